What follows belongs to an exercise in optimizing a design on an open flow for small area; a production flow would make more cautious choices.
Function was checked by simulation only, so behaviour that the tests miss may differ from the original.
Order is by start time. A run may have started before the one above it ended, and the first run may already hold edits.
Not every run is shown, and edits may drop behaviour that the tests do not exercise.

### config.mk
export PLATFORM = sky130hd
export DESIGN_NAME = snake_vga
export DESIGN_NICKNAME = snake_vga
export VERILOG_FILES = /design/flow/design.v
export SDC_FILE = /design/flow/constraint.sdc
export NUM_CORES = 4
export LEC_CHECK = 0
export CAP_MARGIN = 20
export CORE_MARGIN = 2
export CORE_UTILIZATION = 40
export SLEW_MARGIN = 20
### constraint.sdc
create_clock -name core_clock -period 40.0 [get_ports {clk}]
set_input_delay 8.0000 -clock core_clock [delete_from_list [all_inputs] [get_ports {clk}]]
set_output_delay 8.0000 -clock core_clock [all_outputs]
set_load 0.01 [all_outputs]
### design.v
module vga_driver(
	input  clk25,
	input  rst_n,
	output [3:0] vga_red,
	output [3:0] vga_green,
	output [3:0] vga_blue,
	output reg vga_hsync,
	output reg vga_vsync,
	output [9:0] data_h,
	output [9:0] data_v,
	input [11:0] data
    );
parameter hRez   = 640;
parameter hStartSync   = 640+16;
parameter hEndSync     = 640+16+96;
parameter hMaxCount    = 640+16+96+48;
parameter vRez         = 480;
parameter vStartSync   = 480+10;
parameter vEndSync     = 480+10+2;
parameter vMaxCount    = 480+10+2+33;
parameter hsync_active  = 0;
parameter vsync_active  = 0;
reg [9:0] hCounter;
reg [9:0] vCounter;
reg blank;
wire [11:0] colour;
assign colour = (~blank) ? data : 12'd0;
assign vga_red = colour[11:8];
assign vga_green = colour[7:4];
assign vga_blue = colour[3:0];
assign data_h = (~blank) ? hCounter : 10'd0;
assign data_v = (~blank) ? vCounter : 10'd0;
always@(posedge clk25 or negedge rst_n)begin
    if (~rst_n) begin
        hCounter <= 10'b0;
        vCounter <= 10'b0;
        blank <= 1'b1;
    end
    else begin
        if( hCounter == hMaxCount-1 )begin
            hCounter <=  10'b0;
            if (vCounter == vMaxCount-1)
                vCounter <=  10'b0;
            else
                vCounter <= vCounter+1;
        end
        else
            hCounter <= hCounter+1;
        if(  vCounter  >= 480 ) begin
            blank <= 1;
        end
        else begin
            if ( hCounter  < 640 ) begin
                blank <= 0;
            end
            else
                blank <= 1;
        end
    end
end
always@(posedge clk25)begin
   	if( hCounter > hStartSync && hCounter <= hEndSync)
   		vga_hsync <= hsync_active;
   	else
   		vga_hsync <= ~ hsync_active;
   	if( vCounter >= vStartSync && vCounter < vEndSync )
   		vga_vsync <= vsync_active;
   	else
   		vga_vsync <= ~ vsync_active;
end
endmodule
module vga_display(
	input clk25,
	input rst_n,
	input [1:0] snake,
	input egg,
	input score_char,
	input [1:0] status,
	input [9:0] posx,
	input [9:0] posy,
	output reg [11:0] data
);
localparam RESTART = 2'b00;
localparam START = 2'b01;
localparam PLAY = 2'b10;
localparam DIE = 2'b11;
parameter C_BLACK    =   12'b000000000000;
parameter C_RED    =   12'b111100000000;
parameter C_GREEN    =   12'b000011110000;
parameter C_BLUE    =   12'b000000001111;
parameter C_YELLOW    =   12'b111111110000;
parameter C_WHITE    =   12'b111111111111;
parameter C_START    =   12'h349;
localparam N = 2'b00;
localparam H = 2'b01;
localparam B = 2'b10;
localparam W = 2'b11;
wire [11:0] st_display = C_START;
always @(*)begin
	if(status == RESTART || status == START)begin
	   data = st_display;
	end
	else begin
		if(egg || score_char)
			data = C_BLACK;
		else begin
			case(snake)
				N:data=C_WHITE;
				H:data=C_BLUE;
				B:data=C_GREEN;
				W:data=C_RED;
			endcase
		end
	end
end
endmodule
module key_filter #(
	parameter SCAN = 8           
)(
	input  clk,
	input  rst_n,
	input  [4:0] BOTTOM,
	output b_up,
	output b_down,
	output b_left,
	output b_right,
	output b_center
);
reg [4:0] bottom_scan;
reg [4:0] bottom_scan_d0;
reg [4:0] bottom;    
reg [24:0] b_cnt;
always @(posedge clk or negedge rst_n)begin
	if(~rst_n)begin
		b_cnt <= 25'd0;
		bottom_scan <= 5'b0;
	end
	else if(b_cnt == SCAN-1)begin
		b_cnt <= 25'd0;
		bottom_scan <= BOTTOM;
	end
	else
		b_cnt <= b_cnt + 25'd1;
end
always @(posedge clk or negedge rst_n)begin
	if(~rst_n)begin
		bottom_scan_d0 <= 5'b0;
		bottom <= 5'b0;
	end
	else begin
		bottom_scan_d0 <= bottom_scan;
		bottom <= (~bottom_scan_d0) & bottom_scan;   
	end
end
assign b_up = bottom[4];
assign b_down = bottom[3];
assign b_left = bottom[2];
assign b_right = bottom[1];
assign b_center = bottom[0];
endmodule
module game_control #(
	parameter [31:0] DIE_STEP = 32'd250    
)(
	input clk,
	input rst_n,
	input hitwall,
    input hitbody,
	input key,
	input [15:0] point,
	output reg die,
	output reg [1:0]status,
	output reg score_flag
);
	localparam RESTART = 2'b00;
	localparam START = 2'b01;
	localparam PLAY = 2'b10;
	localparam DIE = 2'b11;
	reg restart ;
	reg[31:0]cnt;
	always@(posedge clk or negedge rst_n)
	begin
		if(~rst_n) begin
			status <= RESTART;
			cnt <= 0;
			die <= 1;
			restart <= 0;
		end
		else begin
			case(status)
				RESTART:begin
					if(cnt <= 20) begin
						cnt <= cnt + 1;
						restart <= 1;
					end
					else begin
						status <= START;
						cnt <= 0;
						restart <= 0;
					end
				end
				START:begin
					if (key)
                        status <= PLAY;
					else
					    status <= START;
				end
				PLAY:begin
					if(hitwall | hitbody)
					   status <= DIE;
					else if(point[11:8]>=1'd1)
					   status <= DIE;
					else
					   status <= PLAY;
				end
				DIE:begin
					if(cnt <= 8*DIE_STEP) begin
						cnt <= cnt + 1'b1;
					   if(cnt == DIE_STEP)
					       die <= 0;
					   else if(cnt == 2*DIE_STEP)
					       die <= 1'b1;
					   else if(cnt == 3*DIE_STEP)
					       die <= 1'b0;
					   else if(cnt == 4*DIE_STEP)
					       die <= 1'b1;
					   else if(cnt == 5*DIE_STEP)
					       die <= 1'b0;
					   else if(cnt == 6*DIE_STEP)
					       die <= 1'b1;
				    end
					else if(key)
						begin
							die <= 1;
							cnt <= 0;
							status <= RESTART;
						end
					else
					      status <= DIE;
                    end
			endcase
		end
	end
    always@(posedge clk or negedge rst_n)
    begin
    	if(!rst_n) begin
			score_flag <= 1'd0;
    	end
		else if (status == DIE)
		    score_flag <= 1'd1;
	    else
		    score_flag <= 1'd0;
	end
endmodule
module snake_control #(
	parameter [31:0] CNT_MAX0 = 32'd140,
	parameter [31:0] CNT_MAX1 = 32'd100,
	parameter [31:0] CNT_MAX2 = 32'd60,
	parameter [31:0] CNT_MAX3 = 32'd20
)
(
    input clk,
    input rst_n,
    input b_left,
    input b_right,
    input b_up,
    input b_down,
	input b_center,
	input [1:0]SW,
    input [9:0]posx,
    input [9:0]posy,
    input add,
    input [1:0]status,
    input die,
    output reg [1:0]snake,
	output [6:0] score,
    output [5:0]headx,
    output [5:0]heady,
    output reg hitbody,
    output reg hitwall
);
	reg [31:0] CNT_MAX;
    localparam UP 	= 2'd0;
    localparam DOWN = 2'd1;
    localparam LEFT = 2'd2;
    localparam RIGHT= 2'd3;
    localparam N = 2'b00;    
    localparam H = 2'b01;    
    localparam B = 2'b10;    
    localparam W = 2'b11;    
    localparam RESTART = 2'b00;
    localparam PLAY = 2'b10;
	localparam SEGS = 100;
	reg [6:0]length;
    reg[31:0]cnt;
    reg[1:0]c_state_snake;
    reg[1:0]n_state_snake;
	reg	stop;
    reg [6*SEGS-1:0]cubex;
	reg [6*SEGS-1:0]cubey;
    reg [SEGS-1:0]exist;
    reg addstate;
    assign headx = cubex[5:0];
    assign heady = cubey[5:0];
	assign score = length-7'd3;
	always @(*)
		case(SW)
			2'b00:CNT_MAX=CNT_MAX0;
			2'b01:CNT_MAX=CNT_MAX1;
			2'b10:CNT_MAX=CNT_MAX2;
			2'b11:CNT_MAX=CNT_MAX3;
		endcase
	always @(posedge clk or negedge rst_n) begin
        if(~rst_n)
            stop <= 1'b0;
        else if(b_center)
            stop <= ~stop;
    end
    always @(posedge clk or negedge rst_n) begin
        if(~rst_n)
            c_state_snake <= RIGHT;
        else if(status == RESTART)
            c_state_snake <= RIGHT;
        else if(status == PLAY)
            c_state_snake <= n_state_snake;
    end
    always @(*) begin
		case ({b_up,b_down,b_left,b_right})
			4'b1000: n_state_snake = (c_state_snake != DOWN	)? UP    : c_state_snake;
			4'b0100: n_state_snake = (c_state_snake != UP	)? DOWN  : c_state_snake;
			4'b0010: n_state_snake = (c_state_snake != RIGHT)? LEFT  : c_state_snake;
			4'b0001: n_state_snake = (c_state_snake != LEFT	)? RIGHT : c_state_snake;
			default: n_state_snake = c_state_snake;
		endcase
    end
	wire wall_ahead = (c_state_snake == UP && heady == 1)|(c_state_snake == DOWN && heady == 28)|
	                  (c_state_snake == LEFT && headx == 1)|(c_state_snake == RIGHT && headx == 35);
	reg body_ahead;
	integer i;
	always @(*) begin
		body_ahead = 1'b0;
		for (i = 1; i < SEGS; i = i + 1)
			if (cubey[6*i +: 6] == heady && cubex[6*i +: 6] == headx && exist[i] == 1)
				body_ahead = 1'b1;
	end
	wire step = (status == PLAY) && (cnt > CNT_MAX) && ~stop;
    always @(posedge clk or negedge rst_n) begin
        if(~rst_n) begin
            cnt <= 0;
            hitwall <= 0;
            hitbody <= 0;
        end
        else if(status == RESTART) begin
            cnt <= 0;
			hitwall <= 0;
            hitbody <= 0;
        end
        else if(status == PLAY) begin
            cnt <= cnt + 1;
            if(cnt > CNT_MAX) begin
                cnt <= 0;
				if(~stop)begin
					if(wall_ahead)
						hitwall <= 1;
					else if(body_ahead)
						hitbody <= 1;
				end
            end
        end
    end
	reg [5:0] new_headx, new_heady;
	always @(*) begin
		new_headx = headx;
		new_heady = heady;
		case(c_state_snake)
			UP:    new_heady = heady - 1;
			DOWN:  new_heady = heady + 1;
			LEFT:  new_headx = headx - 1;
			RIGHT: new_headx = headx + 1;
		endcase
	end
	always @(posedge clk) begin
		if(status == RESTART) begin
			cubex <= {{(6*(SEGS-3)){1'b0}}, 6'd8, 6'd9, 6'd10};
			cubey <= {{(6*(SEGS-3)){1'b0}}, 6'd5, 6'd5, 6'd5};
		end
		else if(step && !wall_ahead && !body_ahead) begin
			cubex <= {cubex[6*(SEGS-1)-1:0], new_headx};
			cubey <= {cubey[6*(SEGS-1)-1:0], new_heady};
		end
	end
	always @(posedge clk or negedge rst_n) begin
        if(~rst_n) begin
            exist <= 100'd7;
            length <= 3;
            addstate <= 0;
        end
        else if (status == RESTART) begin
            exist <= 100'd7;
            length <= 3;
            addstate <= 0;
        end
        else begin
            case(addstate)
                0:begin
                    if(add) begin
                        length <= length + 1;
                        if (length < SEGS)
                            exist[length] <= 1;
                        addstate <= 1;
                    end
                end
                1:begin
                    if(~add)
                        addstate <= 0;
                end
            endcase
        end
    end
	reg body_here;
	integer j;
	always @(*) begin
		body_here = 1'b0;
		for (j = 1; j < SEGS; j = j + 1)
			if (posx[9:4] == cubex[6*j +: 6] && posy[9:4] == cubey[6*j +: 6] && exist[j] == 1)
				body_here = 1'b1;
	end
    always @(*) begin
		snake = N;
        if(posx < 640 && posy < 480) begin
            if(posx[9:4] == 0 | (posy[9:4] == 0&&posx[9:4] <= 36) | posx[9:4] == 36 | (posy[9:4] == 29&&posx[9:4] <= 36))
                snake = W;
            else if(posx[9:4] == headx && posy[9:4] == heady && exist[0] == 1)
                snake = (die == 1) ? H : N;
            else if(body_here)
                snake = (die == 1) ? B : N;
            else snake = N;
        end
    end
endmodule
module egg_fresh(
	input   clk,
	input	rst_n,
	input  [5:0] snake_x,
	input  [5:0] snake_y,
	input  [9:0] posx,
    input  [9:0] posy,
	output [5:0] egg_x,
	output [5:0] egg_y,
	output reg   egg,
	output reg 	 add
);
parameter HPOS = 10'd1;
parameter VPOS = 10'd1;
parameter WIDTH = 10'd34;
parameter HEIGHT = 10'd26;
reg [9:0] random_cnt;
reg [9:0] rand_h ;
reg [9:0] rand_v ;
always @(posedge clk or negedge rst_n)begin
	if(~rst_n)
		random_cnt <= 10'd0;
	else
		random_cnt <= random_cnt + 10'd1;
end
always @(posedge clk or negedge rst_n)begin
	if(~rst_n)
		add <= 1'b0;
	else if(snake_x==egg_x && snake_y==egg_y)
		add <= 1'b1;
	else
		add <= 1'b0;
end
always @(posedge clk)begin
	if(~rst_n)begin
		rand_h <= WIDTH / 2 + HPOS;
		rand_v <= HEIGHT / 2 + VPOS;
	end
	else if(add == 1'b1)begin
		rand_h <= random_cnt[9:1] % (WIDTH) + HPOS;
		rand_v <= random_cnt[9:1] % (HEIGHT) + VPOS;
	end
end
always @(*) begin
	egg = 1'b0;
    if(posx < 640 && posy < 480)
		if(posx[9:4] == egg_x && posy[9:4] == egg_y)
			egg = 1'b1;
end
assign egg_x = rand_h[5:0];
assign egg_y = rand_v[5:0];
endmodule
module score_display(
	input        clk,
	input        rst_n,
	input  [6:0] score,
	input  [9:0] posx,
    input  [9:0] posy,
	output reg   score_char
);
localparam FREM_X_START = 	10'd608  ;	 
localparam FREM_Y_START = 	10'd16 ;	 
localparam LENGTH		=	5'd2	;
localparam OSD_WIDTH   	=  	12'd8  ;	 
localparam OSD_HEGIHT  	=  	12'd16 ;	 
reg	 [6:0]  		score_cnt0 ;
reg	 [6:0]  		score_cnt1 ;
reg	 [5:0]  		addr ;
reg  [127:0]        char_data;
reg  [LENGTH-1:0]   score_region_active;
wire [5:0]          score_data0;
wire [5:0]          score_data1;
assign score_data0 = score/10%10;
assign score_data1 = score  %10;
always@(posedge clk)
begin
	if(posy >= FREM_Y_START && posy <= FREM_Y_START + OSD_HEGIHT - 10'd1
		&& posx >= FREM_X_START  && posx  <= FREM_X_START + OSD_WIDTH-10'd1)
        score_region_active[0] <= 1'b1;
	else
		score_region_active[0] <= 1'b0;
	if(posy >= FREM_Y_START && posy <= FREM_Y_START + OSD_HEGIHT - 10'd1
		&& posx >= FREM_X_START + OSD_WIDTH  && posx  <= FREM_X_START + OSD_WIDTH*2-10'd1)
        score_region_active[1] <= 1'b1;
	else
		score_region_active[1] <= 1'b0;
end
always@(posedge clk or negedge rst_n)
begin
    if(~rst_n) begin
        score_cnt0 <= 7'd0;
        score_cnt1 <= 7'd0;
    end
	else begin
		if(score_region_active[0] == 1'b1)
			score_cnt0 <= score_cnt0 + 7'd1;
		if(score_region_active[1] == 1'b1)
			score_cnt1 <= score_cnt1 + 7'd1;
	end
end
always@(posedge clk)
begin
	case(score_region_active)
		'b01: score_char <= (char_data[127-score_cnt0] == 1'b1)? 1'b1: 1'b0;
		'b10: score_char <= (char_data[127-score_cnt1] == 1'b1)? 1'b1: 1'b0;
		default	: score_char <= 1'b0;
	endcase
end
always@(*)
begin
	case(score_region_active)
		'b01: addr = score_data0;
		'b10: addr = score_data1;
		default	: addr = 6'd0;
	endcase
end
always@(*)
begin
	case(addr)
		6'd0: char_data = 128'h00000018244242424242424224180000;
		6'd1: char_data = 128'h000000083808080808080808083E0000;
		6'd2: char_data = 128'h0000003C4242420204081020427E0000;
		6'd3: char_data = 128'h0000003C4242020418040242423C0000;
		6'd4: char_data = 128'h000000040C0C142424447F04041F0000;
		6'd5: char_data = 128'h0000007E404040784402024244380000;
		6'd6: char_data = 128'h000000182440405C62424242221C0000;
		6'd7: char_data = 128'h0000007E420404080810101010100000;
		6'd8: char_data = 128'h0000003C4242422418244242423C0000;
		6'd9: char_data = 128'h0000003844424242463A020224180000;
		default: char_data = 128'd0;
	endcase
end
endmodule
module snake_vga(
	input clk,
	input rst_n,
	input [4:0] BOTTOM,
	input [1:0] SW,
	output [3:0] vga_red,
	output [3:0] vga_green,
	output [3:0] vga_blue,
	output vga_hsync,
	output vga_vsync,
	output [5:0] head_x,
	output [5:0] head_y,
	output [5:0] egg_x,
	output [5:0] egg_y,
	output [6:0] score,
	output [1:0] game_state
);
wire [9:0] data_h;
wire [9:0] data_v;
wire [11:0] data;
wire b_up,b_down,b_left,b_right,b_center;
wire [1:0]snake;
wire [5:0]headx;
wire [5:0]heady;
wire	hitbody;
wire	hitwall;
wire	die;
wire [1:0]status;
wire	score_flag;
wire [15:0] point = 16'd0;
wire		score_char;
wire	   egg;
wire	add;
assign head_x = headx;
assign head_y = heady;
assign game_state = status;
vga_driver u_vga_driver(
	.clk25		(clk),
	.rst_n		(rst_n),
	.vga_red	(vga_red),
	.vga_green	(vga_green),
	.vga_blue	(vga_blue),
	.vga_hsync	(vga_hsync),
	.vga_vsync	(vga_vsync),
	.data_h		(data_h),
	.data_v		(data_v),
	.data		(data)
);
vga_display u_vga_display(
	.clk25		(clk),
	.rst_n		(rst_n),
	.snake		(snake),
	.egg		(egg),
	.data   	(data),
	.status		(status),
	.posx       (data_h),
	.posy       (data_v),
	.score_char	(score_char)
);
key_filter u_key_filter(
	.clk		(clk),
	.rst_n		(rst_n),
	.BOTTOM		(BOTTOM),
	.b_up		(b_up),
	.b_down		(b_down),
	.b_left		(b_left),
	.b_right	(b_right),
	.b_center	(b_center)
);
game_control u_game_control(
    .clk		(clk),
	.rst_n		(rst_n),
	.hitwall	(hitwall),
    .hitbody	(hitbody),
	.key		(b_center),
	.die		(die),
    .status		(status),
	.score_flag	(score_flag),
	.point		(point)
);
snake_control u_snake_control (
    .clk		(clk),
    .rst_n		(rst_n),
    .b_left		(b_left),
    .b_right	(b_right),
    .b_up		(b_up),
    .b_down		(b_down),
	.b_center	(b_center),
	.SW			(SW),
    .posx		(data_h),
    .posy		(data_v),
    .add		(add),
    .status		(status),
    .die		(die),
    .snake		(snake),
	.score		(score),
    .headx		(headx),
    .heady		(heady),
    .hitbody	(hitbody),
    .hitwall    (hitwall)
);
egg_fresh u_egg_fresh(
	.clk		(clk),
	.rst_n		(rst_n),
	.snake_x	(headx),
	.snake_y	(heady),
	.posx		(data_h),
    .posy		(data_v),
	.egg_x		(egg_x),
	.egg_y		(egg_y),
	.egg		(egg),
	.add        (add)
);
score_display u_score_display(
	.clk		(clk),
	.rst_n		(rst_n),
	.score		(score),
	.posx		(data_h),
    .posy		(data_v),
	.score_char	(score_char)
);
endmodule
### run.sh
#!/bin/bash
# synth_recipe.tcl (not shown) runs the flow's synth.tcl, then flattens the netlist and writes it again
# the make line also repeats each setting of config.mk as NAME=value (left out here)
make -C /OpenROAD-flow-scripts/flow DESIGN_CONFIG=/design/flow/config.mk WORK_HOME=/design/flow/orfs CLKGATE_MAP_FILE= SYNTH_SCRIPT=/design/flow/synth_recipe.tcl finish
==> results of run 1 <==
## cell families (layout without fill, tap and decap cells)
| kind of cell | Yosys count | in the layout | synth area share, % |
|---|---|---|---|
| AO/OA/AOI/OAI | 490 | 490 | 3.74 |
| XOR/XNOR | 2535 | 2535 | 25.7 |
| adder cells (fa/ha/maj) | 60 | 60 | 0.867 |
| buffers and inverters | 739 | 565 | 3.39 |
| flip-flops | 1482 | 1482 | 35.9 |
| multiplexers | 1222 | 1222 | 14.2 |
| other | 0 | 8 | 0 |
| AND/OR/NAND/NOR | 2889 | 2889 | 16.1 |
## per-layer routing
metal	part of all wire (%)	track usage [%]
met5	0.027	0
met1	43	35.4
met3	7.7	5.15
met2	44	40.9
met4	4.9	12.6
## final timing paths
check,start,to
worst max-delay path,u_vga_driver.blank$_DFF_PN1_,vga_blue[3]
max in group asynchronous,rst_n,u_snake_control.exist[26]$_DFFE_PN0P_
worst min-delay path,u_key_filter.bottom_scan_d0[4]$_DFF_PN0_,u_key_filter.bottom[4]$_DFF_PN0_
worst max register to register,u_snake_control.cubey[2]$_SDFFE_PP1P_,u_snake_control.cubey[424]$_SDFFE_PP0P_
min in group asynchronous,rst_n,u_snake_control.cnt[6]$_DFFE_PN0N_
worst min register to register,u_key_filter.bottom_scan_d0[4]$_DFF_PN0_,u_key_filter.bottom[4]$_DFF_PN0_
## registers in the layout, indices dropped and copies added, names as in the netlist, 5 cells and up
register                     cells
u_key_filter.bottom              5
u_key_filter.bottom_scan         5
u_game_control.cnt              32
u_egg_fresh.rand_v               6
u_snake_control.cubey          600
u_vga_driver.hCounter           10
u_snake_control.exist          100
u_score_display.score_cnt0       7
u_snake_control.cnt             32
u_key_filter.b_cnt              25
u_key_filter.bottom_scan_d0      5
u_score_display.score_cnt1       7
u_snake_control.length           7
u_egg_fresh.rand_h               5
u_snake_control.cubex          600
u_vga_driver.vCounter           10
u_egg_fresh.random_cnt          10
## cells in the mapped netlist (6+ instances only)
cell type     n
a41oi_1       6
o21ai_0      66
a2111oi_0     6
nand3_1      71
nor2b_1      42
nor3b_1      15
mux2_2       16
and2_1       16
xnor2_1    1079
ha_1         59
xor2_1     1455
nor3_1       46
nor4_1      446
nand2b_1     25
o31ai_1       9
nand3b_1      7
o211ai_1     13
buf_1       229
a211oi_1     19
o21ai_1       8
nor2_1     1508
clkbuf_1    358
nand2_1     143
buf_4        19
dfstp_2       9
a21oi_1     186
a221oi_1     13
a31oi_1      30
nand4_1     484
a21o_1       15
mux2i_1    1204
o22ai_1      10
dfxtp_1    1216
dfrtp_1     257
inv_1        67
buf_2        61
or3_1        10
and3_1       39
a211o_1      15
## critical path: stages, from the launching register on
cell             delay [ps]
dfstp_2                 600
nor2b_4                 680
buf_4                   730
buf_4                   850
buf_4                   720
xor2_1                  190
nor4_1                   70
nand4_1                 180
nand4_1                 230
or4_1                   600
nor4_1                  570
nand4_1                 630
a31oi_1                 350
or2_2                   200
ha_1                    150
o21ai_0                 130
a21oi_1                 220
clkdlybuf4s50_1         580
## stage by stage
stage / hold WS (ps) / utilization [%] / worst slack [ps] / instance area (µm²)
final: 371 / 44.2 / 23410 / 94800
after global routing: 401 / 44.2 / 23390 / 94800
after global placement: 379 / 41.5 / 23880 / 89100
after CTS: 381 / 44.1 / 23500 / 94700
after detailed placement: 382 / 41.5 / 23840 / 89100
after floorplan: 363 / - / 27470 / 86300
## final cells by class
cell class,count,area (µm²)
Inverter,71,267
Clock buffer,256,5060
Tap cell,2838,3550
Sequential cell,1482,31100
Timing Repair Buffer,185,1730
Fill cell,20400,120000
Clock inverter,53,586
Antenna cell,8,20.0
Multi-Input combinational cell,7196,52500
==> run_results.csv, run 1 <==
group,metric,value,unit
global_routing,grt_max_degree,141,
detailed_routing,wl_per_cell,24.7,µm
worst_setup_path,r2r_cells,20,
die,design.core.area,215000,µm²
logic_synthesis,ys_warn_count,7,
outcome,status,"no timing/DRC/antenna violations",
worst_setup_path,cp.arrival,8590,ps
global_routing,gr-total-overflow,0,
final_layout,fin_cells,12100,
worst_hold_path,hold_path.class,"register to register",
detailed_routing,num_vias,69700,
worst_setup_path,r2r_slack,28330,ps
placed_design,io_buffers,55,
clock_tree,htreeDepth,4,
detailed_routing,routed_wl,299000,µm
die,initial_core_util,40.2,%
worst_setup_path,worst_setup_path_end_kind,"output pin",
clock_tree,cts.path.max_buffers,3,
logic_synthesis,netlist_instances,9417,
clock_tree,tritoncts,"yes",
global_routing,antenna_found_initial,10,
die,pin_count,56,
sta,final.period_utilization,41.5,%
final_layout,layout-drive-gt1-share,5.44,%
detailed_routing,detail-route-antenna-nets,0,
clock_tree,ctsHoldBuffers,0,
die,die_height,469,µm
global_routing,grt_pass1_wl,447000,µm
logic_synthesis,syn_area_per_cell,9.17,µm²
worst_setup_path,crit_fanout,32,
logic_synthesis,ys_types,107,
placed_design,dp_hpwl,193000,µm
clock_tree,cts-root-buf,"clkbuf_16",
run,drv_cap,0,
worst_setup_path,cp-start-kind,"register",
global_routing,grt_pass1_vias,67200,
final_layout,synthToLayoutAreaGrowth,9.82,%
sta,finalHoldViolations,0,
logic_synthesis,yosys.area.top_type,"dfxtp_1",
sta,maxSlewViolCount,0,
clock_tree,insertion_delay,840,ps
logic_synthesis,synthArstFlopShare,17.9,%
worst_setup_path,path_class,"register to output pin",
logic_synthesis,yosys-top-cells-area,"dfxtp_1 (28%), xor2_1 (15%), mux2i_1 (14%)",
final_layout,final_common_cell,"nor2_1",
worst_setup_path,cp.required,32000,ps
logic_synthesis,syn-cell-area,86300,µm²
placed_design,place.gp.congestion,0.940,
placed_design,dp.cells,11800,
clock_tree,clkTransAtPathRegs,60,ps
logic_synthesis,syn_nets,9485,
sta,worstMarginPinSlew,1180,ps
clock_tree,cts_buffers,166,
sta,tns,0,ps
detailed_routing,drc,0,
sta,fmax,0.0603,GHz
final_layout,most-common-layout-cells,"nor2_1 (1501), xor2_1 (1455), mux2i_1 (1204), dfxtp_1 (1204), xnor2_1 (1079)",
logic_synthesis,yosysSeqAreaShare,35.9,%
sta,fin_crit,16590,ps
logic_synthesis,synth_flop_cell,"dfxtp_1",
die,die_w,469,µm
global_routing,grt_usage,26.5,%
clock_tree,clock_sinks,1482,
clock_tree,cts_setup_buffers,0,
logic_synthesis,synth_edf_count,0,
detailed_routing,drt_iter0_markers,6845,
die,rows,170,
clock_tree,cts_resized,0,
die,dieArea,220000,µm²
sta,relSlewSlack,21.1,%
logic_synthesis,yosysTopAreaCellShare,28.2,%
sta,skew,35.2,ps
detailed_routing,dr.pass1.iters,5,
sta,rsz0062_at_grt,"no",
detailed_routing,vias_per_cell,5.77,
final_layout,fin_nets,9170,
sta,setup_viol,0,
logic_synthesis,ys_seq_elements,1482,
worst_hold_path,min_path_cells,1,
Power of run 1 is not shown: the default activity estimate is doubtful for this run.
==> inputs of run 2 (changes only) <==
==> design.v (replaced) <==
module vga_driver(
	input clk,
	input rst_n,
	output reg [9:0] hc,
	output reg [9:0] vc,
	output reg blank,
	output reg vga_hsync,
	output reg vga_vsync
);
always @(posedge clk or negedge rst_n) begin
	if (~rst_n) begin
		hc <= 10'd0;
		vc <= 10'd0;
		blank <= 1'b1;
	end
	else begin
		if (hc == 10'd799) begin
			hc <= 10'd0;
			vc <= (vc == 10'd524) ? 10'd0 : vc + 10'd1;
		end
		else
			hc <= hc + 10'd1;
		blank <= (vc >= 10'd480) | (hc >= 10'd640);
	end
end
always @(posedge clk) begin
	vga_hsync <= ~(hc > 10'd656 && hc <= 10'd752);
	vga_vsync <= ~(vc >= 10'd490 && vc < 10'd492);
end
endmodule
module vga_display(
	input        blank,
	input  [9:0] hc,
	input  [9:0] vc,
	input  [1:0] status,
	input        die,
	input  [5:0] headx,
	input  [5:0] heady,
	input  [5:0] egg_x,
	input  [5:0] egg_y,
	input        body_here,
	input        score_char,
	output [3:0] vga_red,
	output [3:0] vga_green,
	output [3:0] vga_blue
);
wire [5:0] cx = hc[9:4];
wire [5:0] cy = vc[9:4];
wire vis = (hc != 10'd640);
wire wall = (cx == 6'd0) | (cx == 6'd36) | ((cy == 6'd0 || cy == 6'd29) && cx <= 6'd36);
wire head = (cx == headx) && (cy == heady);
wire egg = vis && (cx == egg_x) && (cy == egg_y);
reg [11:0] data;
always @(*) begin
	if (~status[1])
		data = 12'h349;
	else if (egg || score_char)
		data = 12'h000;
	else if (!vis)
		data = 12'hfff;
	else if (wall)
		data = 12'hf00;
	else if (head)
		data = die ? 12'h00f : 12'hfff;
	else if (body_here)
		data = die ? 12'h0f0 : 12'hfff;
	else
		data = 12'hfff;
end
wire [11:0] colour = blank ? 12'd0 : data;
assign vga_red = colour[11:8];
assign vga_green = colour[7:4];
assign vga_blue = colour[3:0];
endmodule
module key_filter(
	input  clk,
	input  rst_n,
	input  [4:0] BOTTOM,
	output [4:0] keys
);
reg [2:0] b_cnt;
reg [4:0] bottom_scan;
reg [4:0] bottom_scan_d0;
reg [4:0] bottom;
always @(posedge clk or negedge rst_n) begin
	if (~rst_n) begin
		b_cnt <= 3'd0;
		bottom_scan <= 5'b0;
		bottom_scan_d0 <= 5'b0;
		bottom <= 5'b0;
	end
	else begin
		b_cnt <= b_cnt + 3'd1;
		if (b_cnt == 3'd7)
			bottom_scan <= BOTTOM;
		bottom_scan_d0 <= bottom_scan;
		bottom <= (~bottom_scan_d0) & bottom_scan;
	end
end
assign keys = bottom;
endmodule
module game_control(
	input clk,
	input rst_n,
	input hit,
	input key,
	output reg die,
	output reg [1:0] status
);
	localparam RESTART = 2'b00;
	localparam START = 2'b01;
	localparam PLAY = 2'b10;
	localparam DIE = 2'b11;
	reg [10:0] cnt;
	always @(posedge clk or negedge rst_n) begin
		if (~rst_n) begin
			status <= RESTART;
			cnt <= 11'd0;
			die <= 1'b1;
		end
		else begin
			case (status)
				RESTART: begin
					if (cnt <= 11'd20)
						cnt <= cnt + 11'd1;
					else begin
						status <= START;
						cnt <= 11'd0;
					end
				end
				START: begin
					if (key)
						status <= PLAY;
				end
				PLAY: begin
					if (hit)
						status <= DIE;
				end
				DIE: begin
					if (cnt <= 11'd2000) begin
						cnt <= cnt + 11'd1;
						if (cnt == 11'd250 || cnt == 11'd750 || cnt == 11'd1250)
							die <= 1'b0;
						else if (cnt == 11'd500 || cnt == 11'd1000 || cnt == 11'd1500)
							die <= 1'b1;
					end
					else if (key) begin
						die <= 1'b1;
						cnt <= 11'd0;
						status <= RESTART;
					end
				end
			endcase
		end
	end
endmodule
module snake_control #(
	parameter [7:0] CNT_MAX0 = 8'd140,
	parameter [7:0] CNT_MAX1 = 8'd100,
	parameter [7:0] CNT_MAX2 = 8'd60,
	parameter [7:0] CNT_MAX3 = 8'd20
)(
	input            clk,
	input            rst_n,
	input      [4:0] keys,       
	input      [1:0] SW,
	input            add,
	input      [1:0] status,
	input      [9:0] hc,
	input      [9:0] vc,
	output reg [5:0] headx,
	output reg [5:0] heady,
	output reg [6:0] score,
	output           body_here,
	output reg       hit
);
	localparam UP    = 2'd0;
	localparam DOWN  = 2'd1;
	localparam LEFT  = 2'd2;
	localparam RIGHT = 2'd3;
	localparam RESTART = 2'b00;
	localparam PLAY    = 2'b10;
	wire rs = (status == RESTART);
	wire play = (status == PLAY);
	function [11:0] fwd(input [11:0] p, input [1:0] d);
		case (d)
			UP:    fwd = {p[11:6], p[5:0] - 6'd1};
			DOWN:  fwd = {p[11:6], p[5:0] + 6'd1};
			LEFT:  fwd = {p[11:6] - 6'd1, p[5:0]};
			RIGHT: fwd = {p[11:6] + 6'd1, p[5:0]};
		endcase
	endfunction
	function [11:0] back(input [11:0] p, input [1:0] d);
		case (d)
			UP:    back = {p[11:6], p[5:0] + 6'd1};
			DOWN:  back = {p[11:6], p[5:0] - 6'd1};
			LEFT:  back = {p[11:6] + 6'd1, p[5:0]};
			RIGHT: back = {p[11:6] - 6'd1, p[5:0]};
		endcase
	endfunction
	reg stop;
	always @(posedge clk or negedge rst_n)
		if (~rst_n)
			stop <= 1'b0;
		else if (keys[0])
			stop <= ~stop;
	reg [1:0] dir;
	reg [1:0] ndir;
	always @(*) begin
		case (keys[4:1])
			4'b1000: ndir = (dir != DOWN)  ? UP    : dir;
			4'b0100: ndir = (dir != UP)    ? DOWN  : dir;
			4'b0010: ndir = (dir != RIGHT) ? LEFT  : dir;
			4'b0001: ndir = (dir != LEFT)  ? RIGHT : dir;
			default: ndir = dir;
		endcase
	end
	always @(posedge clk or negedge rst_n)
		if (~rst_n)
			dir <= RIGHT;
		else if (rs)
			dir <= RIGHT;
		else if (play)
			dir <= ndir;
	reg [7:0] cnt_max;
	always @(*)
		case (SW)
			2'b00: cnt_max = CNT_MAX0;
			2'b01: cnt_max = CNT_MAX1;
			2'b10: cnt_max = CNT_MAX2;
			2'b11: cnt_max = CNT_MAX3;
		endcase
	reg [7:0] cnt;
	wire due = (cnt > cnt_max);
	wire [11:0] H = {headx, heady};
	wire wall_ahead = (dir == UP && heady == 6'd1) | (dir == DOWN && heady == 6'd28) |
	                  (dir == LEFT && headx == 6'd1) | (dir == RIGHT && headx == 6'd35);
	reg found;           
	wire step = play & due & ~stop;
	wire mv = step & ~wall_ahead & ~found;
	always @(posedge clk or negedge rst_n) begin
		if (~rst_n) begin
			cnt <= 8'd0;
			hit <= 1'b0;
		end
		else if (rs) begin
			cnt <= 8'd0;
			hit <= 1'b0;
		end
		else if (play) begin
			cnt <= due ? 8'd0 : cnt + 8'd1;
			if (step & (wall_ahead | found))
				hit <= 1'b1;
		end
	end
	reg [6:0] N;         
	reg [6:0] hist;      
	reg addstate;
	wire add_rise = ~rs & ~addstate & add;
	wire gr = add_rise & (N != 7'd100);
	always @(posedge clk or negedge rst_n) begin
		if (~rst_n) begin
			score <= 7'd0;
			addstate <= 1'b0;
		end
		else if (rs) begin
			score <= 7'd0;
			addstate <= 1'b0;
		end
		else if (~addstate) begin
			if (add) begin
				score <= score + 7'd1;
				addstate <= 1'b1;
			end
		end
		else if (~add)
			addstate <= 1'b0;
	end
	always @(posedge clk) begin
		if (rs) begin
			N <= 7'd3;
			hist <= 7'd3;
		end
		else begin
			if (gr)
				N <= N + 7'd1;
			if (mv && hist != 7'd100)
				hist <= hist + 7'd1;
		end
	end
	reg [197:0] D;
	wire [199:0] Dp = {2'b00, D};
	always @(posedge clk) begin
		if (rs) begin
			D[3:0] <= {RIGHT, RIGHT};
		end
		else if (mv)
			D <= {D[195:0], dir};
	end
	wire [11:0] new_head = fwd(H, dir);
	always @(posedge clk) begin
		if (rs)
			{headx, heady} <= {6'd10, 6'd5};
		else if (mv)
			{headx, heady} <= new_head;
	end
	reg  [11:0] TP;
	wire le = (N <= hist);
	wire lt = (N < hist);
	wire [6:0] tidx = gr ? N - 7'd1 : N - 7'd2;
	wire [1:0] dt = Dp[{tidx, 1'b0} +: 2];
	wire [11:0] Tn = back(TP, dt);        
	always @(posedge clk) begin
		if (rs)
			TP <= {6'd8, 6'd5};
		else if (mv & ~gr)
			TP <= le ? fwd(TP, dt) : {6'd8, 6'd5};
		else if (gr & ~mv)
			TP <= Tn;
	end
	reg        busy, doM, hs;
	reg [4:0]  g;
	reg [11:0] P;
	reg [5:0]  r;
	reg [35:1] M, MN;
	wire [5:0] target = vc[9:4] + {5'd0, (vc[3:0] == 4'hf) && (hc >= 10'd640)};
	wire need_rb = (r != target);
	wire [6:0] B = {g, 2'b00} + {2'b00, g};
	wire [6:0] L1 = le ? N : hist;
	wire [7:0] diff = {1'b0, L1} - {1'b0, B};
	wire [7:0] diff2 = diff - {7'd0, le};
	wire done = diff[7] | (diff[6:0] <= 7'd5);
	wire [9:0] win = Dp[g * 10 +: 10];
	reg [11:0] Q [0:4];
	reg [4:0] en, en2, hm, rm;
	integer i, k;
	always @(*) begin
		Q[0] = P;
		for (i = 1; i < 5; i = i + 1)
			Q[i] = back(Q[i-1], win[2*(i-1) +: 2]);
		for (i = 0; i < 5; i = i + 1) begin
			en[i]  = !diff[7] && (diff[6:0] > i) && !(g == 5'd0 && i == 0);
			en2[i] = !diff2[7] && (diff2[6:0] > i);
			hm[i]  = (Q[i] == H);
			rm[i]  = (Q[i][5:0] == r);
		end
	end
	reg [35:1] wsetM, wsetN;
	reg wfound;
	always @(*) begin
		wsetM = 35'd0;
		wsetN = 35'd0;
		wfound = 1'b0;
		for (i = 0; i < 5; i = i + 1) begin
			for (k = 1; k <= 35; k = k + 1)
				if (Q[i][11:6] == k) begin
					if (en[i] & rm[i] & doM)
						wsetM[k] = 1'b1;
					if (en2[i] & rm[i])
						wsetN[k] = 1'b1;
				end
			if (en[i] & hm[i] & hs)
				wfound = 1'b1;
		end
	end
	reg [35:1] gsetM, gsetN;
	always @(*) begin
		gsetM = 35'd0;
		gsetN = 35'd0;
		for (k = 1; k <= 35; k = k + 1) begin
			if (gr && lt && Tn[5:0] == r && Tn[11:6] == k)
				gsetM[k] = 1'b1;
			if (gr && le && TP[5:0] == r && TP[11:6] == k)
				gsetN[k] = 1'b1;
		end
	end
	wire gfound = gr && lt && (Tn == H);
	always @(posedge clk) begin
		if (rs) begin
			busy <= 1'b0;
			doM <= 1'b0;
			hs <= 1'b0;
			found <= 1'b0;
			r <= target;
			M <= (target == 6'd5) ? (35'd1 << 8) | (35'd1 << 7) : 35'd0;
			MN <= (target == 6'd5) ? (35'd1 << 9) | (35'd1 << 8) : 35'd0;
		end
		else if (mv) begin
			busy <= 1'b1;
			hs <= 1'b1;
			g <= 5'd0;
			P <= new_head;
			found <= 1'b0;
			MN <= 35'd0;
			if (need_rb | (busy & doM)) begin
				doM <= 1'b1;
				r <= target;
				M <= 35'd0;
			end
			else begin
				doM <= 1'b0;
				M <= MN | gsetN;
			end
		end
		else if (need_rb & ~busy) begin
			busy <= 1'b1;
			hs <= 1'b0;
			doM <= 1'b1;
			g <= 5'd0;
			P <= H;
			r <= target;
			M <= 35'd0;
			MN <= 35'd0;
			found <= found | gfound;
		end
		else begin
			if (busy) begin
				g <= g + 5'd1;
				P <= back(Q[4], win[9:8]);
				if (done)
					busy <= 1'b0;
			end
			M <= M | gsetM | (busy ? wsetM : 35'd0);
			MN <= MN | gsetN | (busy ? wsetN : 35'd0);
			found <= found | gfound | (busy & wfound);
		end
	end
	assign body_here = (hc[9:4] >= 6'd1 && hc[9:4] <= 6'd35) ? M[hc[9:4]] : 1'b0;
endmodule
module egg_fresh(
	input        clk,
	input        rst_n,
	input  [5:0] snake_x,
	input  [5:0] snake_y,
	output [5:0] egg_x,
	output [5:0] egg_y,
	output reg   add
);
reg [9:0] random_cnt;
reg [5:0] rand_h;
reg [4:0] rand_v;
always @(posedge clk or negedge rst_n) begin
	if (~rst_n)
		random_cnt <= 10'd0;
	else
		random_cnt <= random_cnt + 10'd1;
end
always @(posedge clk or negedge rst_n) begin
	if (~rst_n)
		add <= 1'b0;
	else
		add <= (snake_x == egg_x) && (snake_y == egg_y);
end
always @(posedge clk) begin
	if (~rst_n) begin
		rand_h <= 6'd18;
		rand_v <= 5'd14;
	end
	else if (add) begin
		rand_h <= random_cnt[9:1] % 9'd34 + 9'd1;
		rand_v <= random_cnt[9:1] % 9'd26 + 9'd1;
	end
end
assign egg_x = rand_h;
assign egg_y = {1'b0, rand_v};
endmodule
module score_display(
	input        clk,
	input  [6:0] score,
	input  [9:0] hc,
	input  [9:0] vc,
	input        blank,
	output reg   score_char
);
reg  [1:0]   region;
always @(posedge clk) begin
	region[0] <= ~blank && vc[9:4] == 6'd1 && hc[9:3] == 7'd76;
	region[1] <= ~blank && vc[9:4] == 6'd1 && hc[9:3] == 7'd77;
end
wire [3:0] tens = score / 7'd10 % 7'd10;
wire [3:0] ones = score % 7'd10;
wire [3:0] digit = region[0] ? tens : ones;
wire [2:0] col = hc[2:0] - 3'd1;
wire [6:0] idx = {vc[3:0], col};
reg [127:0] char_data;
always @(*) begin
	case (digit)
		4'd0: char_data = 128'h00000018244242424242424224180000;
		4'd1: char_data = 128'h000000083808080808080808083E0000;
		4'd2: char_data = 128'h0000003C4242420204081020427E0000;
		4'd3: char_data = 128'h0000003C4242020418040242423C0000;
		4'd4: char_data = 128'h000000040C0C142424447F04041F0000;
		4'd5: char_data = 128'h0000007E404040784402024244380000;
		4'd6: char_data = 128'h000000182440405C62424242221C0000;
		4'd7: char_data = 128'h0000007E420404080810101010100000;
		4'd8: char_data = 128'h0000003C4242422418244242423C0000;
		4'd9: char_data = 128'h0000003844424242463A020224180000;
		default: char_data = 128'd0;
	endcase
end
always @(posedge clk)
	score_char <= (region[0] ^ region[1]) & char_data[~idx];
endmodule
module snake_vga(
	input clk,
	input rst_n,
	input [4:0] BOTTOM,
	input [1:0] SW,
	output [3:0] vga_red,
	output [3:0] vga_green,
	output [3:0] vga_blue,
	output vga_hsync,
	output vga_vsync,
	output [5:0] head_x,
	output [5:0] head_y,
	output [5:0] egg_x,
	output [5:0] egg_y,
	output [6:0] score,
	output [1:0] game_state
);
wire [9:0] hc, vc;
wire blank;
wire [4:0] keys;
wire die, hit, add, body_here, score_char;
vga_driver u_vga_driver(
	.clk		(clk),
	.rst_n		(rst_n),
	.hc			(hc),
	.vc			(vc),
	.blank		(blank),
	.vga_hsync	(vga_hsync),
	.vga_vsync	(vga_vsync)
);
key_filter u_key_filter(
	.clk		(clk),
	.rst_n		(rst_n),
	.BOTTOM		(BOTTOM),
	.keys		(keys)
);
game_control u_game_control(
	.clk		(clk),
	.rst_n		(rst_n),
	.hit		(hit),
	.key		(keys[0]),
	.die		(die),
	.status		(game_state)
);
snake_control u_snake_control(
	.clk		(clk),
	.rst_n		(rst_n),
	.keys		(keys),
	.SW			(SW),
	.add		(add),
	.status		(game_state),
	.hc			(hc),
	.vc			(vc),
	.headx		(head_x),
	.heady		(head_y),
	.score		(score),
	.body_here	(body_here),
	.hit		(hit)
);
egg_fresh u_egg_fresh(
	.clk		(clk),
	.rst_n		(rst_n),
	.snake_x	(head_x),
	.snake_y	(head_y),
	.egg_x		(egg_x),
	.egg_y		(egg_y),
	.add		(add)
);
score_display u_score_display(
	.clk		(clk),
	.score		(score),
	.hc			(hc),
	.vc			(vc),
	.blank		(blank),
	.score_char	(score_char)
);
vga_display u_vga_display(
	.blank		(blank),
	.hc			(hc),
	.vc			(vc),
	.status		(game_state),
	.die		(die),
	.headx		(head_x),
	.heady		(head_y),
	.egg_x		(egg_x),
	.egg_y		(egg_y),
	.body_here	(body_here),
	.score_char	(score_char),
	.vga_red	(vga_red),
	.vga_green	(vga_green),
	.vga_blue	(vga_blue)
);
endmodule
==> run 2 against run 1 <==
Against the previous run: design area decreased by 60%; hold slack improved by 24 ps; worst setup slack improved by 3700 ps; register-to-register slack improved by 900 ps; synthesized area decreased by 59%; clock skew increased by 7.0 ps; synthesized cell count decreased by 58%; utilization decreased by 0.21 points; critical path depth increased by 2.
==> run_results.csv, run 2 <==
group,metric,value,unit
outcome,status,"no timing/DRC/antenna violations",
worst_setup_path,cp.required,40500,ps
die,dieArea,90200,µm²
worst_setup_path,path_common_cell,"inv_1",
logic_synthesis,ys_types,123,
clock_tree,insertion_delay,640,ps
final_layout,fin_nets,4028,
worst_hold_path,hold_path.class,"register to register",
final_layout,top_register,"u_snake_control.D",
worst_setup_path,worst_setup_path_end_kind,"register",
sta,rsz0062_at_grt,"no",
run,drv_cap,0,
die,pin_count,56,
worst_setup_path,path_class,"input port to register",
clock_tree,tritoncts,"yes",
sta,relSlewSlack,16.7,%
die,die_height,300,µm
worst_setup_path,path_cells,"clkdlybuf4s50_1 > inv_1 > ha_1 > inv_1 > ha_1 > a21o_1 > a21oi_1 > nor2b_1 > o32ai_1 > inv_1 > nand2_1 > or3_1 > nor2_4 > buf_4 > nand2_1 > o21ai_0 > a211oi_1 > o21ai_0 > o22a_1",
detailed_routing,drc,0,
global_routing,grt_pass1_vias,29800,
logic_synthesis,ys_seq_elements,432,
sta,maxSlewViolCount,0,
logic_synthesis,synth.most_common_cell,"nand2_1",
detailed_routing,vias_per_cell,6.32,
detailed_routing,wl_per_cell,24.1,µm
detailed_routing,drt_iter0_markers,3657,
final_layout,synthToLayoutAreaGrowth,8.71,%
clock_tree,cts_resized,0,
clock_tree,clock_sinks,432,
logic_synthesis,yosysTopAreaCellShare,18.5,%
clock_tree,ctsHoldBuffers,0,
global_routing,grt_max_degree,85,
logic_synthesis,synth_commonest_cells,"nand2_1 (381), nor2_1 (283), edfxtp_1 (217)",
logic_synthesis,yosysSeqAreaShare,32.0,%
final_layout,antenna_cells,0,
die,design.core.area,86900,µm²
sta,tns,0,ps
worst_setup_path,rr_endpoint,"u_snake_control.MN[24]$_SDFF_PP0_",
clock_tree,cts_buffers,51,
placed_design,place.gp.congestion,1.01,
logic_synthesis,yosys.area.top_type,"edfxtp_1",
global_routing,grt_pass1_wl,186000,µm
worst_setup_path,cp-start-kind,"input port",
logic_synthesis,syn_nets,4154,
final_layout,largestRegisters,"u_snake_control.D x198, u_snake_control.MN x35, u_snake_control.M x35",
clock_tree,cts_setup_buffers,0,
sta,fmax,0.0777,GHz
worst_setup_path,cp_top_family,"simple AND/OR/NAND/NOR gates",
detailed_routing,num_vias,32000,
worst_setup_path,r2r_slack,29230,ps
logic_synthesis,ys_warn_count,8,
sta,finalHoldViolations,0,
sta,worstMarginPinSlew,1250,ps
clock_tree,clkTransAtPathRegs,60,ps
sta,final.period_utilization,32.2,%
sta,skew,42.2,ps
final_layout,most-common-layout-cells,"nand2_1 (381), nor2_1 (280), edfxtp_1 (217), nand3_1 (214), a21oi_1 (205)",
final_layout,fill_cells,8484,
final_layout,layout-drive-gt1-share,8.54,%
worst_hold_path,hold_path_end,"u_key_filter.bottom_scan_d0[3]$_DFF_PN0_",
logic_synthesis,synth_flop_cell,"edfxtp_1",
logic_synthesis,yosys-top-cells-area,"edfxtp_1 (19%), dfxtp_1 (7.5%), dfrtp_1 (5.7%)",
worst_setup_path,critPathSlowestCell,"nand2_1",
sta,setup_viol,0,
worst_setup_path,crit_fanout,57,
worst_hold_path,min_path_cells,0,
global_routing,antenna_found_initial,0,
die,initial_core_util,40.4,%
global_routing,grt_usage,26.2,%
clock_tree,htreeDepth,2,
logic_synthesis,synth_edf_count,217,
sta,fin_crit,12860,ps
detailed_routing,detail-route-antenna-nets,0,
worst_setup_path,cp.arrival,13360,ps
worst_setup_path,slowest_delay,910,ps
final_layout,final_common_cell,"nand2_1",
logic_synthesis,netlist_instances,3996,
final_layout,largest_register_ff_count,198,
global_routing,gr-total-overflow,0,
worst_setup_path,worstReg2RegStart,"u_snake_control.g[0]$_SDFFCE_PP0P_",
logic_synthesis,syn-cell-area,35100,µm²
clock_tree,cts-root-buf,"clkbuf_16",
die,rows,108,
logic_synthesis,syn_area_per_cell,8.79,µm²
placed_design,io_buffers,54,
placed_design,dp_hpwl,88700,µm
detailed_routing,dr.pass1.iters,8,
worst_setup_path,path_buf_inv,5,
worst_setup_path,r2r_cells,34,
detailed_routing,routed_wl,122000,µm
clock_tree,cts.path.max_buffers,3,
worst_hold_path,hold_path.startpoint,"u_key_filter.bottom_scan[3]$_DFFE_PN0N_",
logic_synthesis,synthArstFlopShare,19.4,%
die,die_w,300,µm
==> run 2: cell types whose count changed after synthesis, moves of 115 or more <==
cell      change
buf_1       -203
clkbuf_1    -148
dfrtp_1     -177
dfxtp_1    -1085
edfxtp_1    +217
mux2i_1    -1070
nand2_1     +238
nand3_1     +143
nand4_1     -420
nor2_1     -1225
nor4_1      -420
o21ai_0     +115
xnor2_1     -879
xor2_1     -1362
==> run 2: layout make-up <==
cell class                 instances  area [µm²]  area share [%]
clock buffer                      65        1420            3.72
inverter                         152         573            1.50
multi-input combinational       3112       22100            57.8
tap                             1155        1450            3.78
clock inverter                    30         395            1.04
timing repair buffer             121        1040            2.73
sequential                       432       11200            29.4
==> run 2: cells by family (layout without fill, tap and decap cells) <==
kind of cell / count (synthesis) / after routing / share of synthesized area (%)
AOI/OAI and AO/OA: 1049 / 1049 / 21.0
xor gates and xnor gates: 313 / 313 / 8.46
adders and majority gates: 150 / 150 / 5.48
buffers and inverters: 452 / 368 / 5.36
DFF: 432 / 432 / 32.0
muxes: 216 / 216 / 8.12
other: 1 / 1 / 0.0107
and+or+nand+nor: 1383 / 1383 / 19.6
==> run 2: metal layers <==
metal	part of all wire [%]	track usage (%)	up-vias
met5	0	0	-
li1	-	-	14600
met4	4.7	11.4	0
met1	43	35.9	15600
met3	7.6	4.13	320
met2	45	41.0	1455
==> run 2: how the worst max path moves through the flow <==
stage                                          to  slack (ps)   from  depth (start not counted)
2_1_floorplan        u_snake_control.M[9]$_DFF_P_       19880  SW[0]                         18
3_5_place_dp        u_snake_control.MN[9]$_DFF_P_       26550  SW[0]                         19
4_1_cts             u_snake_control.MN[9]$_DFF_P_       27180  SW[0]                         19
3_3_place_gp        u_snake_control.MN[9]$_DFF_P_       26700  SW[0]                         19
5_1_grt        u_snake_control.TP[8]$_SDFFE_PP0P_       26650  SW[0]                         21
6_report             u_snake_control.M[9]$_DFF_P_       27140  SW[0]                         19
==> run 2: through the flow <==
stage | hold slack (ps) | utilization [%] | area (µm²) | setup slack (ps) | cells
after floorplan | 363 | - | 35100 | 19880 | 3996
after global placement | 375 | 41.9 | 36400 | 26700 | 4972
after detailed placement | 385 | 41.9 | 36400 | 26550 | 4972
after CTS | 398 | 44.0 | 38200 | 27180 | 5067
after global routing | 414 | 44.0 | 38200 | 26650 | 5067
final | 395 | 44.0 | 38200 | 27140 | 5067
Power of run 2 is not shown: the default activity estimate is doubtful for this run.
==> inputs of run 3 (changes only) <==
--- a/design.v
+++ b/design.v
@@ -171,6 +171,8 @@
 	output reg [5:0] headx,
 	output reg [5:0] heady,
 	output reg [6:0] score,
+	output reg [3:0] tens,
+	output reg [3:0] ones,
 	output           body_here,
 	output reg       hit
 );
@@ -215,10 +217,8 @@
 			default: ndir = dir;
 		endcase
 	end
-	always @(posedge clk or negedge rst_n)
-		if (~rst_n)
-			dir <= RIGHT;
-		else if (rs)
+	always @(posedge clk)
+		if (rs)
 			dir <= RIGHT;
 		else if (play)
 			dir <= ndir;
@@ -238,12 +238,8 @@
 	reg found;           
 	wire step = play & due & ~stop;
 	wire mv = step & ~wall_ahead & ~found;
-	always @(posedge clk or negedge rst_n) begin
-		if (~rst_n) begin
-			cnt <= 8'd0;
-			hit <= 1'b0;
-		end
-		else if (rs) begin
+	always @(posedge clk) begin
+		if (rs) begin
 			cnt <= 8'd0;
 			hit <= 1'b0;
 		end
@@ -258,19 +254,27 @@
 	reg addstate;
 	wire add_rise = ~rs & ~addstate & add;
 	wire gr = add_rise & (N != 7'd100);
-	always @(posedge clk or negedge rst_n) begin
-		if (~rst_n) begin
-			score <= 7'd0;
-			addstate <= 1'b0;
-		end
-		else if (rs) begin
+	always @(posedge clk) begin
+		if (rs) begin
 			score <= 7'd0;
+			tens <= 4'd0;
+			ones <= 4'd0;
 			addstate <= 1'b0;
 		end
 		else if (~addstate) begin
 			if (add) begin
 				score <= score + 7'd1;
 				addstate <= 1'b1;
+				if (score == 7'd127) begin
+					tens <= 4'd0;
+					ones <= 4'd0;
+				end
+				else if (ones == 4'd9) begin
+					ones <= 4'd0;
+					tens <= (tens == 4'd9) ? 4'd0 : tens + 4'd1;
+				end
+				else
+					ones <= ones + 4'd1;
 			end
 		end
 		else if (~add)
@@ -291,9 +295,8 @@
 	reg [197:0] D;
 	wire [199:0] Dp = {2'b00, D};
 	always @(posedge clk) begin
-		if (rs) begin
+		if (rs)
 			D[3:0] <= {RIGHT, RIGHT};
-		end
 		else if (mv)
 			D <= {D[195:0], dir};
 	end
@@ -318,11 +321,11 @@
 		else if (gr & ~mv)
 			TP <= Tn;
 	end
-	reg        busy, doM, hs;
+	reg        busy, doM, hs, u;
 	reg [4:0]  g;
 	reg [11:0] P;
 	reg [5:0]  r;
-	reg [35:1] M, MN;
+	reg [35:1] M;
 	wire [5:0] target = vc[9:4] + {5'd0, (vc[3:0] == 4'hf) && (hc >= 10'd640)};
 	wire need_rb = (r != target);
 	wire [6:0] B = {g, 2'b00} + {2'b00, g};
@@ -332,48 +335,39 @@
 	wire done = diff[7] | (diff[6:0] <= 7'd5);
 	wire [9:0] win = Dp[g * 10 +: 10];
 	reg [11:0] Q [0:4];
-	reg [4:0] en, en2, hm, rm;
+	reg [4:0] en, en2;
+	reg [35:1] wsetM;
+	reg wfound, wtail;
 	integer i, k;
 	always @(*) begin
 		Q[0] = P;
 		for (i = 1; i < 5; i = i + 1)
 			Q[i] = back(Q[i-1], win[2*(i-1) +: 2]);
-		for (i = 0; i < 5; i = i + 1) begin
-			en[i]  = !diff[7] && (diff[6:0] > i) && !(g == 5'd0 && i == 0);
-			en2[i] = !diff2[7] && (diff2[6:0] > i);
-			hm[i]  = (Q[i] == H);
-			rm[i]  = (Q[i][5:0] == r);
-		end
-	end
-	reg [35:1] wsetM, wsetN;
-	reg wfound;
-	always @(*) begin
 		wsetM = 35'd0;
-		wsetN = 35'd0;
 		wfound = 1'b0;
+		wtail = 1'b0;
 		for (i = 0; i < 5; i = i + 1) begin
+			en[i]  = !diff[7] && (diff[6:0] > i) && !(g == 5'd0 && i == 0);
+			en2[i] = en[i] && !diff2[7] && (diff2[6:0] > i);
 			for (k = 1; k <= 35; k = k + 1)
-				if (Q[i][11:6] == k) begin
-					if (en[i] & rm[i] & doM)
-						wsetM[k] = 1'b1;
-					if (en2[i] & rm[i])
-						wsetN[k] = 1'b1;
-				end
-			if (en[i] & hm[i] & hs)
+				if (Q[i][11:6] == k && Q[i][5:0] == r && en[i])
+					wsetM[k] = 1'b1;
+			if (en[i] && Q[i] == H)
 				wfound = 1'b1;
+			if (en2[i] && Q[i] == TP)
+				wtail = 1'b1;
 		end
 	end
-	reg [35:1] gsetM, gsetN;
+	reg [35:1] hbit, tbit, nbit;
 	always @(*) begin
-		gsetM = 35'd0;
-		gsetN = 35'd0;
 		for (k = 1; k <= 35; k = k + 1) begin
-			if (gr && lt && Tn[5:0] == r && Tn[11:6] == k)
-				gsetM[k] = 1'b1;
-			if (gr && le && TP[5:0] == r && TP[11:6] == k)
-				gsetN[k] = 1'b1;
+			hbit[k] = (heady == r) && (headx == k);
+			tbit[k] = (TP[5:0] == r) && (TP[11:6] == k);
+			nbit[k] = lt && (Tn[5:0] == r) && (Tn[11:6] == k);
 		end
 	end
+	wire [35:1] Mw = M | (doM ? wsetM : 35'd0);
+	wire Tn_in_body = |(Mw & nbit);           
 	wire gfound = gr && lt && (Tn == H);
 	always @(posedge clk) begin
 		if (rs) begin
@@ -381,9 +375,9 @@
 			doM <= 1'b0;
 			hs <= 1'b0;
 			found <= 1'b0;
+			u <= 1'b1;
 			r <= target;
 			M <= (target == 6'd5) ? (35'd1 << 8) | (35'd1 << 7) : 35'd0;
-			MN <= (target == 6'd5) ? (35'd1 << 9) | (35'd1 << 8) : 35'd0;
 		end
 		else if (mv) begin
 			busy <= 1'b1;
@@ -391,7 +385,7 @@
 			g <= 5'd0;
 			P <= new_head;
 			found <= 1'b0;
-			MN <= 35'd0;
+			u <= 1'b1;
 			if (need_rb | (busy & doM)) begin
 				doM <= 1'b1;
 				r <= target;
@@ -399,7 +393,7 @@
 			end
 			else begin
 				doM <= 1'b0;
-				M <= MN | gsetN;
+				M <= (M | hbit) & ~((~gr & le & u) ? tbit : 35'd0);
 			end
 		end
 		else if (need_rb & ~busy) begin
@@ -410,7 +404,7 @@
 			P <= H;
 			r <= target;
 			M <= 35'd0;
-			MN <= 35'd0;
+			u <= 1'b1;
 			found <= found | gfound;
 		end
 		else begin
@@ -420,9 +414,12 @@
 				if (done)
 					busy <= 1'b0;
 			end
-			M <= M | gsetM | (busy ? wsetM : 35'd0);
-			MN <= MN | gsetN | (busy ? wsetN : 35'd0);
-			found <= found | gfound | (busy & wfound);
+			M <= Mw | (gr ? nbit : 35'd0);
+			found <= found | gfound | (busy & hs & wfound);
+			if (gr)
+				u <= ~Tn_in_body;
+			else if (busy & wtail)
+				u <= 1'b0;
 		end
 	end
 	assign body_here = (hc[9:4] >= 6'd1 && hc[9:4] <= 6'd35) ? M[hc[9:4]] : 1'b0;
@@ -437,13 +434,29 @@
 	output reg   add
 );
 reg [9:0] random_cnt;
+reg [5:0] mh;
+reg [4:0] mv;
 reg [5:0] rand_h;
 reg [4:0] rand_v;
 always @(posedge clk or negedge rst_n) begin
-	if (~rst_n)
+	if (~rst_n) begin
 		random_cnt <= 10'd0;
-	else
+		mh <= 6'd1;
+		mv <= 5'd1;
+	end
+	else begin
 		random_cnt <= random_cnt + 10'd1;
+		if (random_cnt[0]) begin
+			if (random_cnt[9:1] == 9'd511) begin
+				mh <= 6'd1;
+				mv <= 5'd1;
+			end
+			else begin
+				mh <= (mh == 6'd34) ? 6'd1 : mh + 6'd1;
+				mv <= (mv == 5'd26) ? 5'd1 : mv + 5'd1;
+			end
+		end
+	end
 end
 always @(posedge clk or negedge rst_n) begin
 	if (~rst_n)
@@ -457,8 +470,8 @@
 		rand_v <= 5'd14;
 	end
 	else if (add) begin
-		rand_h <= random_cnt[9:1] % 9'd34 + 9'd1;
-		rand_v <= random_cnt[9:1] % 9'd26 + 9'd1;
+		rand_h <= mh;
+		rand_v <= mv;
 	end
 end
 assign egg_x = rand_h;
@@ -466,7 +479,8 @@
 endmodule
 module score_display(
 	input        clk,
-	input  [6:0] score,
+	input  [3:0] tens,
+	input  [3:0] ones,
 	input  [9:0] hc,
 	input  [9:0] vc,
 	input        blank,
@@ -477,29 +491,126 @@
 	region[0] <= ~blank && vc[9:4] == 6'd1 && hc[9:3] == 7'd76;
 	region[1] <= ~blank && vc[9:4] == 6'd1 && hc[9:3] == 7'd77;
 end
-wire [3:0] tens = score / 7'd10 % 7'd10;
-wire [3:0] ones = score % 7'd10;
 wire [3:0] digit = region[0] ? tens : ones;
 wire [2:0] col = hc[2:0] - 3'd1;
-wire [6:0] idx = {vc[3:0], col};
-reg [127:0] char_data;
+reg [7:0] rowbits;
 always @(*) begin
-	case (digit)
-		4'd0: char_data = 128'h00000018244242424242424224180000;
-		4'd1: char_data = 128'h000000083808080808080808083E0000;
-		4'd2: char_data = 128'h0000003C4242420204081020427E0000;
-		4'd3: char_data = 128'h0000003C4242020418040242423C0000;
-		4'd4: char_data = 128'h000000040C0C142424447F04041F0000;
-		4'd5: char_data = 128'h0000007E404040784402024244380000;
-		4'd6: char_data = 128'h000000182440405C62424242221C0000;
-		4'd7: char_data = 128'h0000007E420404080810101010100000;
-		4'd8: char_data = 128'h0000003C4242422418244242423C0000;
-		4'd9: char_data = 128'h0000003844424242463A020224180000;
-		default: char_data = 128'd0;
+	case ({digit, vc[3:0]})
+		8'h03: rowbits = 8'h18;
+		8'h04: rowbits = 8'h24;
+		8'h05: rowbits = 8'h42;
+		8'h06: rowbits = 8'h42;
+		8'h07: rowbits = 8'h42;
+		8'h08: rowbits = 8'h42;
+		8'h09: rowbits = 8'h42;
+		8'h0a: rowbits = 8'h42;
+		8'h0b: rowbits = 8'h42;
+		8'h0c: rowbits = 8'h24;
+		8'h0d: rowbits = 8'h18;
+		8'h13: rowbits = 8'h08;
+		8'h14: rowbits = 8'h38;
+		8'h15: rowbits = 8'h08;
+		8'h16: rowbits = 8'h08;
+		8'h17: rowbits = 8'h08;
+		8'h18: rowbits = 8'h08;
+		8'h19: rowbits = 8'h08;
+		8'h1a: rowbits = 8'h08;
+		8'h1b: rowbits = 8'h08;
+		8'h1c: rowbits = 8'h08;
+		8'h1d: rowbits = 8'h3e;
+		8'h23: rowbits = 8'h3c;
+		8'h24: rowbits = 8'h42;
+		8'h25: rowbits = 8'h42;
+		8'h26: rowbits = 8'h42;
+		8'h27: rowbits = 8'h02;
+		8'h28: rowbits = 8'h04;
+		8'h29: rowbits = 8'h08;
+		8'h2a: rowbits = 8'h10;
+		8'h2b: rowbits = 8'h20;
+		8'h2c: rowbits = 8'h42;
+		8'h2d: rowbits = 8'h7e;
+		8'h33: rowbits = 8'h3c;
+		8'h34: rowbits = 8'h42;
+		8'h35: rowbits = 8'h42;
+		8'h36: rowbits = 8'h02;
+		8'h37: rowbits = 8'h04;
+		8'h38: rowbits = 8'h18;
+		8'h39: rowbits = 8'h04;
+		8'h3a: rowbits = 8'h02;
+		8'h3b: rowbits = 8'h42;
+		8'h3c: rowbits = 8'h42;
+		8'h3d: rowbits = 8'h3c;
+		8'h43: rowbits = 8'h04;
+		8'h44: rowbits = 8'h0c;
+		8'h45: rowbits = 8'h0c;
+		8'h46: rowbits = 8'h14;
+		8'h47: rowbits = 8'h24;
+		8'h48: rowbits = 8'h24;
+		8'h49: rowbits = 8'h44;
+		8'h4a: rowbits = 8'h7f;
+		8'h4b: rowbits = 8'h04;
+		8'h4c: rowbits = 8'h04;
+		8'h4d: rowbits = 8'h1f;
+		8'h53: rowbits = 8'h7e;
+		8'h54: rowbits = 8'h40;
+		8'h55: rowbits = 8'h40;
+		8'h56: rowbits = 8'h40;
+		8'h57: rowbits = 8'h78;
+		8'h58: rowbits = 8'h44;
+		8'h59: rowbits = 8'h02;
+		8'h5a: rowbits = 8'h02;
+		8'h5b: rowbits = 8'h42;
+		8'h5c: rowbits = 8'h44;
+		8'h5d: rowbits = 8'h38;
+		8'h63: rowbits = 8'h18;
+		8'h64: rowbits = 8'h24;
+		8'h65: rowbits = 8'h40;
+		8'h66: rowbits = 8'h40;
+		8'h67: rowbits = 8'h5c;
+		8'h68: rowbits = 8'h62;
+		8'h69: rowbits = 8'h42;
+		8'h6a: rowbits = 8'h42;
+		8'h6b: rowbits = 8'h42;
+		8'h6c: rowbits = 8'h22;
+		8'h6d: rowbits = 8'h1c;
+		8'h73: rowbits = 8'h7e;
+		8'h74: rowbits = 8'h42;
+		8'h75: rowbits = 8'h04;
+		8'h76: rowbits = 8'h04;
+		8'h77: rowbits = 8'h08;
+		8'h78: rowbits = 8'h08;
+		8'h79: rowbits = 8'h10;
+		8'h7a: rowbits = 8'h10;
+		8'h7b: rowbits = 8'h10;
+		8'h7c: rowbits = 8'h10;
+		8'h7d: rowbits = 8'h10;
+		8'h83: rowbits = 8'h3c;
+		8'h84: rowbits = 8'h42;
+		8'h85: rowbits = 8'h42;
+		8'h86: rowbits = 8'h42;
+		8'h87: rowbits = 8'h24;
+		8'h88: rowbits = 8'h18;
+		8'h89: rowbits = 8'h24;
+		8'h8a: rowbits = 8'h42;
+		8'h8b: rowbits = 8'h42;
+		8'h8c: rowbits = 8'h42;
+		8'h8d: rowbits = 8'h3c;
+		8'h93: rowbits = 8'h38;
+		8'h94: rowbits = 8'h44;
+		8'h95: rowbits = 8'h42;
+		8'h96: rowbits = 8'h42;
+		8'h97: rowbits = 8'h42;
+		8'h98: rowbits = 8'h46;
+		8'h99: rowbits = 8'h3a;
+		8'h9a: rowbits = 8'h02;
+		8'h9b: rowbits = 8'h02;
+		8'h9c: rowbits = 8'h24;
+		8'h9d: rowbits = 8'h18;
+		default: rowbits = 8'h00;
 	endcase
 end
 always @(posedge clk)
-	score_char <= (region[0] ^ region[1]) & char_data[~idx];
+	score_char <= (region[0] ^ region[1]) & rowbits[~col];
 endmodule
 module snake_vga(
 	input clk,
@@ -521,6 +632,7 @@
 wire [9:0] hc, vc;
 wire blank;
 wire [4:0] keys;
+wire [3:0] tens, ones;
 wire die, hit, add, body_here, score_char;
 vga_driver u_vga_driver(
 	.clk		(clk),
@@ -557,6 +669,8 @@
 	.headx		(head_x),
 	.heady		(head_y),
 	.score		(score),
+	.tens		(tens),
+	.ones		(ones),
 	.body_here	(body_here),
 	.hit		(hit)
 );
@@ -571,7 +685,8 @@
 );
 score_display u_score_display(
 	.clk		(clk),
-	.score		(score),
+	.tens		(tens),
+	.ones		(ones),
 	.hc			(hc),
 	.vc			(vc),
 	.blank		(blank),
==> config.mk (replaced) <==
export PLATFORM = sky130hd
export DESIGN_NAME = snake_vga
export DESIGN_NICKNAME = snake_vga
export VERILOG_FILES = /design/flow/design.v
export SDC_FILE = /design/flow/constraint.sdc
export NUM_CORES = 4
export LEC_CHECK = 0
export ABC_AREA = 1
export CAP_MARGIN = 0
export CORE_MARGIN = 2
export CORE_UTILIZATION = 55
export CTS_BUF_LIST = sky130_fd_sc_hd__clkbuf_4
export GPL_TIMING_DRIVEN = 0
export SLEW_MARGIN = 0
==> run 3 against run 2 <==
Against the previous run: sequential share of layout area increased by 1.0 points; largest cell class unchanged; die area shrank 32%; clock-buffer cell count up 101; critical path depth decreased by 1; global-route usage is 14 points higher; hold slack worse by 33 ps; clock skew increased by 43 ps; synthesized cell count up 17%; via count is 10% higher; critical path type is now register to output pin; synthesized area fell by 7.1%; still clean on timing, DRC and antenna.
==> run_results.csv, run 3 <==
group,metric,value,unit
worst_setup_path,cp.required,32000,ps
worst_setup_path,slowest_delay,520,ps
logic_synthesis,syn_area_per_cell,6.97,µm²
logic_synthesis,yosysTopAreaCellShare,20.0,%
logic_synthesis,synthAdderAreaFrac,5.53,%
logic_synthesis,yosysSeqAreaShare,33.5,%
worst_setup_path,worst_setup_path_end_kind,"output pin",
global_routing,grt_usage,40.7,%
logic_synthesis,synth_compound_area_share,16.3,%
final_layout,fin_nets,5005,
detailed_routing,detail-route-antenna-nets,0,
final_layout,synthToLayoutAreaGrowth,9.87,%
detailed_routing,dr.pass1.iters,11,
sta,maxSlewViolCount,0,
detailed_routing,vias_per_cell,6.16,
worst_setup_path,path_common_cell,"nand3_1",
run,drv_cap,0,
logic_synthesis,yosys-top-cells-area,"edfxtp_1 (20%), nand2_1 (13%), dfxtp_1 (7.7%)",
worst_setup_path,crit_fanout,10,
logic_synthesis,syn-cell-area,32600,µm²
worst_setup_path,path_buf_inv,6,
sta,finalHoldViolations,0,
die,rows,89,
detailed_routing,wl_per_cell,22.3,µm
sta,final.period_utilization,33.5,%
global_routing,grt_pass1_wl,189000,µm
final_layout,fill_cells,5763,
worst_setup_path,critPathSlowestCell,"clkdlybuf4s50_1",
worst_hold_path,hold_path.class,"register to register",
clock_tree,tritoncts,"yes",
logic_synthesis,yosys.area.top_type,"edfxtp_1",
logic_synthesis,synthSimpleGateAreaFrac,29.8,%
logic_synthesis,ys_types,78,
placed_design,io_buffers,54,
clock_tree,cts_resized,0,
logic_synthesis,syn_nets,4829,
sta,skew,84.9,ps
sta,tns,0,ps
final_layout,seqCellArea,10900,µm²
logic_synthesis,synthArstFlopShare,18.2,%
sta,relSlewSlack,18.2,%
logic_synthesis,synth_mux_area_share,0.0307,%
logic_synthesis,synth_commonest_cells,"nand2_1 (1098), inv_1 (549), nor2_1 (476)",
detailed_routing,drc,0,
global_routing,grt_pass1_vias,32100,
final_layout,largest_register_ff_count,198,
worst_setup_path,cp_top_family,"buffers and inverters",
outcome,status,"no timing/DRC/antenna violations",
logic_synthesis,ys_warn_count,8,
die,dieArea,61300,µm²
worst_hold_path,hold_path.startpoint,"u_key_filter.bottom_scan[3]$_DFFE_PN0N_",
clock_tree,cts.path.max_buffers,3,
logic_synthesis,synth_flop_cell,"edfxtp_1",
worst_setup_path,cp.arrival,5420,ps
worst_setup_path,cp-start-kind,"register",
logic_synthesis,synth_edf_count,217,
final_layout,final_common_cell,"nand2_1",
logic_synthesis,synth.most_common_cell,"nand2_1",
clock_tree,clkTransAtPathRegs,70,ps
clock_tree,htreeDepth,3,
logic_synthesis,synth_top_family_by_area,"simple AND/OR/NAND/NOR gates",
placed_design,place.gp.congestion,1.06,
sta,setup_viol,0,
global_routing,grt_max_degree,70,
detailed_routing,drt_iter0_markers,4971,
die,initial_core_util,55.5,%
global_routing,antenna_found_initial,3,
final_layout,top_register,"u_snake_control.D",
clock_tree,cts_setup_buffers,0,
logic_synthesis,ys_seq_elements,418,
worst_setup_path,path_class,"register to output pin",
die,design.core.area,58800,µm²
placed_design,dp_hpwl,96300,µm
sta,fin_crit,13420,ps
clock_tree,cts-root-buf,"clkbuf_4",
worst_setup_path,worstReg2RegStart,"u_snake_control.g[1]$_SDFFCE_PP0P_",
die,die_height,248,µm
die,pin_count,56,
final_layout,layout-drive-gt1-share,7.87,%
detailed_routing,num_vias,35400,
clock_tree,ctsHoldBuffers,0,
global_routing,gr-total-overflow,0,
worst_setup_path,r2r_slack,30470,ps
sta,fmax,0.0745,GHz
logic_synthesis,netlist_instances,4680,
detailed_routing,routed_wl,128000,µm
worst_setup_path,path_cells,"buf_1 > inv_1 > ha_1 > clkbuf_1 > clkinv_1 > a21oi_1 > o21ai_0 > nand3_1 > nand3_1 > o21ai_0 > nand2_1 > nand3_1 > o21ai_0 > nand3_1 > nand2_1 > a21oi_1 > buf_4 > clkdlybuf4s50_1",
clock_tree,insertion_delay,980,ps
clock_tree,clock_sinks,418,
sta,worstMarginPinSlew,1220,ps
placed_design,dp.cells,5514,
final_layout,fin_cells,5734,
final_layout,largestRegisters,"u_snake_control.D x198, u_snake_control.M x35",
final_layout,most-common-layout-cells,"nand2_1 (1098), inv_1 (549), nor2_1 (475), nand3_1 (362), o21ai_0 (324)",
sta,rsz0062_at_grt,"no",
logic_synthesis,synthXorXnorAreaFrac,4.96,%
worst_setup_path,startpoint,"u_vga_driver.hc[4]$_DFF_PN0_",
final_layout,multi_input_area,18500,µm²
clock_tree,cts_buffers,113,
die,die_w,248,µm
[run 3: cell count changes after synthesis, sizes merged, moves of 60 or more]
cell | before | now
mux2i | 138 | 1
nand2 | 381 | 1135
o21ai | 188 | 345
o211ai | 28 | 90
xnor2 | 208 | 43
inv | 143 | 579
nor2 | 286 | 495
nand3 | 225 | 370
and3 | 62 | 2
clkbuf | 210 | 104
[run 3: worst paths after layout]
kind / endpoint / cells after the start
min in group asynchronous: u_vga_driver.hc[0]$_DFF_PN0_ / 1
hold / removal: u_key_filter.bottom_scan_d0[3]$_DFF_PN0_ / 0
max in group asynchronous: u_game_control.die$_DFFE_PN1P_ / 2
hold reg to reg: u_key_filter.bottom_scan_d0[3]$_DFF_PN0_ / 0
setup / recovery: vga_red[1] / 18
setup reg to reg: u_snake_control.u$_SDFFE_PP1P_ / 55
[run 3: cell families after synthesis]
logic type / Yosys count
other: 1
adders and majority gates: 140
muxes: 1
DFF: 418
buffers and inverters: 795
xor gates and xnor gates: 183
and+or+nand+nor: 2249
AOI/OAI and AO/OA: 893
[run 3: metal layers]
layer / vias to the layer above / global-route usage, % / share of wire (%)
li1: 16200 / - / -
met1: 16200 / 55.7 / 40
met2: 2542 / 58.9 / 41
met3: 441 / 13.4 / 15
met4: 0 / 16.7 / 4.4
met5: - / 0 / 0
[run 3: layout make-up]
type | count | share of cell area (%)
repair buffers | 61 | 1.95
flip-flops and latches | 418 | 30.5
clock inverters | 47 | 0.785
multi-input cells | 3467 | 51.5
plain buffers | 197 | 2.77
inverters | 598 | 6.27
diodes | 7 | 0.0489
well taps | 773 | 2.70
clock buffers | 166 | 3.48
[run 3: stage by stage]
| step | setup slack (ps) | hold WS [ps] | util, % | area, µm² |
|---|---|---|---|---|
| 3_5_place_dp | 26210 | 359 | 58.3 | 34300 |
| 2_1_floorplan | 20310 | 354 | - | 32600 |
| 6_report | 26580 | 362 | 61.0 | 35900 |
| 3_3_place_gp | 13690 | 355 | 58.1 | 34100 |
| 4_1_cts | 26670 | 365 | 60.9 | 35800 |
| 5_1_grt | 26240 | 381 | 61.0 | 35800 |
Power of run 3 is not shown: the default activity estimate is doubtful for this run.
==> inputs of run 4 (changes only) <==
==> flow/run.sh (new file) <==
#!/bin/bash
# Layout flow: the standard layout (standard.sh), with the synthesis
# script swapped for flow/area_synth.tcl, which maps the logic with ABC's
# area-oriented script flow/area.abc. Everything else is standard.sh's.
set -euo pipefail
W=$(pwd)
export AREA_ABC_SCRIPT="$W/flow/area.abc"
grep -q "SYNTH_SCRIPT=" standard.sh
sed -E "s#SYNTH_SCRIPT=[^ ]+#SYNTH_SCRIPT=$W/flow/area_synth.tcl#" standard.sh > area_standard.sh
grep -q "SYNTH_SCRIPT=$W/flow/area_synth.tcl" area_standard.sh
bash area_standard.sh > area_standard.log 2>&1
test -s out/final.def
==> flow/area.abc (new file) <==
strash
balance -l
resub -K 6 -l
rewrite -l
resub -K 6 -N 2 -l
refactor -l
resub -K 8 -l
balance -l
resub -K 8 -N 2 -l
rewrite -l
resub -K 10 -l
rewrite -z -l
resub -K 10 -N 2 -l
balance -l
resub -K 12 -l
refactor -z -l
resub -K 12 -N 2 -l
rewrite -z -l
balance -l
dch
map -a
mfs2
strash
dch
map -a
mfs2
strash
dch
map -a
topo
dnsize -c
==> flow/area_synth.tcl (new file) <==
# The standard flow's synthesis script (synth_recipe.tcl), with ABC's technology mapping
# run with an area-oriented script (flow/area.abc) in place of ORFS's own.
# Only ABC's mapping of the logic between registers changes: the registers,
# their names and their cells are those of the standard synthesis.
proc synth {args} { yosys synth -nofsm -noshare {*}$args }
proc abc {args} {
  set i [lsearch -exact $args -script]
  if { $i >= 0 } { lset args [expr {$i + 1}] $::env(AREA_ABC_SCRIPT) }
  yosys abc {*}$args
}
source $::env(SCRIPTS_DIR)/synth.tcl
# left out here: clear keep_hierarchy, flatten, clean up, hide names made inside functions, write 1_2_yosys.v
==> standard.sh (new file) <==
#!/bin/bash
# synth_recipe.tcl (not shown) runs the flow's synth.tcl, then flattens the netlist and writes it again
# the make line also repeats each setting of config.mk as NAME=value (left out here)
make -C /OpenROAD-flow-scripts/flow DESIGN_CONFIG=/design/flow/config.mk WORK_HOME=/design/flow/orfs CLKGATE_MAP_FILE= SYNTH_SCRIPT=/design/flow/synth_recipe.tcl "${@:-finish}"
removed: run.sh
==> run 4 against run 3 <==
Against the previous run: critical path depth grew 27; worst setup slack worse by 2800 ps; clock skew is 24 ps lower; largest cell class unchanged; highest routed layer is now met5.
==> run_results.csv, run 4 <==
group,metric,value,unit
worst_setup_path,cp.required,40720,ps
logic_synthesis,syn_area_per_cell,7.68,µm²
logic_synthesis,yosys-top-cells-area,"edfxtp_1 (22%), dfxtp_1 (8.6%), clkinv_1 (6.8%)",
logic_synthesis,synth_commonest_cells,"clkinv_1 (529), nor2_1 (499), nand2_1 (465)",
detailed_routing,drc,0,
detailed_routing,drt_iter0_markers,5060,
clock_tree,cts.path.max_buffers,3,
sta,setup_viol,0,
detailed_routing,dr.pass1.iters,8,
final_layout,most-common-layout-cells,"clkinv_1 (553), nor2_1 (495), nand2_1 (465), o21ai_0 (365), a21oi_1 (335)",
final_layout,fill_cells,4727,
worst_setup_path,critPathSlowestCell,"clkinv_1",
clock_tree,insertion_delay,920,ps
die,pin_count,56,
logic_synthesis,ys_warn_count,8,
detailed_routing,routed_wl,111000,µm
logic_synthesis,ys_seq_elements,418,
worst_setup_path,cp-start-kind,"register",
worst_setup_path,slowest_delay,1510,ps
worst_setup_path,path_buf_inv,9,
sta,relSlewSlack,5.73,%
logic_synthesis,synth.most_common_cell,"clkinv_1",
final_layout,top_register,"u_snake_control.D",
global_routing,antenna_found_initial,2,
worst_setup_path,path_class,"register to register",
sta,maxSlewViolCount,0,
logic_synthesis,yosys.area.top_type,"edfxtp_1",
clock_tree,ctsHoldBuffers,0,
run,drv_cap,0,
sta,tns,0,ps
logic_synthesis,syn-cell-area,29200,µm²
clock_tree,clock_sinks,418,
final_layout,largest_register_ff_count,198,
final_layout,largestRegisters,"u_snake_control.D x198, u_snake_control.M x35",
final_layout,fin_nets,4143,
logic_synthesis,yosysSeqAreaShare,37.4,%
clock_tree,clkTransAtPathRegs,70,ps
final_layout,synthToLayoutAreaGrowth,11.6,%
logic_synthesis,ys_types,53,
die,die_w,235,µm
die,rows,84,
die,initial_core_util,55.6,%
clock_tree,cts-root-buf,"clkbuf_4",
global_routing,gr-total-overflow,0,
worst_setup_path,path_common_cell,"o21ai_0",
final_layout,design_area,32600,µm²
placed_design,dp_hpwl,81900,µm
placed_design,place.gp.congestion,1.03,
sta,skew,61.0,ps
placed_design,io_buffers,54,
logic_synthesis,synthArstFlopShare,18.2,%
sta,finalHoldViolations,0,
sta,fmax,0.0615,GHz
clock_tree,cts_resized,0,
logic_synthesis,netlist_instances,3804,
worst_hold_path,hold_path.class,"register to register",
worst_setup_path,cp_top_family,"compound AO/OA/AOI/OAI gates",
global_routing,grt_pass1_vias,29800,
global_routing,grt_usage,39.6,%
global_routing,grt_pass1_wl,169000,µm
detailed_routing,wl_per_cell,23.3,µm
global_routing,grt_max_degree,74,
final_layout,final_common_cell,"clkinv_1",
logic_synthesis,synth_flop_cell,"edfxtp_1",
detailed_routing,detail-route-antenna-nets,0,
placed_design,detailed_place.area,31100,µm²
sta,worstMarginPinSlew,1410,ps
worst_setup_path,crit_fanout,37,
clock_tree,tritoncts,"yes",
clock_tree,cts_setup_buffers,0,
sta,fin_crit,16260,ps
worst_setup_path,cp.arrival,16980,ps
sta,rsz0062_at_grt,"no",
sta,final.period_utilization,40.6,%
logic_synthesis,syn_nets,3953,
final_layout,layout-drive-gt1-share,6.09,%
die,die_height,235,µm
die,dieArea,55000,µm²
outcome,status,"no timing/DRC/antenna violations",
die,design.core.area,52600,µm²
detailed_routing,vias_per_cell,6.63,
detailed_routing,num_vias,31700,
logic_synthesis,synth_edf_count,217,
clock_tree,htreeDepth,3,
worst_setup_path,worst_setup_path_end_kind,"register",
clock_tree,cts_buffers,110,
logic_synthesis,yosysTopAreaCellShare,22.3,%
run 4: changes by cell type in the layout (fill, tap and decap cells not counted), moves of 40 or more:
cell      previous run  this run
nand4_1             79        27
a31oi_1             16        63
o21ai_0            324       365
buf_2               47         1
o211ai_1            89        49
nand3_1            362       179
clkbuf_1           104         0
clkinv_1            53       553
o221ai_1            12        75
inv_1              549         0
a21oi_1            230       335
nand2_1           1098       465
run 4: cells by family (layout without fill, tap and decap cells):
| kind of cell | Yosys count | count (layout) | synth area share, % |
|---|---|---|---|
| AOI/OAI and AO/OA | 1213 | 1213 | 25.4 |
| xor gates and xnor gates | 168 | 168 | 5.03 |
| adders and majority gates | 140 | 140 | 6.17 |
| buffers and inverters | 536 | 821 | 6.97 |
| DFF | 418 | 418 | 37.4 |
| other | 1 | 2 | 0.0128 |
| and+or+nand+nor | 1328 | 1328 | 19.0 |
run 4: path summary, 6_finish.rpt:
path | startpoint | endpoint | slack (ps) | cells after the start
worst max-delay path | u_snake_control.g[0]$_SDFFCE_PP0P_ | u_snake_control.u$_SDFFE_PP1P_ | 23740 | 45
worst min-delay path | u_key_filter.bottom_scan[2]$_DFFE_PN0N_ | u_key_filter.bottom_scan_d0[2]$_DFF_PN0_ | 390 | 0
max in group asynchronous | rst_n | u_egg_fresh.mh[0]$_DFFE_PN1P_ | 32390 | 2
worst max register to register | u_snake_control.g[0]$_SDFFCE_PP0P_ | u_snake_control.u$_SDFFE_PP1P_ | 23740 | 45
worst min register to register | u_key_filter.bottom_scan[2]$_DFFE_PN0N_ | u_key_filter.bottom_scan_d0[2]$_DFF_PN0_ | 390 | 0
min in group asynchronous | rst_n | u_game_control.cnt[9]$_DFFE_PN0P_ | 6930 | 1
run 4: area by class of cell:
| cell class | count | area, µm² | share of cell area (%) |
|---|---|---|---|
| clock inverter | 35 | 199 | 0.610 |
| sequential | 418 | 10900 | 33.5 |
| timing repair buffer | 78 | 981 | 3.01 |
| inverter | 529 | 1990 | 6.09 |
| buffer | 7 | 52.6 | 0.161 |
| multi-input combinational | 2850 | 16300 | 50.0 |
| tap | 688 | 861 | 2.64 |
| clock buffer | 172 | 1290 | 3.96 |
| antenna | 1 | 2.50 | 0.00767 |
run 4: routing by layer:
layer	vias up	wire length (µm)	track usage (%)
met3	356	14100	10.8
li1	14200	-	-
met1	14900	44500	53.7
met5	-	13	0
met2	2243	48000	59.9
met4	2	4560	16.1
run 4: per-stage QoR:
step	cells	setup WS [ps]	utilization [%]	hold slack [ps]
global route	4778	23100	62.1	389
CTS	4776	24600	62.1	385
finish	4778	23740	62.1	388
floorplan	3804	18120	-	361
global placement	4546	11290	58.3	362
detailed placement	4569	24760	59.2	370
Power of run 4 is not shown: the default activity estimate is doubtful for this run.
==> inputs of run 5 (changes only) <==
--- a/design.v
+++ b/design.v
@@ -86,17 +86,17 @@
 	if (~rst_n) begin
 		b_cnt <= 3'd0;
 		bottom_scan <= 5'b0;
-		bottom_scan_d0 <= 5'b0;
-		bottom <= 5'b0;
 	end
 	else begin
 		b_cnt <= b_cnt + 3'd1;
 		if (b_cnt == 3'd7)
 			bottom_scan <= BOTTOM;
-		bottom_scan_d0 <= bottom_scan;
-		bottom <= (~bottom_scan_d0) & bottom_scan;
 	end
 end
+always @(posedge clk) begin
+	bottom_scan_d0 <= bottom_scan;
+	bottom <= (~bottom_scan_d0) & bottom_scan;
+end
 assign keys = bottom;
 endmodule
 module game_control(
@@ -249,11 +249,12 @@
 				hit <= 1'b1;
 		end
 	end
-	reg [6:0] N;         
+	reg sat;             
+	wire [6:0] N = sat ? 7'd100 : score + 7'd3;    
 	reg [6:0] hist;      
 	reg addstate;
 	wire add_rise = ~rs & ~addstate & add;
-	wire gr = add_rise & (N != 7'd100);
+	wire gr = add_rise & ~sat;
 	always @(posedge clk) begin
 		if (rs) begin
 			score <= 7'd0;
@@ -282,12 +283,12 @@
 	end
 	always @(posedge clk) begin
 		if (rs) begin
-			N <= 7'd3;
+			sat <= 1'b0;
 			hist <= 7'd3;
 		end
 		else begin
-			if (gr)
-				N <= N + 7'd1;
+			if (gr && score == 7'd96)
+				sat <= 1'b1;
 			if (mv && hist != 7'd100)
 				hist <= hist + 7'd1;
 		end
@@ -321,7 +322,7 @@
 		else if (gr & ~mv)
 			TP <= Tn;
 	end
-	reg        busy, doM, hs, u;
+	reg        busy, doM, u;
 	reg [4:0]  g;
 	reg [11:0] P;
 	reg [5:0]  r;
@@ -373,7 +374,6 @@
 		if (rs) begin
 			busy <= 1'b0;
 			doM <= 1'b0;
-			hs <= 1'b0;
 			found <= 1'b0;
 			u <= 1'b1;
 			r <= target;
@@ -381,7 +381,6 @@
 		end
 		else if (mv) begin
 			busy <= 1'b1;
-			hs <= 1'b1;
 			g <= 5'd0;
 			P <= new_head;
 			found <= 1'b0;
@@ -398,7 +397,6 @@
 		end
 		else if (need_rb & ~busy) begin
 			busy <= 1'b1;
-			hs <= 1'b0;
 			doM <= 1'b1;
 			g <= 5'd0;
 			P <= H;
@@ -415,7 +413,7 @@
 					busy <= 1'b0;
 			end
 			M <= Mw | (gr ? nbit : 35'd0);
-			found <= found | gfound | (busy & hs & wfound);
+			found <= found | gfound | (busy & wfound);
 			if (gr)
 				u <= ~Tn_in_body;
 			else if (busy & wtail)
==> flow/run.sh (replaced) <==
#!/bin/bash
# Layout flow: the standard layout (standard.sh) with three changes.
#  - Synthesis runs flow/area_synth.tcl, the standard flow's synthesis script with ABC's
#    technology mapping done by the area-oriented script flow/area.abc.
#  - ADDER_MAP_FILE is empty, so adders are left to ABC as plain logic
#    rather than mapped to half/full-adder cells.
#  - Port buffers use the smallest buffer, sky130_fd_sc_hd__buf_1.
# The registers, their names and cells are those of the standard synthesis;
# floorplan, power grid, placement, clock tree and routing are standard.sh's.
# Each tool's log is under orfs/logs; make's own output is area_standard.log.
set -euo pipefail
W=$(pwd)
export AREA_ABC_SCRIPT="$W/flow/area.abc"
export ADDER_MAP_FILE=
export BUFFER_PORTS_ARGS="-buffer_cell sky130_fd_sc_hd__buf_1"
grep -q "SYNTH_SCRIPT=" standard.sh
sed -E "s#SYNTH_SCRIPT=[^ ]+#SYNTH_SCRIPT=$W/flow/area_synth.tcl#" standard.sh > area_standard.sh
grep -q "SYNTH_SCRIPT=$W/flow/area_synth.tcl" area_standard.sh
bash area_standard.sh > area_standard.log 2>&1
test -s out/final.def
--- a/flow/area.abc
+++ b/flow/area.abc
@@ -18,14 +18,14 @@
 rewrite -z -l
 balance -l
 dch
-map -a
+amap
 mfs2
 strash
 dch
-map -a
+amap
 mfs2
 strash
 dch
-map -a
+amap
 topo
 dnsize -c
==> run 5 against run 4 <==
Against the previous run: the layout now fails its checks (max-capacitance violations, max-slew violations); clock-buffer cell count fell by 12; worst setup slack improved by 1700 ps; global-route usage rose by 1.1 points; flip-flop and latch count fell by 7; clock skew rose by 40 ps; via count fell by 3.5%; utilization fell by 0.51 points; design area fell by 10%; hold slack got worse by 13 ps; first-iteration DRC count rose by 16%; critical path type unchanged.
==> run_results.csv, run 5 <==
group,metric,value,unit
placed_design,io_buffers,54,
sta,worstMarginPinSlew,1510,ps
sta,rsz0062_at_grt,"no",
worst_setup_path,slowest_delay,1200,ps
detailed_routing,routed_wl,105000,µm
sta,skew,101,ps
logic_synthesis,synth_edf_count,217,
clock_tree,tritoncts,"yes",
worst_hold_path,hold_path_end,"u_key_filter.bottom_scan_d0[3]$_DFF_P_",
sta,maxSlewViolCount,13,
detailed_routing,drc,0,
run,drv_cap,1,
logic_synthesis,yosys.area.top_type,"edfxtp_1",
detailed_routing,drt_iter0_markers,5845,
placed_design,detailed_place.area,27800,µm²
worst_setup_path,cp.arrival,15440,ps
final_layout,design_area,29300,µm²
die,die_w,223,µm
worst_hold_path,hold_path.class,"register to register",
sta,fmax,0.0686,GHz
worst_setup_path,rr_endpoint,"u_snake_control.u$_SDFFE_PP1P_",
worst_setup_path,cp-start-kind,"register",
sta,final.period_utilization,36.4,%
global_routing,grt_max_degree,107,
detailed_routing,vias_per_cell,7.23,
clock_tree,cts_resized,0,
global_routing,grt_pass1_vias,27800,
logic_synthesis,netlist_instances,3336,
logic_synthesis,yosys-top-cells-area,"edfxtp_1 (25%), nor2_1 (9.8%), dfxtp_1 (9.7%)",
worst_setup_path,path_class,"register to register",
detailed_routing,wl_per_cell,24.9,µm
placed_design,dp.cells,4021,
final_layout,fin_nets,3528,
clock_tree,cts.path.max_buffers,3,
logic_synthesis,synth.most_common_cell,"nor2_1",
final_layout,fin_cells,4232,
sta,tns,0,ps
logic_synthesis,syn-cell-area,26400,µm²
final_layout,largestRegisters,"u_snake_control.D x198, u_snake_control.M x35",
die,dieArea,49800,µm²
final_layout,layout-drive-gt1-share,6.23,%
worst_setup_path,worstReg2RegStart,"u_snake_control.g[0]$_SDFFCE_PP0P_",
final_layout,synthToLayoutAreaGrowth,10.8,%
logic_synthesis,syn_nets,3345,
worst_setup_path,crit_fanout,35,
detailed_routing,num_vias,30600,
clock_tree,clkTransAtPathRegs,70,ps
clock_tree,insertion_delay,960,ps
outcome,status,"failed layout checks",
sta,finalHoldViolations,0,
global_routing,grt_pass1_wl,159000,µm
die,pin_count,56,
logic_synthesis,ys_warn_count,8,
worst_setup_path,r2r_cells,42,
die,die_height,223,µm
worst_setup_path,cp.required,40870,ps
final_layout,fill_cells,4264,
final_layout,most-common-layout-cells,"nor2_1 (681), clkinv_1 (368), o22ai_1 (252), o21ai_0 (232), edfxtp_1 (217)",
detailed_routing,dr.pass1.iters,10,
die,rows,80,
clock_tree,clock_sinks,411,
worst_hold_path,hold_path.startpoint,"u_key_filter.bottom_scan[3]$_DFFE_PN0N_",
worst_setup_path,r2r_slack,25430,ps
clock_tree,cts_setup_buffers,0,
global_routing,gr-total-overflow,0,
detailed_routing,detail-route-antenna-nets,0,
logic_synthesis,ys_types,60,
sta,fin_crit,14570,ps
logic_synthesis,synth_flop_cell,"edfxtp_1",
worst_hold_path,min_path_cells,0,
logic_synthesis,syn_area_per_cell,7.92,µm²
logic_synthesis,yosysTopAreaCellShare,24.7,%
die,design.core.area,47500,µm²
clock_tree,cts_buffers,109,
global_routing,grt_usage,40.7,%
final_layout,final_common_cell,"nor2_1",
final_layout,top_register,"u_snake_control.D",
placed_design,place.gp.congestion,1.06,
clock_tree,ctsHoldBuffers,0,
clock_tree,cts-root-buf,"clkbuf_4",
sta,relSlewSlack,-0.739,%
global_routing,antenna_found_initial,2,
logic_synthesis,synth_commonest_cells,"nor2_1 (688), clkinv_1 (346), o22ai_1 (253)",
final_layout,largest_register_ff_count,198,
sta,setup_viol,0,
logic_synthesis,ys_seq_elements,411,
logic_synthesis,synthArstFlopShare,16.1,%
clock_tree,htreeDepth,3,
die,initial_core_util,55.6,%
worst_setup_path,worst_setup_path_end_kind,"register",
logic_synthesis,yosysSeqAreaShare,40.6,%
outcome,so_faults,"max-capacitance violations, max-slew violations",
placed_design,dp_hpwl,74000,µm
worst_setup_path,critPathSlowestCell,"a21oi_1",
[run 5: changes by cell type in the layout (fill, tap and decap cells not counted), sizes merged, moves of 112 or more]
cell,previous run,this run
a21oi,336,199
nand3,179,67
o21ai,368,237
clkinv,560,383
nor2,499,688
ha,133,0
o22ai,92,253
nand2,465,191
xor2,123,1
[run 5: critical path: cells and delay by family, from the launching register on]
family	cells	cell delay, ps
AO/OA/AOI/OAI	18	6540
AND/OR/NAND/NOR	15	3750
buffers and inverters	9	3490
flip-flops	1	620
[run 5: cell type report]
| type | count | area (µm²) | share of cell area [%] |
|---|---|---|---|
| Multi-Input combinational cell | 2572 | 14400 | 49.3 |
| Sequential cell | 411 | 10700 | 36.7 |
| Inverter | 346 | 1310 | 4.46 |
| Clock buffer | 160 | 1200 | 4.10 |
| Tap cell | 615 | 769 | 2.63 |
| Timing Repair Buffer | 72 | 549 | 1.88 |
| Clock inverter | 44 | 210 | 0.718 |
| Buffer | 7 | 52.6 | 0.180 |
| Antenna cell | 5 | 12.5 | 0.0427 |
[run 5: kinds of logic after synthesis]
kind of cell / share of synthesized area, %
simple gates: 22.7
compound gates: 31.5
xor+xnor: 0.0331
other cells: 0.0142
flops: 40.6
buf+inv: 5.11
[run 5: how the worst max path moves through the flow]
stage	start	end	slack (ps)	cells after the start
after floorplan	SW[1]	u_snake_control.u$_SDFFE_PP1P_	23360	14
after global placement	SW[1]	u_snake_control.M[4]$_SDFF_PP0_	19130	14
after detailed placement	u_snake_control.g[0]$_SDFFCE_PP0P_	u_snake_control.u$_SDFFE_PP1P_	26210	42
after CTS	u_snake_control.g[0]$_SDFFCE_PP0P_	u_snake_control.u$_SDFFE_PP1P_	26130	42
after global routing	u_snake_control.g[0]$_SDFFCE_PP0P_	u_snake_control.u$_SDFFE_PP1P_	24680	44
final	u_snake_control.g[0]$_SDFFCE_PP0P_	u_snake_control.u$_SDFFE_PP1P_	25430	42
[run 5: per-stage QoR]
| stage | hold slack (ps) | setup slack [ps] | util, % |
|---|---|---|---|
| after floorplan | 354 | 23360 | - |
| after global placement | 359 | 19130 | 57.6 |
| after detailed placement | 359 | 26210 | 58.5 |
| after CTS | 378 | 26130 | 61.5 |
| after global routing | 391 | 24680 | 61.6 |
| final | 375 | 25430 | 61.6 |
[run 5: layer usage]
| metal | vias to the layer above | part of all wire (%) | global-route usage (%) |
|---|---|---|---|
| met5 | - | 0 | 0 |
| met4 | 0 | 4.6 | 17.1 |
| met3 | 476 | 16 | 13.6 |
| met2 | 2618 | 41 | 58.4 |
| met1 | 14100 | 39 | 56.2 |
| li1 | 13400 | - | - |
Power of run 5 is not shown: the default activity estimate is doubtful for this run.
==> inputs of run 6 (changes only) <==
==> flow/run.sh (replaced) <==
#!/bin/bash
# Layout flow: the standard layout (standard.sh) with these changes.
#  - Synthesis runs flow/area_synth.tcl, the standard flow's synthesis script with ABC's
#    technology mapping done by the area-oriented script flow/area.abc.
#  - ADDER_MAP_FILE is empty, so adders are left to ABC as plain logic
#    rather than mapped to half/full-adder cells.
#  - Port buffers use the smallest buffer, sky130_fd_sc_hd__buf_1.
#  - Clock tree synthesis builds the tree from sky130_fd_sc_hd__clkbuf_4
#    and inserts no dummy loads.
# The registers, their names and cells are those of the standard synthesis;
# floorplan, power grid, placement, clock tree and routing are standard.sh's.
# Each tool's log is under orfs/logs; make's own output is area_standard.log.
set -euo pipefail
W=$(pwd)
export AREA_ABC_SCRIPT="$W/flow/area.abc"
export ADDER_MAP_FILE=
export BUFFER_PORTS_ARGS="-buffer_cell sky130_fd_sc_hd__buf_1"
export CTS_ARGS="-sink_clustering_enable -repair_clock_nets -dont_use_dummy_load -buf_list sky130_fd_sc_hd__clkbuf_4"
grep -q "SYNTH_SCRIPT=" standard.sh
sed -E "s#SYNTH_SCRIPT=[^ ]+#SYNTH_SCRIPT=$W/flow/area_synth.tcl#" standard.sh > area_standard.sh
grep -q "SYNTH_SCRIPT=$W/flow/area_synth.tcl" area_standard.sh
bash area_standard.sh > area_standard.log 2>&1
test -s out/final.def
--- a/config.mk
+++ b/config.mk
@@ -6,9 +6,9 @@
 export NUM_CORES = 4
 export LEC_CHECK = 0
 export ABC_AREA = 1
-export CAP_MARGIN = 0
+export CAP_MARGIN = 15
 export CORE_MARGIN = 2
-export CORE_UTILIZATION = 55
+export CORE_UTILIZATION = 65
 export CTS_BUF_LIST = sky130_fd_sc_hd__clkbuf_4
 export GPL_TIMING_DRIVEN = 0
-export SLEW_MARGIN = 0
+export SLEW_MARGIN = 15
==> run 6 against run 5 <==
Against the previous run: the run now finishes clean; non-clock buffer count is 3 higher; design area is 2.4% lower; clock skew is 46 ps higher; die area is 15% lower; hold slack worse by 100 ps.
==> run_results.csv, run 6 <==
group,metric,value,unit
outcome,status,"no timing/DRC/antenna violations",
detailed_routing,routed_wl,108000,µm
final_layout,fin_nets,3528,
worst_hold_path,hold_path.class,"register to register",
clock_tree,cts.path.max_buffers,3,
clock_tree,ctsHoldBuffers,0,
worst_setup_path,slowest_delay,950,ps
final_layout,most-common-layout-cells,"nor2_1 (680), clkinv_1 (341), o22ai_1 (251), o21ai_0 (227), edfxtp_1 (217)",
sta,skew,147,ps
worst_setup_path,path_class,"register to register",
global_routing,gr-total-overflow,0,
worst_setup_path,cp.required,40800,ps
final_layout,post-route-util,71.6,%
clock_tree,htreeDepth,3,
logic_synthesis,syn_area_per_cell,7.92,µm²
die,pin_count,56,
final_layout,largest_register_ff_count,198,
detailed_routing,detail-route-antenna-nets,0,
run,drv_cap,0,
logic_synthesis,synth_edf_count,217,
clock_tree,cts-root-buf,"clkbuf_4",
die,design.core.area,39900,µm²
logic_synthesis,yosys-top-cells-area,"edfxtp_1 (25%), nor2_1 (9.8%), dfxtp_1 (9.7%)",
detailed_routing,drc,0,
global_routing,grt_pass1_vias,29700,
final_layout,synthToLayoutAreaGrowth,8.15,%
worst_setup_path,worst_setup_path_end_kind,"register",
die,initial_core_util,66.2,%
global_routing,grt_max_degree,87,
logic_synthesis,yosysTopAreaCellShare,24.7,%
global_routing,grt_pass1_wl,165000,µm
clock_tree,tritoncts,"yes",
detailed_routing,wl_per_cell,26.8,µm
final_layout,final_common_cell,"nor2_1",
worst_setup_path,crit_fanout,18,
global_routing,grt_usage,50.4,%
sta,fmax,0.0690,GHz
die,dieArea,42300,µm²
sta,worstMarginPinSlew,1360,ps
logic_synthesis,synth_commonest_cells,"nor2_1 (688), clkinv_1 (346), o22ai_1 (253)",
die,rows,73,
logic_synthesis,yosysSeqAreaShare,40.6,%
sta,setup_viol,0,
clock_tree,cts_buffers,106,
detailed_routing,vias_per_cell,7.89,
logic_synthesis,ys_types,60,
sta,relSlewSlack,9.07,%
clock_tree,clkTransAtPathRegs,70,ps
sta,maxSlewViolCount,0,
die,die_w,206,µm
logic_synthesis,ys_seq_elements,411,
global_routing,antenna_found_initial,3,
logic_synthesis,synth.most_common_cell,"nor2_1",
detailed_routing,drt_iter0_markers,7256,
final_layout,largestRegisters,"u_snake_control.D x198, u_snake_control.M x35",
worst_setup_path,cp.arrival,15290,ps
sta,fin_crit,14490,ps
worst_setup_path,cp-start-kind,"register",
clock_tree,cts_setup_buffers,0,
logic_synthesis,ys_warn_count,8,
clock_tree,insertion_delay,900,ps
sta,tns,0,ps
worst_setup_path,critPathSlowestCell,"edfxtp_1",
logic_synthesis,yosys.area.top_type,"edfxtp_1",
placed_design,place.gp.congestion,1.07,
logic_synthesis,netlist_instances,3336,
sta,rsz0062_at_grt,"no",
logic_synthesis,syn_nets,3345,
final_layout,top_register,"u_snake_control.D",
placed_design,io_buffers,54,
final_layout,layout-drive-gt1-share,4.66,%
sta,finalHoldViolations,0,
logic_synthesis,syn-cell-area,26400,µm²
logic_synthesis,synth_flop_cell,"edfxtp_1",
detailed_routing,num_vias,31900,
logic_synthesis,synthArstFlopShare,16.1,%
clock_tree,cts_resized,0,
clock_tree,clock_sinks,411,
detailed_routing,dr.pass1.iters,20,
die,die_height,206,µm
placed_design,dp_hpwl,74900,µm
sta,final.period_utilization,36.2,%
run 6: changes by cell type in the layout (fill, tap and decap cells not counted), sizes merged:
cell      before  now
clkinv       383  346
clkinvlp       1    0
diode          5    2
clkbuf       160  106
buf           79   82
inv            6    0
run 6: layout make-up:
cell class                      instances  area (µm²)
Antenna cell                            2        5.00
Fill cell                            2996       11300
Inverter                              346        1310
Timing Repair Buffer                   75         563
Buffer                                  7        52.6
Sequential cell                       411       10700
Clock buffer                          106         796
Multi-Input combinational cell       2572       14500
Tap cell                              525         657
run 6: worst paths after layout:
path	startpoint	to	slack [ps]	cells past startpoint
min	u_key_filter.bottom_scan[4]$_DFFE_PN0N_	u_key_filter.bottom_scan_d0[4]$_DFF_P_	280	0
min in group asynchronous	rst_n	u_vga_driver.hc[7]$_DFF_PN0_	7090	1
min reg2reg	u_key_filter.bottom_scan[4]$_DFFE_PN0N_	u_key_filter.bottom_scan_d0[4]$_DFF_P_	280	0
max in group asynchronous	rst_n	u_egg_fresh.mv[0]$_DFFE_PN1P_	32000	3
max reg2reg	u_snake_control.g[2]$_SDFFCE_PP0P_	u_snake_control.u$_SDFFE_PP1P_	25510	39
max	u_snake_control.g[2]$_SDFFCE_PP0P_	u_snake_control.u$_SDFFE_PP1P_	25510	39
run 6: critical path, delay by kind of cell (launching register included):
family	cells	cell delay, ps
flip-flops	1	950
buffers and inverters	8	3570
AO/OA/AOI/OAI	17	6040
AND/OR/NAND/NOR	14	3810
run 6: cell families (layout without fill, tap and decap cells):
group	count (synthesis)	in the layout	synth area share, %
and+or+nand+nor	1337	1337	22.7
buffers and inverters	353	534	5.11
AOI/OAI and AO/OA	1233	1233	31.5
DFF	411	411	40.6
xor gates and xnor gates	1	1	0.0331
other	1	3	0.0142
run 6: metrics by stage:
step | worst slack, ps | instance area (µm²) | hold WS (ps) | std cells
finish | 25510 | 28600 | 276 | 4044
global placement | 19650 | 27300 | 357 | 3915
floorplan | 23360 | 26400 | 354 | 3336
global route | 25040 | 28600 | 286 | 4044
CTS | 26700 | 28500 | 282 | 4040
detailed placement | 25950 | 27700 | 368 | 3934
run 6: layer usage:
layer	global-route usage (%)	wire, µm	vias up
met3	18.6	19800	852
met4	27.0	7530	2
met5	0	13	-
met1	65.0	36400	14300
li1	-	-	13300
met2	73.5	44800	3410
Power of run 6 is not shown: the default activity estimate is doubtful for this run.
==> inputs of run 7 (changes only) <==
--- a/design.v
+++ b/design.v
@@ -75,23 +75,18 @@
 module key_filter(
 	input  clk,
 	input  rst_n,
+	input  [2:0] phase,      
 	input  [4:0] BOTTOM,
 	output [4:0] keys
 );
-reg [2:0] b_cnt;
 reg [4:0] bottom_scan;
 reg [4:0] bottom_scan_d0;
 reg [4:0] bottom;
 always @(posedge clk or negedge rst_n) begin
-	if (~rst_n) begin
-		b_cnt <= 3'd0;
+	if (~rst_n)
 		bottom_scan <= 5'b0;
-	end
-	else begin
-		b_cnt <= b_cnt + 3'd1;
-		if (b_cnt == 3'd7)
-			bottom_scan <= BOTTOM;
-	end
+	else if (phase == 3'd7)
+		bottom_scan <= BOTTOM;
 end
 always @(posedge clk) begin
 	bottom_scan_d0 <= bottom_scan;
@@ -644,6 +639,7 @@
 key_filter u_key_filter(
 	.clk		(clk),
 	.rst_n		(rst_n),
+	.phase		(hc[2:0]),
 	.BOTTOM		(BOTTOM),
 	.keys		(keys)
 );
--- a/flow/run.sh
+++ b/flow/run.sh
@@ -1,7 +1,8 @@
 #!/bin/bash
 # Layout flow: the standard layout (standard.sh) with these changes.
 #  - Synthesis runs flow/area_synth.tcl, the standard flow's synthesis script with ABC's
-#    technology mapping done by the area-oriented script flow/area.abc.
+#    technology mapping done by the area-oriented script flow/area.abc
+#    (logic restructuring, a 90-second &deepsyn search, then area mapping).
 #  - ADDER_MAP_FILE is empty, so adders are left to ABC as plain logic
 #    rather than mapped to half/full-adder cells.
 #  - Port buffers use the smallest buffer, sky130_fd_sc_hd__buf_1.
--- a/flow/area.abc
+++ b/flow/area.abc
@@ -17,6 +17,9 @@
 resub -K 12 -N 2 -l
 rewrite -z -l
 balance -l
+&get -n
+&deepsyn -T 90
+&put
 dch
 amap
 mfs2
==> run 7 against run 6 <==
Against the previous run: synthesized area shrank 4.0%; clock-buffer cell count decreased by 2; global-route usage increased by 0.98 points; die area decreased by 3.9%; clock skew up 16 ps; largest cell class unchanged; final cell count decreased by 2.3%; design area fell by 4.2%; via count down 4.2%; still clean on timing, DRC and antenna; critical path depth down 2; utilization is 0.60 points lower; wire length fell by 0.64%; worst setup slack worse by 740 ps.
==> run_results.csv, run 7 <==
group,metric,value,unit
final_layout,fill_cells,3046,
logic_synthesis,synth_top_family_by_area,"compound AO/OA/AOI/OAI gates",
worst_hold_path,hold_path.class,"register to register",
logic_synthesis,synthSimpleGateAreaFrac,25.0,%
logic_synthesis,syn-cell-area,25400,µm²
logic_synthesis,synth_edf_count,217,
final_layout,layout-drive-gt1-share,4.75,%
global_routing,grt_pass1_vias,28000,
worst_setup_path,cp_top_family,"compound AO/OA/AOI/OAI gates",
worst_setup_path,critPathSlowestCell,"clkinv_1",
die,pin_count,56,
placed_design,place.gp.congestion,1.15,
worst_hold_path,min_path_cells,0,
logic_synthesis,yosysSeqAreaShare,42.0,%
clock_tree,cts.path.max_buffers,3,
sta,skew,163,ps
detailed_routing,num_vias,30600,
worst_hold_path,hold_path_end,"u_key_filter.bottom_scan_d0[2]$_DFF_P_",
worst_hold_path,hold_path.startpoint,"u_key_filter.bottom_scan[2]$_DFFE_PN0N_",
worst_setup_path,cp.required,40690,ps
detailed_routing,detail-route-antenna-nets,0,
die,die_w,202,µm
detailed_routing,vias_per_cell,7.73,
logic_synthesis,synth_mux_area_share,0,%
sta,worstMarginPinSlew,1430,ps
worst_setup_path,r2r_slack,24770,ps
die,die_height,202,µm
logic_synthesis,ys_warn_count,8,
die,rows,72,
logic_synthesis,synth_flop_cell,"edfxtp_1",
clock_tree,clkTransAtPathRegs,70,ps
worst_setup_path,crit_fanout,28,
sta,finalHoldViolations,0,
clock_tree,insertion_delay,890,ps
logic_synthesis,netlist_instances,3234,
sta,final.period_utilization,38.1,%
final_layout,fin_nets,3439,
clock_tree,cts-root-buf,"clkbuf_4",
global_routing,grt_max_degree,37,
worst_setup_path,rr_endpoint,"u_snake_control.u$_SDFFE_PP1P_",
final_layout,final_common_cell,"nor2_1",
global_routing,gr-total-overflow,0,
logic_synthesis,yosys-top-cells-area,"edfxtp_1 (26%), nor2_1 (11%), dfxtp_1 (10%)",
detailed_routing,wl_per_cell,27.3,µm
worst_setup_path,r2r_cells,37,
clock_tree,cts_resized,0,
final_layout,design_area,27400,µm²
final_layout,largest_register_ff_count,198,
logic_synthesis,synth_compound_area_share,27.3,%
die,initial_core_util,65.8,%
detailed_routing,drt_iter0_markers,6706,
sta,relSlewSlack,4.57,%
sta,tns,0,ps
global_routing,grt_pass1_wl,162000,µm
logic_synthesis,synthXorXnorAreaFrac,0,%
clock_tree,htreeDepth,3,
clock_tree,clock_sinks,408,
sta,rsz0062_at_grt,"no",
worst_setup_path,path_common_cell,"nor2_1",
final_layout,post-route-util,71.0,%
global_routing,antenna_found_initial,6,
placed_design,dp_hpwl,77300,µm
logic_synthesis,syn_nets,3243,
final_layout,synthToLayoutAreaGrowth,7.93,%
sta,fmax,0.0657,GHz
clock_tree,tritoncts,"yes",
detailed_routing,dr.pass1.iters,22,
placed_design,detailed_place.area,26600,µm²
worst_setup_path,worstReg2RegStart,"u_snake_control.g[0]$_SDFFCE_PP0P_",
logic_synthesis,synthAdderAreaFrac,0,%
logic_synthesis,synthArstFlopShare,15.4,%
final_layout,seqCellArea,10700,µm²
clock_tree,cts_buffers,104,
final_layout,most-common-layout-cells,"nor2_1 (728), clkinv_1 (368), o22ai_1 (266), edfxtp_1 (217), nand2_1 (214)",
worst_setup_path,cp-start-kind,"register",
logic_synthesis,synth.most_common_cell,"nor2_1",
die,design.core.area,38600,µm²
logic_synthesis,yosysTopAreaCellShare,25.7,%
clock_tree,ctsHoldBuffers,0,
final_layout,top_register,"u_snake_control.D",
outcome,status,"no timing/DRC/antenna violations",
sta,maxSlewViolCount,0,
logic_synthesis,yosys.area.top_type,"edfxtp_1",
sta,fin_crit,15230,ps
final_layout,multi_input_area,13300,µm²
logic_synthesis,ys_seq_elements,408,
logic_synthesis,syn_area_per_cell,7.84,µm²
worst_setup_path,path_buf_inv,7,
worst_setup_path,worst_setup_path_end_kind,"register",
worst_setup_path,path_class,"register to register",
logic_synthesis,synth_commonest_cells,"nor2_1 (735), clkinv_1 (368), o22ai_1 (267)",
worst_setup_path,slowest_delay,1240,ps
placed_design,io_buffers,54,
worst_setup_path,startpoint,"u_snake_control.g[0]$_SDFFCE_PP0P_",
final_layout,largestRegisters,"u_snake_control.D x198, u_snake_control.M x35",
die,dieArea,40600,µm²
sta,setup_viol,0,
global_routing,grt_usage,51.4,%
run,drv_cap,0,
detailed_routing,drc,0,
detailed_routing,routed_wl,108000,µm
logic_synthesis,ys_types,61,
worst_setup_path,cp.arrival,15910,ps
clock_tree,cts_setup_buffers,0,
[run 7: area by class of cell]
cell class	instances	area share, %
inverter	368	5.05
tap	518	2.37
buffer	7	0.192
clock buffer	104	2.85
multi-input combinational	2451	48.7
antenna	5	0.0457
timing repair buffer	90	1.82
sequential	408	38.9
[run 7: stage by stage]
step,cells,hold WS [ps],setup slack (ps)
floorplan,3234,354,4720
global placement,3806,355,-11070
detailed placement,3841,365,25890
CTS,3945,375,25890
global route,3948,380,24490
finish,3951,372,24770
[run 7: worst register-to-register path: cells and delay by family (launching register included)]
kind                   cells  cell delay, ps
flip-flops                 1             600
AND/OR/NAND/NOR           16            4660
AO/OA/AOI/OAI             14            6510
buffers and inverters      7            3340
[run 7: kinds of logic after synthesis]
kind of cell,after synthesis
AO/OA/AOI/OAI,1026
other,1
AND/OR/NAND/NOR,1424
flip-flops,408
buffers and inverters,375
[run 7: how the worst max path moves through the flow]
stage | end | slack (ps) | cells after the start
4_1_cts | u_snake_control.u$_SDFFE_PP1P_ | 25890 | 45
2_1_floorplan | u_snake_control.M[14]$_SDFF_PP0_ | 4720 | 11
5_1_grt | u_snake_control.u$_SDFFE_PP1P_ | 24490 | 37
6_report | u_snake_control.u$_SDFFE_PP1P_ | 24770 | 37
3_5_place_dp | u_snake_control.u$_SDFFE_PP1P_ | 25890 | 45
3_3_place_gp | u_snake_control.M[14]$_SDFF_PP0_ | -11070 | 12
[run 7: per-layer routing]
layer	global-route usage, %	part of all wire [%]	vias up
met5	0.952	0.12	-
met2	72.6	39	3386
li1	-	-	12700
met3	23.3	20	891
met1	66.8	34	13600
met4	24.6	7.0	8
Power of run 7 is not shown: the default activity estimate is doubtful for this run.
==> inputs of run 8 (changes only) <==
--- a/flow/run.sh
+++ b/flow/run.sh
@@ -6,8 +6,9 @@
 #  - ADDER_MAP_FILE is empty, so adders are left to ABC as plain logic
 #    rather than mapped to half/full-adder cells.
 #  - Port buffers use the smallest buffer, sky130_fd_sc_hd__buf_1.
-#  - Clock tree synthesis builds the tree from sky130_fd_sc_hd__clkbuf_4
-#    and inserts no dummy loads.
+#  - Clock tree synthesis builds the tree from sky130_fd_sc_hd__clkbuf_4,
+#    clusters up to 6 sinks (within 50 um) under each leaf buffer and
+#    inserts no dummy loads.
 # The registers, their names and cells are those of the standard synthesis;
 # floorplan, power grid, placement, clock tree and routing are standard.sh's.
 # Each tool's log is under orfs/logs; make's own output is area_standard.log.
@@ -16,7 +17,7 @@
 export AREA_ABC_SCRIPT="$W/flow/area.abc"
 export ADDER_MAP_FILE=
 export BUFFER_PORTS_ARGS="-buffer_cell sky130_fd_sc_hd__buf_1"
-export CTS_ARGS="-sink_clustering_enable -repair_clock_nets -dont_use_dummy_load -buf_list sky130_fd_sc_hd__clkbuf_4"
+export CTS_ARGS="-sink_clustering_enable -repair_clock_nets -dont_use_dummy_load -buf_list sky130_fd_sc_hd__clkbuf_4 -sink_clustering_size 6 -sink_clustering_max_diameter 50"
 grep -q "SYNTH_SCRIPT=" standard.sh
 sed -E "s#SYNTH_SCRIPT=[^ ]+#SYNTH_SCRIPT=$W/flow/area_synth.tcl#" standard.sh > area_standard.sh
 grep -q "SYNTH_SCRIPT=$W/flow/area_synth.tcl" area_standard.sh
--- a/config.mk
+++ b/config.mk
@@ -10,5 +10,7 @@
 export CORE_MARGIN = 2
 export CORE_UTILIZATION = 65
 export CTS_BUF_LIST = sky130_fd_sc_hd__clkbuf_4
+export CTS_CLUSTER_DIAMETER = 50
+export CTS_CLUSTER_SIZE = 6
 export GPL_TIMING_DRIVEN = 0
 export SLEW_MARGIN = 15
==> run 8 against run 7 <==
Against the previous run: synthesized area decreased by 0.19%; sequential share of layout area increased by 0.28 points; first-iteration DRC count down 0.48%; via count fell by 1.7%; clock skew down 26 ps.
==> run_results.csv, run 8 <==
group,metric,value,unit
placed_design,io_buffers,54,
clock_tree,cts_resized,0,
clock_tree,clkTransAtPathRegs,80,ps
die,pin_count,56,
sta,skew,137,ps
placed_design,detailed_place.area,26500,µm²
worst_setup_path,cp.arrival,14590,ps
clock_tree,cts-root-buf,"clkbuf_4",
clock_tree,cts_setup_buffers,0,
die,rows,72,
clock_tree,cts_buffers,80,
logic_synthesis,yosys.area.top_type,"edfxtp_1",
logic_synthesis,syn_nets,3205,
sta,rsz0062_at_grt,"no",
logic_synthesis,yosysSeqAreaShare,42.1,%
global_routing,grt_pass1_vias,28000,
final_layout,most-common-layout-cells,"nor2_1 (694), clkinv_1 (381), o22ai_1 (279), edfxtp_1 (217), nand2_1 (192)",
final_layout,layout-drive-gt1-share,4.31,%
sta,relSlewSlack,10.3,%
worst_setup_path,cp_top_family,"compound AO/OA/AOI/OAI gates",
worst_setup_path,cp-start-kind,"register",
final_layout,top_register,"u_snake_control.D",
final_layout,synthToLayoutAreaGrowth,7.36,%
sta,maxSlewViolCount,0,
worst_setup_path,critPathSlowestCell,"o21ai_2",
sta,final.period_utilization,34.9,%
logic_synthesis,ys_warn_count,8,
logic_synthesis,netlist_instances,3196,
detailed_routing,dr.pass1.iters,11,
outcome,status,"no timing/DRC/antenna violations",
detailed_routing,detail-route-antenna-nets,0,
global_routing,grt_pass1_wl,159000,µm
global_routing,antenna_found_initial,1,
logic_synthesis,ys_seq_elements,408,
detailed_routing,drt_iter0_markers,6674,
worst_setup_path,path_class,"register to register",
worst_setup_path,worst_setup_path_end_kind,"register",
die,design.core.area,38600,µm²
logic_synthesis,syn_area_per_cell,7.92,µm²
global_routing,gr-total-overflow,0,
logic_synthesis,synth_edf_count,217,
final_layout,largest_register_ff_count,198,
detailed_routing,vias_per_cell,7.72,
final_layout,final_common_cell,"nor2_1",
worst_setup_path,crit_fanout,27,
worst_setup_path,cp.required,40640,ps
worst_setup_path,path_common_cell,"clkinv_1",
global_routing,grt_usage,50.5,%
sta,finalHoldViolations,0,
final_layout,design_area,27200,µm²
die,initial_core_util,65.7,%
logic_synthesis,syn-cell-area,25300,µm²
logic_synthesis,yosysTopAreaCellShare,25.7,%
die,die_height,201,µm
logic_synthesis,synthArstFlopShare,15.4,%
global_routing,grt_max_degree,37,
logic_synthesis,synth_flop_cell,"edfxtp_1",
sta,fin_crit,13950,ps
placed_design,place.gp.congestion,1.12,
sta,fmax,0.0717,GHz
clock_tree,ctsHoldBuffers,0,
detailed_routing,num_vias,30000,
sta,worstMarginPinSlew,1340,ps
detailed_routing,wl_per_cell,27.0,µm
clock_tree,tritoncts,"yes",
logic_synthesis,synth.most_common_cell,"nor2_1",
die,die_w,201,µm
run,drv_cap,0,
detailed_routing,drc,0,
worst_setup_path,path_buf_inv,11,
clock_tree,htreeDepth,3,
sta,setup_viol,0,
detailed_routing,routed_wl,105000,µm
logic_synthesis,ys_types,60,
final_layout,fin_nets,3378,
clock_tree,clock_sinks,408,
clock_tree,insertion_delay,840,ps
logic_synthesis,synth_commonest_cells,"nor2_1 (701), clkinv_1 (381), o22ai_1 (281)",
placed_design,dp_hpwl,76600,µm
worst_hold_path,hold_path.class,"register to register",
clock_tree,cts.path.max_buffers,3,
worst_setup_path,slowest_delay,1020,ps
logic_synthesis,yosys-top-cells-area,"edfxtp_1 (26%), nor2_1 (10%), dfxtp_1 (10%)",
sta,tns,0,ps
die,dieArea,40500,µm²
final_layout,largestRegisters,"u_snake_control.D x198, u_snake_control.M x35",
[run 8: cells by family (layout without fill, tap and decap cells)]
| group | Yosys count | count (layout) | share of synthesized area (%) |
|---|---|---|---|
| xor gates and xnor gates | 1 | 1 | 0.0346 |
| other | 1 | 4 | 0.0148 |
| DFF | 408 | 408 | 42.1 |
| AOI/OAI and AO/OA | 1079 | 1079 | 28.9 |
| buffers and inverters | 388 | 559 | 5.86 |
| and+or+nand+nor | 1319 | 1319 | 23.1 |
[run 8: final cells by class]
class / count / area (µm²)
clock buffers: 80 / 601
diodes: 3 / 7.51
multi-input cells: 2400 / 13300
fillers: 3049 / 11400
repair buffers: 91 / 515
inverters: 381 / 1430
well taps: 518 / 648
flip-flops and latches: 408 / 10700
plain buffers: 7 / 52.6
[run 8: final timing paths]
check | cells after the start | start | to | slack [ps]
worst max-delay path | 34 | u_game_control.status[1]$_DFFE_PN0P_ | u_snake_control.u$_SDFFE_PP1P_ | 26050
worst min-delay path | 0 | u_key_filter.bottom_scan[2]$_DFFE_PN0N_ | u_key_filter.bottom_scan_d0[2]$_DFF_P_ | 370
worst max register to register | 34 | u_game_control.status[1]$_DFFE_PN0P_ | u_snake_control.u$_SDFFE_PP1P_ | 26050
worst min register to register | 0 | u_key_filter.bottom_scan[2]$_DFFE_PN0N_ | u_key_filter.bottom_scan_d0[2]$_DFF_P_ | 370
max in group asynchronous | 2 | rst_n | u_game_control.die$_DFFE_PN1P_ | 32020
min in group asynchronous | 1 | rst_n | u_egg_fresh.random_cnt[1]$_DFF_PN0_ | 7210
[run 8: per-stage QoR]
stage          hold slack [ps]  util, %  setup WS, ps  std cells
2_1_floorplan              354        -          3990       3196
3_3_place_gp               357     67.9        -10400       3768
3_5_place_dp               363     68.9         26540       3804
4_1_cts                    371     70.4         26390       3884
5_1_grt                    382     70.5         25940       3886
6_report                   371     70.5         26050       3888
[run 8: per-layer routing]
metal	up-vias	global-route usage (%)	share of wire (%)
met5	-	0.119	0.10
met4	6	25.4	7.2
met2	3244	71.0	39
met1	13400	65.8	34
met3	866	22.5	19
li1	12600	-	-
Power of run 8 is not shown: the default activity estimate is doubtful for this run.

==> port drivers added, routing unchanged <==
Ports are ideal in the flow. The routed layouts listed here were re-timed in OpenROAD. Step 1 assumes that a clkbuf_16 drives the clock port and a buf_2 every other input. Step 2 times the ports against the registers' clock, not the clock port: input delays grow and output delays shrink by t, the midpoint of the rising clock arrivals with the driver on. Slacks: ideal / step 1 / step 2; pairs: ideal / step 1.
run	t, ns	setup slack, ns	slew at the worst register clock pin (ns)
run 1	0.909	23.413 / 23.322 / 23.667	0.06 / 0.06
run 2	0.682	27.137 / 27.174 / 26.492	0.07 / 0.07
run 3	1.000	26.581 / 26.524 / 26.030	0.10 / 0.10
run 4	0.948	23.740 / 23.740 / 23.740	0.08 / 0.08
run 5	0.965	25.428 / 25.428 / 25.428	0.08 / 0.08
run 6	0.888	25.510 / 25.510 / 25.367	0.08 / 0.08
run 7	0.867	24.774 / 24.774 / 24.774	0.07 / 0.07
run 8	0.834	26.050 / 26.050 / 26.050	0.10 / 0.10
The setup slack of run 2, which loses most, moves by +0.037 ns with the drivers and by -0.645 ns with both steps.
